Source: an optimization exercise on an open RTL-to-GDS flow (aim: small area). Production flows keep margins and buffers that such runs may drop.
In this exercise RTL edits were held to simulation tests only and were not proved equivalent to the original.
The runs stand in the order in which they began. Some may have run side by side, so a run need not build on the results above it, and the first need not be the original design.
Not every run is shown, and edits may drop behaviour that the tests do not exercise. The flow treats the clock pin as an ideal source, which a real chip does not have.

===== flow/design.v =====
module baud_tick_gen #(
    parameter int unsigned CLK_FREQ_HZ = 100_000_000
) (
    input  logic        clk,
    input  logic        rst,
    input  logic [31:0] baud_rate,
    output logic        baud_tick
);
    logic [31:0] baud_cycles;
    logic [31:0] counter;
    always_comb begin
        baud_cycles = (baud_rate != 0) ? (CLK_FREQ_HZ / baud_rate) : 1;
    end
    always_ff @(posedge clk or posedge rst) begin
        if (rst)
            counter <= 0;
        else if (counter >= baud_cycles - 1)
            counter <= 0;
        else
            counter <= counter + 1;
    end
    assign baud_tick = (counter == baud_cycles - 1);
endmodule
typedef enum logic [2:0] {
    RX_IDLE,        
    RX_START,       
    RX_DATA,        
    RX_STOP,        
    RX_DONE         
} rx_state_e;
module uart_rx (
    input logic clk,
    input logic rst,
    input logic rx,
    input logic baud_tick,
    input logic baud_half_tick,
    output logic [7:0] data_out,
    output logic data_ready,
    output logic rx_idle,
    output logic rx_start,
    output logic rx_data
);
rx_state_e rx_state;
logic [7:0] sample_data;
logic [3:0] bit_count;
logic data_ready_r;
assign data_ready = data_ready_r;
always_ff @(posedge clk, posedge rst) begin
    if (rst) begin
        rx_state <= RX_IDLE;
        sample_data <= 8'b0;
        bit_count <= 0;
        rx_idle <= 0;
        rx_data <= 0;
        rx_start <= 0;
        data_out <= 8'b0;
        data_ready_r <= 0;
    end else if (baud_tick) begin
        case (rx_state)
            RX_IDLE: begin
                rx_idle <= 1;
                if (rx == 0)
                    rx_state <= RX_START;
            end
            RX_DATA : begin
                rx_data <= 1;
                if (bit_count == 8) begin
                    rx_state <= RX_STOP;
                    bit_count <= 0;
                end else begin
                    sample_data <= {rx, sample_data[7:1]};  
                    bit_count <= bit_count + 1;
                end
            end
            default: rx_state <= RX_IDLE;
        endcase
    end else if (baud_half_tick) begin
        case (rx_state)
            RX_START: begin
                begin
                    rx_state <= RX_DATA;
                    sample_data <= 8'b0;
                    bit_count <= 0;
                    rx_start <= 1;
                end
            end
        endcase
    end else if (rx_state == RX_DONE) begin
        data_ready_r <= 1;
        rx_state <= RX_IDLE;
    end else if (rx_state == RX_STOP) begin
        if (rx == 1) begin
            rx_state <= RX_DONE;
            data_out <= sample_data;
        end else begin
            rx_state <= RX_IDLE;  
        end
    end else begin
        data_ready_r <= 0;
    end
end
endmodule
module byte_fifo #(
    parameter DEPTH = 16,
    parameter ADDR_WIDTH = $clog2(DEPTH)
)(
    input  logic        clk,
    input  logic        rst,
    input  logic        wr_en,
    input  [7:0]  wr_data,
    input  logic        rd_en,
    output [7:0]  rd_data,
    output logic        valid,
    output logic        full,
    output logic        empty
);
logic [7:0] mem [0:DEPTH-1];
logic [ADDR_WIDTH-1:0] wr_ptr, rd_ptr;
logic [ADDR_WIDTH:0] count;
bit valid_write;
bit valid_read;
assign full = (count == DEPTH);
assign empty = (count == 0);
assign valid = !empty;
assign rd_data = mem[rd_ptr];
assign valid_write = (!full && wr_en);
assign valid_read = (!empty && rd_en);
always_ff @(posedge clk, posedge rst) begin
    if (rst) begin
        wr_ptr <= 0;
    end else if (valid_write) begin
        mem[wr_ptr] <= wr_data;
        wr_ptr <= wr_ptr + 1;  
    end 
end
always_ff @(posedge clk, posedge rst) begin
    if (rst) begin
        rd_ptr <= 0;
    end else if (valid_read) begin
        rd_ptr <= rd_ptr + 1;
    end
end
always_ff @ (posedge clk, posedge rst) begin
    if (rst) begin
        count <= 0;
    end else if (valid_write) begin
        count <= count - 1;
    end else if (valid_read) begin
        count <= count + 1;
    end
end
endmodule
module cmd_parser (
    input  logic        clk,
    input  logic        rst,
    input  logic        byte_fifo_valid,
    input  logic [7:0]  byte_fifo_data,
    output logic        byte_fifo_rd_en,
    output logic        cmd_fifo_wr_en,
    output logic [23:0] cmd_fifo_wr_data
);
logic [23:0] cmd_reg;
logic [1:0]  byte_count;
assign byte_fifo_rd_en = byte_fifo_valid;
always_ff @(posedge clk, posedge rst) begin
    if (rst) begin
        cmd_reg <= 0;
        byte_count <= 0;
        cmd_fifo_wr_data <= 0;
        cmd_fifo_wr_en <= 0;
    end else begin
        cmd_fifo_wr_en   <= 0;
        if (byte_fifo_valid) begin
            case (byte_count)
                2'b00: begin
                    cmd_reg[17:16] <= byte_fifo_data[1:0];
                end
                2'b01: begin
                    cmd_reg[15:8] <= byte_fifo_data;
                end
                2'b10: begin
                    cmd_fifo_wr_data <= {
                        cmd_reg[23:16],
                        cmd_reg[15:8],
                        byte_fifo_data
                    };
                    cmd_fifo_wr_en <= 1;
                end
            endcase
            if (byte_count == 2)
                byte_count <= 0;
            else
                byte_count <= byte_count + 1;
        end
    end
end
endmodule
module cmd_fifo #(
    parameter DEPTH = 16,
    parameter ADDR_WIDTH = $clog2(DEPTH)
)(
    input  logic        clk,
    input  logic        rst,
    input  logic        wr_en,
    input  logic [23:0]  wr_data,
    input  logic        rd_en,
    output logic [23:0]  rd_data,
    output logic        valid,
    output logic        full,
    output logic        empty
);
logic [23:0] mem [0:DEPTH-1];
logic [ADDR_WIDTH-1:0] wr_ptr, rd_ptr;
logic [ADDR_WIDTH:0] count;
assign full = (count == DEPTH);
assign empty = (count == 0);
assign valid = !empty;
assign rd_data = mem[rd_ptr];
always_ff @(posedge clk, posedge rst) begin
    if (rst) begin
        wr_ptr <= 0;
    end else if (wr_en && !full) begin
        mem[wr_ptr] <= wr_data;
        wr_ptr <= wr_ptr + 1;  
    end 
end
always_ff @(posedge clk, posedge rst) begin
    if (rst) begin
        rd_ptr <= 0;
    end else if (rd_en && !empty) begin
        rd_ptr <= rd_ptr + 1;
    end
end
always_ff @ (posedge clk, posedge rst) begin
    if (rst) begin
        count <= 0;
    end else if (wr_en && !full) begin
        count <= count + 1;
    end else if (rd_en && !empty) begin
        count <= count - 1;
    end
end
endmodule
typedef enum logic [2:0]{
    IDLE,
    FIFO_COLLECT,
    READ,
    READ_DELAY,
    READ_RX,
    WRITE,
    MODIFY,
    DONE
} cmd_state_t;
module cmd_dispatcher (
    input logic clk,
    input logic rst,
    input logic [23:0] cmd_rd_data,
    input logic cmd_valid,
    output logic cmd_rd_en,
    output logic [7:0] mem_addr,
    output logic mem_write_en,
    output logic [7:0] mem_write_data,
    output logic mem_read_en,
    input logic [7:0] mem_read_data,
    output logic [23:0] data_out_tx,
    output logic out_tx_en
);
cmd_state_t cmd_state;
logic [23:0] active_cmd;
always_ff @(posedge clk, posedge rst) begin
    if (rst) begin
        cmd_rd_en <= '0;
        cmd_state <= IDLE;
        mem_addr <= '0;
        mem_write_en <= '0;
        mem_read_en <= '0;
        data_out_tx <= '0;
        out_tx_en <= '0;
        active_cmd <= 0;
    end else begin
        cmd_rd_en      <= 0;
        mem_write_en   <= 0;
        mem_read_en    <= 0;
        out_tx_en      <= 0;
        case (cmd_state)
            IDLE: begin
                data_out_tx <= '0;
                if (cmd_valid) begin
                    cmd_rd_en <= 1;
                    cmd_state <= FIFO_COLLECT;
                end
            end
            FIFO_COLLECT: begin
                active_cmd <= cmd_rd_data;
                data_out_tx <= cmd_rd_data;
                case (cmd_rd_data[23:16])
                    2'd0: 
                        cmd_state <= READ;
                    2'd1:
                        cmd_state <= WRITE;
                    2'd2:
                        cmd_state <= MODIFY;
                    default:
                        cmd_state <= DONE;
                endcase
            end
            MODIFY: begin
                mem_addr       <= active_cmd[15:8];
                mem_read_en    <= 1;
                cmd_state      <= READ_DELAY;  
            end
            READ: begin
                mem_addr <= active_cmd[15:8];
                mem_read_en <= 1;
                cmd_state <= READ_DELAY;    
            end
            READ_DELAY: begin
                cmd_state <= READ_RX;
            end
            READ_RX: begin
                data_out_tx[7:0] <= mem_read_data;  
                out_tx_en <= 1;
                cmd_state <= DONE;
            end
            WRITE: begin
                mem_addr <= active_cmd[15:8];
                mem_write_en <= 1;
                mem_write_data <= active_cmd[7:0];
                out_tx_en <= 1;
                cmd_state <= DONE;
            end
            DONE: begin
                cmd_state <= IDLE;
            end
        endcase
    end
end
endmodule
module ram (
    input logic clk,
    input logic write_en,
    input logic read_strobe,
    input logic [7:0] addr,
    input logic [7:0] write_data,
    output logic [7:0] read_data 
);
    logic [7:0] ram [0:255];  
    always_ff @(posedge clk) begin
        if (write_en) 
            ram[addr] <= write_data;
    end
    always_ff @(posedge clk) begin
        if (read_strobe)
            read_data <= ram[addr];
    end
endmodule
module resp_fifo #(
    parameter DEPTH = 16,
    parameter ADDR_WIDTH = $clog2(DEPTH)
)(
    input  logic        clk,
    input  logic        rst,
    input  logic        wr_en,
    input  logic [23:0]  wr_data,
    input  logic        rd_en,
    output logic [23:0]  rd_data,
    output logic        valid,
    output logic        full,
    output logic        empty
);
logic [23:0] mem [0:DEPTH-1];
logic [ADDR_WIDTH-1:0] wr_ptr, rd_ptr;
logic [ADDR_WIDTH:0] count;
assign full = (count == DEPTH);
assign empty = (count == 0);
assign valid = !empty;
assign rd_data = mem[rd_ptr];
always_ff @(posedge clk, posedge rst) begin
    if (rst) begin
        wr_ptr <= 0;
    end else if (wr_en && !full) begin
        mem[wr_ptr] <= wr_data;
        wr_ptr <= wr_ptr + 1;  
    end 
end
always_ff @(posedge clk, posedge rst) begin
    if (rst) begin
        rd_ptr <= 0;
    end else if (rd_en && !empty) begin
        rd_ptr <= rd_ptr + 1;
    end
end
always_ff @ (posedge clk, posedge rst) begin
    if (rst) begin
        count <= 0;
    end else if (wr_en && !full) begin
        count <= count + 1;
    end else if (rd_en && !empty) begin
        count <= count - 1;
    end
end
endmodule
typedef enum logic [3:0] {
    TX_IDLE,        
    TX_READ,       
    TX_READ_DELAY,
    TX_READ_FIFO_COLLECT,
    TX_DATA,        
    TX_STOP,        
    TX_DONE         
} tx_state_e;
module uart_tx (
    input logic clk,
    input logic rst,
    input logic baud_tick,
    input logic [23:0] cmd_rsp,
    input logic data_ready,
    output logic data_read_en,
    output logic tx_en,
    output logic tx
);
tx_state_e tx_state;
logic [23:0] current_cmd_rsp;
logic [4:0] bit_count;
logic [29:0] shift_reg;
always_ff @(posedge clk, posedge rst) begin
    if (rst) begin
        tx_state     <= TX_IDLE;
        bit_count    <= 0;
        shift_reg    <= 0;
        tx           <= 1;
        tx_en        <= 0;
        current_cmd_rsp <= '0;
    end else if (baud_tick) begin
        tx           <= 1;
        data_read_en <= 0;
        case (tx_state)            
            TX_DATA : begin
                tx <= shift_reg[0];
                tx_en <= 1;
                shift_reg <= shift_reg >> 1;
                bit_count <= bit_count + 1;
                if (bit_count == 29)
                    tx_state <= TX_STOP;
            end
            TX_STOP : begin
                tx       <= 1;
                tx_en    <= 0;
                tx_state <= TX_DONE;
                shift_reg <= '0;
                bit_count <= '0;
            end
            default: tx_state <= TX_IDLE;
        endcase
    end else begin
        data_read_en <= 0;
        case (tx_state)            
            TX_IDLE: begin
                if (data_ready == 1) begin
                    tx_state     <= TX_READ;
                end
                tx_en <= 0;
            end
            TX_READ: begin
                data_read_en <= 1;
                tx_state     <= TX_READ_FIFO_COLLECT;
                current_cmd_rsp <= cmd_rsp;
            end
            TX_READ_FIFO_COLLECT: begin
                shift_reg <= {
                    1'b1,                                      
                    current_cmd_rsp[7:0],                              
                    1'b0,                                      
                    1'b1,
                    current_cmd_rsp[15:8],
                    1'b0,
                    1'b1,
                    current_cmd_rsp[23:16],
                    1'b0
                };
                tx_state  <= TX_DATA;
            end
            TX_DONE : begin
                tx_state <= TX_IDLE;
            end
        endcase
    end
end
endmodule
module mem_access_tlb(
    input logic clk,
    input logic rst,
    input logic rx,
    output logic tx_en,
    output logic tx,
    output logic rx_idle,
    output logic rx_start,
    output logic rx_data,
    output logic rx_byte_valid,
    input logic baud_half_tick,
    input logic baud_tick
);
    logic [7:0] sampled_byte_data;
    logic       sampled_byte_valid;
    assign rx_byte_valid = sampled_byte_valid;
    logic       byte_fifo_rd_en;
    logic [7:0] byte_fifo_data;
    logic       byte_fifo_valid;
    logic [23:0] cmd_fifo_wr_data;
    logic        cmd_fifo_wr_en;
    logic [23:0] cmd_fifo_rd_data;
    logic        cmd_fifo_rd_en;
    logic        cmd_fifo_valid;
    logic        cmd_fifo_full;
    logic        cmd_fifo_empty;
    logic        reg_read_en;
    logic        reg_write_en;
    logic [7:0]  reg_read_data;
    logic [7:0]  reg_write_data;
    logic [7:0]  reg_addr;
    logic [23:0] resp_fifo_wr_data;
    logic        resp_fifo_wr_en;
    logic [23:0] resp_fifo_rd_data;
    logic        resp_fifo_rd_en;
    logic        resp_fifo_valid;
    uart_rx uart_rx (
        .clk(clk),
        .rst(rst),
        .rx(rx),
        .baud_tick(baud_tick),
        .baud_half_tick(baud_half_tick),
        .data_out(sampled_byte_data),
        .data_ready(sampled_byte_valid),
        .rx_idle(rx_idle),
        .rx_start(rx_start),
        .rx_data(rx_data)
    );
    byte_fifo byte_fifo (
        .clk(clk),
        .rst(rst),
        .wr_en(sampled_byte_valid),
        .wr_data(sampled_byte_data),
        .rd_en(byte_fifo_rd_en),
        .rd_data(byte_fifo_data),
        .valid(byte_fifo_valid),
        .full(),
        .empty()
    );
    cmd_parser cmd_parser (
        .clk(clk),
        .rst(rst),
        .byte_fifo_valid(byte_fifo_valid),
        .byte_fifo_data(byte_fifo_data),
        .byte_fifo_rd_en(byte_fifo_rd_en),
        .cmd_fifo_wr_en(cmd_fifo_wr_en),
        .cmd_fifo_wr_data(cmd_fifo_wr_data)
    );
    cmd_fifo cmd_fifo (
        .clk(clk),
        .rst(rst),
        .wr_en(cmd_fifo_wr_en),
        .wr_data(cmd_fifo_wr_data),
        .rd_en(cmd_fifo_rd_en),
        .rd_data(cmd_fifo_rd_data),
        .valid(cmd_fifo_valid),
        .full(),
        .empty()
    );
    cmd_dispatcher cmd_dispatch (
        .clk(clk),
        .rst(rst),
        .cmd_rd_data(cmd_fifo_rd_data),
        .cmd_valid(cmd_fifo_valid),
        .cmd_rd_en(cmd_fifo_rd_en),
        .mem_addr(reg_addr),
        .mem_write_en(reg_write_en),
        .mem_write_data(reg_write_data),
        .mem_read_en(reg_read_en),
        .mem_read_data(reg_read_data),
        .data_out_tx(resp_fifo_wr_data),
        .out_tx_en(resp_fifo_wr_en)
    );
    ram ram(
        .clk(clk),
        .addr(reg_addr),
        .write_en(reg_write_en),
        .write_data(reg_write_data),
        .read_strobe(reg_read_en),
        .read_data(reg_read_data) 
    );
    resp_fifo resp_fifo (
        .clk(clk),
        .rst(rst),
        .wr_en(resp_fifo_wr_en),
        .wr_data(resp_fifo_wr_data),
        .rd_en(resp_fifo_rd_en),
        .rd_data(resp_fifo_rd_data),
        .valid(resp_fifo_valid),
        .full(),
        .empty()
    );
    uart_tx uart_tx (
        .clk(clk),
        .rst(rst),
        .baud_tick(baud_tick),
        .cmd_rsp(resp_fifo_rd_data),
        .data_ready(resp_fifo_valid),
        .data_read_en(resp_fifo_rd_en),
        .tx(tx),
        .tx_en(tx_en)
    );
endmodule
module mem_access_top(
    input wire clk,
    input wire rst,
    input wire uart_rx,
    output wire uart_tx,
    output reg  led_captured,
    output reg  led_reset,
    output reg uart_idle,
    output reg uart_start,
    output reg uart_data
);  
    logic baud_tick;
    logic baud_half_tick;
    logic rx_idle;
    logic rx_start;
    logic rx_data;
    logic rx_byte_valid;
    mem_access_tlb mem_access (
        .clk(clk),
        .rst(rst),
        .tx(uart_tx),
        .tx_en(),
        .rx(uart_rx),
        .baud_tick(baud_tick),
        .baud_half_tick(baud_half_tick),
        .rx_idle(rx_idle),
        .rx_start(rx_start),
        .rx_data(rx_data),
        .rx_byte_valid(rx_byte_valid)
    );
    baud_tick_gen baud_tick1 (
        .clk(clk),
        .rst(rst),
        .baud_rate(115200),
        .baud_tick(baud_tick)
    );
    baud_tick_gen baud_tick2 (
        .clk(clk),
        .rst(rst),
        .baud_rate(230400),
        .baud_tick(baud_half_tick)
    );
    always_ff @(posedge clk, posedge rst) begin
        if (rst) begin
            led_captured <= 0;
            led_reset    <= 1;
            uart_idle    <= 0;
            uart_start   <= 0;
            uart_data    <= 0;
        end else begin
            led_reset <= 0;
            if (rx_byte_valid == 1) begin
                led_captured <= 1; 
            end
            if (rx_idle == 1) begin
                uart_idle <= 1;
            end 
            if (rx_start == 1) begin
                uart_start <= 1;
            end
            if (rx_data == 1) begin
                uart_data <= 1;
            end
        end
    end
endmodule

===== flow/run.sh =====
#!/bin/bash
# synth_recipe.tcl (not shown) runs the flow's synth.tcl, then flattens the netlist and writes it again
# the make line also repeats each setting of config.mk as NAME=value (left out here)
make -C /OpenROAD-flow-scripts/flow DESIGN_CONFIG=/design/flow/config.mk WORK_HOME=/design/flow/orfs CLKGATE_MAP_FILE= SYNTH_SCRIPT=/design/flow/synth_recipe.tcl finish

===== flow/config.mk =====
export PLATFORM = sky130hd
export DESIGN_NAME = mem_access_top
export DESIGN_NICKNAME = mem_access_top
export VERILOG_FILES = /design/flow/design.v
export SDC_FILE = /design/flow/constraint.sdc
export NUM_CORES = 4
export LEC_CHECK = 0
export CAP_MARGIN = 20
export CORE_MARGIN = 2
export CORE_UTILIZATION = 40
export SLEW_MARGIN = 20

===== flow/constraint.sdc =====
create_clock -name core_clock -period 10.0 [get_ports {clk}]
set_input_delay 2.0000 -clock core_clock [delete_from_list [all_inputs] [get_ports {clk}]]
set_output_delay 2.0000 -clock core_clock [all_outputs]
set_load 0.01 [all_outputs]

==> results of run 1 <==
## routing by layer
metal / vias to the layer above / track usage, % / wire length (µm)
met5: - / 0 / 41
met2: 2281 / 31.6 / 141000
met1: 31930 / 26.6 / 119000
li1: 25405 / - / -
met3: 401 / 3.17 / 19000
met4: 6 / 4.80 / 6920
## worst paths after layout
| kind | slack (ns) | endpoint | from |
|---|---|---|---|
| max | 4.75 | mem_access.ram.read_data[5] | mem_access.cmd_dispatch.mem_addr[0] |
| min | 0.45 | mem_access.cmd_dispatch.mem_write_data[0] | mem_access.cmd_dispatch.active_cmd[0] |
| max reg2reg | 4.75 | mem_access.ram.read_data[5] | mem_access.cmd_dispatch.mem_addr[0] |
| min reg2reg | 0.45 | mem_access.cmd_dispatch.mem_write_data[0] | mem_access.cmd_dispatch.active_cmd[0] |
| max in group asynchronous | 6.86 | mem_access.cmd_dispatch.mem_addr[1] | rst |
| min in group asynchronous | 1.74 | led_captured | rst |
## critical path, cell delays in order, from the launching register on
cell and delay [ns]:
dfrtp_4 0.99, buf_12 0.71, buf_4 0.81, mux4_2 0.59
a22oi_1 0.28, a21oi_1 0.17, o41ai_1 1.09, nand4_1 0.16
## through the flow
stage | std cells | util (%) | cell area [µm²] | setup slack (ns) | hold WS (ns)
CTS | 10450 | 45.4 | 132000 | 4.56 | 0.440
finish | 10457 | 45.5 | 132000 | 4.75 | 0.447
floorplan | 6201 | - | 117000 | 0.481 | 0.420
global placement | 9898 | 42.0 | 122000 | 4.15 | 0.435
global route | 10455 | 45.5 | 132000 | 4.35 | 0.451
detailed placement | 9903 | 42.0 | 122000 | 4.59 | 0.439
## cells by family after synthesis
logic type,share of synthesized area [%]
AND/OR/NAND/NOR,3.90
flip-flops,77.1
multiplexers,10.8
other,0.00321
adder cells (fa/ha/maj),0.491
XOR/XNOR,0.323
buffers and inverters,1.53
AO/OA/AOI/OAI,5.90
## cell usage in the layout, fill, tap and decap left out, drive strengths merged, types with 26 or more instances in the layout
cell type / count
dfrtp: 270
nor3: 73
a222oi: 44
nand4: 32
mux2i: 30
nand2b: 29
inv: 57
mux4: 520
bufinv: 26
edfxtp: 2769
nor2b: 27
clkbuf: 407
conb: 46
buf: 183
a221oi: 51
nand2: 281
nand3: 104
a31oi: 38
mux2: 52
o21ai: 108
xnor2: 32
ha: 41
nor2: 372
o41ai: 33
a22o: 35
a21oi: 205
clkinv: 94
a22oi: 351
## final cells by class
class	count	area (µm²)
Antenna cell	4	10.0
Clock inverter	140	1460
Fill cell	24456	158000
Sequential cell	3041	90000
Timing Repair Buffer	191	1700
Tap cell	3900	4880
Inverter	50	195
Clock buffer	407	8470
Multi-Input combinational cell	2724	25500
==> impl_metrics.tcl, run 1 <==
set metrics [dict create \
    place_congestion 0.801 \
    synth_flop_cell "edfxtp_1" \
    drcViolationCount 0 \
    yosysUniqueCellTypes 80 \
    coreArea_um2 291000 \
    antenna_found_initial 9 \
    die_w_um 544 \
    cts.repair.resized 0 \
    grt_pass1_vias 60428 \
    overflow 0 \
    synthTopCellsByArea "edfxtp_1, mux4_2, dfrtp_1" \
    grt_setup_unrepaired "no" \
    maxSlewViolCount 0 \
    finalHoldViolCount 0 \
    maxCapViolCount 0 \
    cts_buffer_depth 4 \
    reg_top3 "mem_access.ram.ram: 2048 flops, mem_access.cmd_fifo.mem: 288 flops, mem_access.resp_fifo.mem: 288 flops" \
    avgRoutedWirePerCell_um 27.4 \
    worstHoldPathType "reg2reg" \
    synthCells 6156 \
    status "complete, no violations" \
    post_cts_buffers 0 \
    tritoncts "yes" \
    die_area_um2 296000 \
    max_slew_margin_pct 11.8 \
    period_needed_ns 5.25 \
    vias 60023 \
    rows 198 \
    numClockSinks 3041 \
    yosysWarnings 13 \
    yosysSeqAreaShare_pct 77.1 \
    r2r_cells 7 \
    synth-seq-cells 3041 \
    area_delta_synth_final_pct 13.3 \
    critPathMaxFanout 102 \
    largest_register_ffs 2048 \
    initial_core_util_pct 40.2 \
    drt-total-wl_mm 286 \
    final-setup-viol-count 0 \
    drive_above_1_share_pct 19.8 \
    arrival_ns 5.81 \
    dr.pass1.iters 8 \
    layout.nets 6366 \
    clkTransAtPathRegs_ns 0.06 \
    synth_most_common_cell "edfxtp_1" \
    ios 9 \
    regMostFlops "mem_access.ram.ram" \
    worst_pin_slew_ns 1.32 \
    worstPathRequired_ns 10.56 \
    synth_top_area_share_pct 71.2 \
    die_y_um 544 \
    crit_type "reg2reg" \
    dp_hpwl_mm 164 \
    h-tree-depth 5 \
    hold_buffers 0 \
    syn_area_um2 117000 \
    cp-start-kind "flop" \
    via_per_inst 5.74 \
    place.port_buffers 8 \
    fmax_mhz 190 \
    avgSynthCellArea_um2 19.0 \
    crit_path_end_kind "flop" \
    holdPathStages 0 \
    worst_clock_skew_ns 0.0541 \
    synth-edff-count 2769 \
    insertion_delay_ns 0.89 \
    synthTopCellsByCount "edfxtp_1, mux4_2, nor2_1, a22oi_1, nand2_1" \
    cts_buffers 311 \
    yosys.area.top_type "edfxtp_1" \
    setup_tns_ns 0 \
    cts_root_buffer "clkbuf_16" \
    grt_usage_pct 19.2 \
    ant_nets 0 \
    drtIter0Drc 6730 \
    grt_max_degree 257 \
    grt_pass1_wl_mm 421 \
    async_flop_share_pct 8.94 \
    fin_crit_sh_pct 52.5 \
]
Power of run 1 is not shown: the default activity estimate is doubtful for this run.
==> inputs of run 2 (changes only) <==
==> flow/design.v (replaced) <==
module mem_access_top(
    input wire clk,
    input wire rst,
    input wire uart_rx,
    output wire uart_tx,
    output reg  led_captured,
    output reg  led_reset,
    output reg uart_idle,
    output reg uart_start,
    output reg uart_data
);
    localparam int L = 265;
    logic [9:0] cnt;
    wire tick = (cnt == 10'd867);
    wire half = (cnt == 10'd433);
    always_ff @(posedge clk or posedge rst)
        if (rst) cnt <= '0;
        else     cnt <= tick ? 10'd0 : cnt + 10'd1;
    logic [8:0] p;
    logic [8*L-1:0] ring;
    wire  [7:0] tap = ring[8*L-1 -: 8];
    logic [7:0] we, wd;
    wire  [7:0] rin = (we & wd) | (~we & tap);
    always_ff @(posedge clk) begin
        ring <= {ring[8*L-9:0], rin};
        p    <= (p == L-1) ? 9'd0 : p + 9'd1;
    end
    localparam logic [3:0] S_IDLE = 4'd0, S_START = 4'd1, S_STOP = 4'd2,
                           S_DONE = 4'd3, S_RDY = 4'd4, S_D8 = 4'd5;
    logic [3:0] st;
    logic [7:0] sample;
    logic ri, rs, rd;
    always_ff @(posedge clk or posedge rst)
        if (rst) st <= S_IDLE;
        else if (tick) begin
            if (st[3])             st <= (st == 4'd15) ? S_D8 : st + 4'd1;
            else if (st == S_D8)   st <= S_STOP;
            else if (st == S_IDLE) st <= uart_rx ? S_IDLE : S_START;
            else                   st <= S_IDLE;
        end else if (half) begin
            if (st == S_START) st <= 4'd8;
        end else if (st == S_STOP) st <= uart_rx ? S_DONE : S_IDLE;
        else if (st == S_DONE) st <= S_RDY;
        else if (st == S_RDY)  st <= S_IDLE;
    always_ff @(posedge clk or posedge rst)
        if (rst) begin
            ri <= 1'b0; rs <= 1'b0; rd <= 1'b0;
            uart_idle <= 1'b0; uart_start <= 1'b0; uart_data <= 1'b0;
            led_captured <= 1'b0; led_reset <= 1'b1;
        end else begin
            if (tick && st == S_IDLE) ri <= 1'b1;
            if (half && st == S_START) rs <= 1'b1;
            if (tick && (st[3] || st == S_D8)) rd <= 1'b1;
            if (ri) uart_idle <= 1'b1;
            if (rs) uart_start <= 1'b1;
            if (rd) uart_data <= 1'b1;
            if (st == S_RDY) led_captured <= 1'b1;
            led_reset <= 1'b0;
        end
    logic [1:0] bc;           
    logic [1:0] typ;
    logic [7:0] addr;
    logic pend, mpend;        
    logic [2:0] head, tail;   
    wire [8:0] wslot = (bc == 2'd0) ? 9'd264 : {5'b10000, 1'b0, bc == 2'd2, tail[1:0]};
    wire do_mem  = mpend & (p == {1'b0, addr});
    wire do_slot = pend & ~mpend & (p == wslot);
    wire mem_wr  = do_mem & (typ == 2'd1);
    wire mem_rd  = do_mem & (typ != 2'd1);
    wire commit  = (bc == 2'd2) & (typ != 2'd3);
    always_comb
        for (int i = 0; i < 8; i++) begin
            we[i] = mem_wr | (do_slot & ((bc != 2'd0) | (tail[1:0] == i / 2)));
            wd[i] = (bc == 2'd0) ? sample[i % 2] : sample[i];
        end
    always_ff @(posedge clk)
        if (mem_rd) sample <= tap;
        else if (tick && st[3]) sample <= {uart_rx, sample[7:1]};
    always_ff @(posedge clk) begin
        if (do_slot && bc == 2'd0) typ <= sample[1:0];
        if (do_slot && bc == 2'd1) addr <= sample;
    end
    always_ff @(posedge clk or posedge rst)
        if (rst) begin
            bc <= 2'd0; pend <= 1'b0; mpend <= 1'b0; tail <= 3'd0;
        end else begin
            if (st == S_RDY) begin
                pend <= 1'b1;
                if (commit) mpend <= 1'b1;
            end
            if (do_mem) mpend <= 1'b0;
            if (do_slot) begin
                pend <= 1'b0;
                bc <= (bc == 2'd2) ? 2'd0 : bc + 2'd1;
                if (commit) tail <= tail + 3'd1;
            end
        end
    logic active;
    logic [1:0] y;            
    logic [3:0] k;            
    logic fb;                 
    logic txo;
    assign uart_tx = txo;
    wire [8:0] rslot = (y == 2'd0) ? 9'd264 : {5'b10000, 1'b0, y == 2'd2, head[1:0]};
    wire [2:0] bi = k[2:0] - 3'd1;
    wire [2:0] sel = (y == 2'd0) ? {head[1:0], bi[0]} : bi;
    always_ff @(posedge clk)
        if (p == rslot) fb <= (y == 2'd0 && bi[2:1] != 2'd0) ? 1'b0 : tap[sel];
    always_ff @(posedge clk or posedge rst)
        if (rst) begin
            active <= 1'b0; y <= 2'd0; k <= 4'd0; txo <= 1'b1; head <= 3'd0;
        end else if (tick) begin
            if (active) begin
                if (y == 2'd3) begin
                    txo <= 1'b1;
                    active <= 1'b0;
                    head <= head + 3'd1;
                end else begin
                    txo <= (k == 4'd0) ? 1'b0 : (k == 4'd9) ? 1'b1 : fb;
                    if (k == 4'd9) begin
                        k <= 4'd0;
                        y <= y + 2'd1;
                    end else k <= k + 4'd1;
                end
            end else if (head != tail) begin
                txo <= 1'b0;
                active <= 1'b1;
                y <= 2'd0;
                k <= 4'd1;
            end
        end
endmodule
==> impl_metrics.tcl, run 2 <==
set metrics [dict create \
    cts_root_buffer "clkbuf_16" \
    rows 124 \
    multi_input_area_um2 1830 \
    cpPeakStageDelay_ns 0.53 \
    avgSynthCellArea_um2 18.6 \
    fin_crit_sh_pct 38.1 \
    grt_pass1_vias 17517 \
    synthCells 2484 \
    yosysUniqueCellTypes 59 \
    clkTransAtPathRegs_ns 0.06 \
    synthTopCellsByCount "dfxtp_1, dfrtp_1, nor2_1, inv_1, nand2_1" \
    synth_top_area_share_pct 92.3 \
    syn_area_um2 46200 \
    grt_setup_unrepaired "no" \
    antenna_found_initial 0 \
    yosysSeqAreaShare_pct 95.7 \
    synth_flop_cell "dfxtp_1" \
    via_per_inst 3.78 \
    reg_top3 "ring: 2120 flops, cnt: 10 flops, p: 9 flops" \
    cp-start-kind "flop" \
    max_slew_margin_pct 30.3 \
    h-tree-depth 4 \
    diodes 0 \
    cp_top_family "flip-flops" \
    final_common_cell "dfxtp_1" \
    numClockSinks 2188 \
    crit_type "reg2out" \
    insertion_delay_ns 0.74 \
    finalHoldViolCount 0 \
    grt_pass1_wl_mm 87.0 \
    drt-total-wl_mm 50.4 \
    synthTopCellsByArea "dfxtp_1, dfrtp_1, edfxtp_1" \
    drtIter0Drc 886 \
    dr.pass1.iters 6 \
    grt_max_degree 41 \
    drive_above_1_share_pct 11.7 \
    yosys.area.top_type "dfxtp_1" \
    ios 9 \
    cp.buffers_inverters 1 \
    place.port_buffers 8 \
    ant_nets 0 \
    initial_core_util_pct 40.4 \
    vias 16406 \
    yosysWarnings 1 \
    crit_path_top_delay_cell "dfstp_2" \
    place_congestion 0.767 \
    setup_tns_ns 0 \
    die_y_um 344 \
    hold_buffers 0 \
    seqCellArea_um2 44200 \
    overflow 0 \
    avgRoutedWirePerCell_um 11.6 \
    fmax_mhz 263 \
    drcViolationCount 0 \
    die_area_um2 118000 \
    worstPathRequired_ns 8.00 \
    synth_most_common_cell "dfxtp_1" \
    cts.repair.resized 0 \
    status "complete, no violations" \
    cts_buffers 188 \
    arrival_ns 1.81 \
    area_delta_synth_final_pct 17.8 \
    period_needed_ns 3.81 \
    post_cts_buffers 0 \
    regMostFlops "ring" \
    maxCapViolCount 0 \
    dp_hpwl_mm 23.7 \
    coreArea_um2 114000 \
    grt_usage_pct 8.88 \
    maxSlewViolCount 0 \
    final-setup-viol-count 0 \
    cts_buffer_depth 3 \
    synth-seq-cells 2188 \
    worst_clock_skew_ns 0.0250 \
    largest_register_ffs 2120 \
    crit_chain "clkdlybuf4s50_1" \
    worst_pin_slew_ns 1.04 \
    die_w_um 344 \
    synth-edff-count 19 \
    layout.nets 2694 \
    worstHoldPathType "reg2reg" \
    crit_path_end_kind "primary output" \
    nFillCells 9298 \
    layout_common_cells "dfxtp_1, clkbuf_16, clkbuf_1, dfrtp_1, clkbuf_8" \
    tritoncts "yes" \
    critPathMaxFanout 2 \
    async_flop_share_pct 1.83 \
]
## run 2: changes by cell type after synthesis, sizes merged, moves of 94 or more
cell	previous run	this run
buf	136	4
nand3	104	10
a21oi	205	16
clkbuf	250	8
nand2	281	26
dfxtp	0	2129
dfrtp	270	38
mux4	520	2
nor2	372	30
edfxtp	2769	19
a22oi	351	1
## run 2: path summary, 6_finish.rpt
kind                                  from          to  slack (ns)  depth (start not counted)
worst min register to register  ring[1914]  ring[1922]        0.30                          0
max in group asynchronous              rst        k[0]        7.92                          3
worst max register to register        p[2]   sample[5]        7.32                          4
min in group asynchronous              rst       bc[1]        1.70                          3
worst max-delay path                   txo     uart_tx        6.19                          1
worst min-delay path            ring[1914]  ring[1922]        0.30                          0
## run 2: metrics by stage
step / cell area, µm² / instances / setup slack, ns / hold WS, ns / util [%]
4_1_cts: 54400 / 4335 / 6.11 / 0.299 / 47.5
3_5_place_dp: 48100 / 3993 / 6.92 / 0.312 / 42.1
5_1_grt: 54400 / 4336 / 6.09 / 0.304 / 47.6
3_3_place_gp: 48100 / 3993 / 6.89 / 0.312 / 42.1
2_1_floorplan: 46200 / 2484 / 7.09 / 0.310 / -
6_report: 54400 / 4336 / 6.19 / 0.304 / 47.6
## run 2: area by class of cell
| class | count | area share, % |
|---|---|---|
| repair buffers | 10 | 0.182 |
| flip-flops and latches | 2188 | 81.3 |
| inverters | 27 | 0.186 |
| clock buffers | 277 | 10.2 |
| well taps | 1512 | 3.48 |
| clock inverters | 65 | 1.31 |
| multi-input cells | 257 | 3.36 |
## run 2: cell families after synthesis
logic type / count (synthesis) / synth area share [%]
xor gates and xnor gates: 33 / 0.626
AOI/OAI and AO/OA: 67 / 0.951
muxes: 18 / 0.463
adders and majority gates: 19 / 0.515
buffers and inverters: 39 / 0.333
and+or+nand+nor: 119 / 1.38
other: 1 / 0.00812
DFF: 2188 / 95.7
## run 2: metal layers
metal  track usage, %  share of wire [%]  vias to the layer above  routed length [µm]
met5                0                  0                        -                   0
met4             4.97                3.6                        0                1820
met3             2.86                5.6                      175                2820
met2             12.0                 39                      356               19700
met1             12.5                 52                     7679               26000
li1                 -                  -                     8196                   -
Power of run 2 is not shown: the default activity estimate is doubtful for this run.
==> inputs of run 3 (changes only) <==
==> flow/design.v (replaced) <==
module mem_access_top(
    input wire clk,
    input wire rst,
    input wire uart_rx,
    output wire uart_tx,
    output reg  led_captured,
    output reg  led_reset,
    output reg uart_idle,
    output reg uart_start,
    output reg uart_data
);
    localparam int L = 265;
    logic [9:0] cnt;
    wire tick = cnt[0] & cnt[1] & ~cnt[2] & cnt[3] & ~cnt[4] & ~cnt[5] & ~cnt[6]
              & cnt[7] & cnt[8];
    wire half = cnt[0] & cnt[1] & cnt[2] & ~cnt[3] & cnt[4] & ~cnt[6] & cnt[7]
              & ~cnt[8] & ~cnt[9];
    always_ff @(posedge clk or posedge rst)
        if (rst) cnt <= 10'b1100010111;
        else     cnt <= {cnt[8:0], ~(cnt[2] ^ cnt[9]) ^ tick};
    logic [8:0] p;
    logic [8*L-1:0] ring;
    wire  [7:0] tap = ring[8*L-1 -: 8];
    logic [7:0] we, wd;
    wire  [7:0] rin = (we & wd) | (~we & tap);
    always_ff @(posedge clk) begin
        ring <= {ring[8*L-9:0], rin};
        p    <= (p[8] & p[3]) ? 9'd0 : p + 9'd1;    
    end
    localparam logic [3:0] S_IDLE = 4'd0, S_START = 4'd1, S_STOP = 4'd2,
                           S_DONE = 4'd3, S_RDY = 4'd4, S_D8 = 4'd5;
    logic [3:0] st;
    logic [7:0] sample;
    logic ri;
    always_ff @(posedge clk or posedge rst)
        if (rst) st <= S_IDLE;
        else if (tick) begin
            if (st[3])             st <= (st == 4'd15) ? S_D8 : st + 4'd1;
            else if (st == S_D8)   st <= S_STOP;
            else if (st == S_IDLE) st <= uart_rx ? S_IDLE : S_START;
            else                   st <= S_IDLE;
        end else if (half) begin
            if (st == S_START) st <= 4'd8;
        end else if (st == S_STOP) st <= uart_rx ? S_DONE : S_IDLE;
        else if (st == S_DONE) st <= S_RDY;
        else if (st == S_RDY)  st <= S_IDLE;
    always_ff @(posedge clk or posedge rst)
        if (rst) begin
            ri <= 1'b0;
            uart_idle <= 1'b0; uart_start <= 1'b0; uart_data <= 1'b0;
            led_captured <= 1'b0; led_reset <= 1'b1;
        end else begin
            if (tick && st == S_IDLE) ri <= 1'b1;
            uart_idle <= ri;
            if (st == 4'd8) uart_start <= 1'b1;
            if (st == 4'd9) uart_data <= 1'b1;
            if (st == S_RDY) led_captured <= 1'b1;
            led_reset <= 1'b0;
        end
    logic [1:0] bc;           
    logic [1:0] typ;
    logic [7:0] addr;
    logic pend, mpend;        
    logic [1:0] head, tail;   
    wire hit_w   = p[8] & ((bc == 2'd0) ? p[3] : (~p[3] & (p[2] == bc[1]) & (p[1:0] == tail)));
    wire do_mem  = mpend & (p == {1'b0, addr});
    wire do_slot = pend & ~mpend & hit_w;
    wire mem_wr  = do_mem & (typ == 2'd1);
    wire mem_rd  = do_mem & (typ != 2'd1);
    wire commit  = (bc == 2'd2) & (typ != 2'd3);
    always_comb
        for (int i = 0; i < 8; i++) begin
            we[i] = mem_wr | (do_slot & ((bc != 2'd0) | (tail == i / 2)));
            wd[i] = (bc == 2'd0) ? sample[i % 2] : sample[i];
        end
    always_ff @(posedge clk)
        if (mem_rd) sample <= tap;
        else if (tick && st[3]) sample <= {uart_rx, sample[7:1]};
    always_ff @(posedge clk) begin
        if (do_slot && bc == 2'd0) typ <= sample[1:0];
        if (do_slot && bc == 2'd1) addr <= sample;
    end
    always_ff @(posedge clk or posedge rst)
        if (rst) begin
            bc <= 2'd0; pend <= 1'b0; mpend <= 1'b0; tail <= 2'd0;
        end else begin
            if (st == S_RDY) begin
                pend <= 1'b1;
                if (commit) mpend <= 1'b1;
            end
            if (do_mem) mpend <= 1'b0;
            if (do_slot) begin
                pend <= 1'b0;
                bc <= (bc == 2'd2) ? 2'd0 : bc + 2'd1;
                if (commit) tail <= tail + 2'd1;
            end
        end
    logic active;
    logic [1:0] y;            
    logic [3:0] k;            
    logic fb;                 
    logic txo;
    assign uart_tx = txo;
    wire hit_r = p[8] & ((y == 2'd0) ? p[3] : (~p[3] & (p[2] == y[1]) & (p[1:0] == head)));
    wire [2:0] bi = k[2:0] - 3'd1;
    wire [2:0] sel = (y == 2'd0) ? {head, bi[0]} : bi;
    always_ff @(posedge clk)
        if (hit_r) fb <= (y == 2'd0 && bi[2:1] != 2'd0) ? 1'b0 : tap[sel];
    always_ff @(posedge clk or posedge rst)
        if (rst) begin
            active <= 1'b0; y <= 2'd0; k <= 4'd0; txo <= 1'b1; head <= 2'd0;
        end else if (tick) begin
            if (active) begin
                if (y == 2'd3) begin
                    txo <= 1'b1;
                    active <= 1'b0;
                    head <= head + 2'd1;
                end else begin
                    txo <= (k == 4'd0) ? 1'b0 : (k == 4'd9) ? 1'b1 : fb;
                    if (k == 4'd9) begin
                        k <= 4'd0;
                        y <= y + 2'd1;
                    end else k <= k + 4'd1;
                end
            end else if (head != tail) begin
                txo <= 1'b0;
                active <= 1'b1;
                y <= 2'd0;
                k <= 4'd1;
            end
        end
endmodule
--- a/flow/config.mk
+++ b/flow/config.mk
@@ -8,4 +8,6 @@
 export CAP_MARGIN = 20
 export CORE_MARGIN = 2
 export CORE_UTILIZATION = 40
+export CTS_CLUSTER_DIAMETER = 100
+export CTS_CLUSTER_SIZE = 35
 export SLEW_MARGIN = 20
==> impl_metrics.tcl, run 3 <==
set metrics [dict create \
    yosysUniqueCellTypes 62 \
    numClockSinks 2184 \
    maxSlewViolCount 0 \
    grt_setup_unrepaired "no" \
    layout_common_cells "dfxtp_1, clkbuf_16, dfrtp_1, inv_1" \
    finalHoldViolCount 0 \
    initial_core_util_pct 40.2 \
    yosys.area.top_type "dfxtp_1" \
    synth_compound_area_share_pct 1.15 \
    rows 124 \
    synthCells 2438 \
    insertion_delay_ns 0.66 \
    synth_top_area_share_pct 93.0 \
    hold_buffers 0 \
    place_congestion 0.722 \
    cp-start-kind "flop" \
    post_cts_buffers 0 \
    max_slew_margin_pct 27.7 \
    cts_buffers 72 \
    cts.repair.resized 0 \
    grt_pass1_wl_mm 79.9 \
    final_common_cell "dfxtp_1" \
    nFillCells 9708 \
    grt_usage_pct 8.09 \
    h-tree-depth 3 \
    synthXorXnorAreaFrac_pct 0.459 \
    tritoncts "yes" \
    ant_nets 0 \
    setup_tns_ns 0 \
    dr.pass1.iters 5 \
    synth_top_family_by_area "compound AO/OA/AOI/OAI gates" \
    via_per_inst 3.76 \
    antenna_found_initial 0 \
    die_w_um 343 \
    synth-simple-area-share_pct 0.977 \
    worst_clock_skew_ns 0.0234 \
    worstHoldPathType "reg2reg" \
    synth-seq-cells 2184 \
    crit_path_end_kind "primary output" \
    coreArea_um2 114000 \
    reg_top3 "ring: 2120 flops, cnt: 10 flops, p: 9 flops" \
    cp_top_family "flip-flops" \
    avgRoutedWirePerCell_um 11.4 \
    yosysWarnings 1 \
    synth-edff-count 19 \
    overflow 0 \
    synth_flop_cell "dfxtp_1" \
    die_area_um2 117000 \
    area_delta_synth_final_pct 8.41 \
    synth_fa_ha_area_share_pct 0.382 \
    fmax_mhz 268 \
    status "complete, no violations" \
    worstPathRequired_ns 8.00 \
    async_flop_share_pct 1.65 \
    yosysSeqAreaShare_pct 96.2 \
    final-setup-viol-count 0 \
    fin_crit_sh_pct 37.4 \
    arrival_ns 1.74 \
    synthMuxAreaShare_pct 0.431 \
    ios 9 \
    drtIter0Drc 815 \
    synthTopCellsByCount "dfxtp_1, dfrtp_1, inv_1, a21oi_1, o21ai_0" \
    drive_above_1_share_pct 4.29 \
    syn_area_um2 45800 \
    drcViolationCount 0 \
    clkTransAtPathRegs_ns 0.12 \
    worst_pin_slew_ns 1.08 \
    largest_register_ffs 2120 \
    synth_most_common_cell "dfxtp_1" \
    crit_chain "clkdlybuf4s50_1" \
    diodes 0 \
    cts_buffer_depth 3 \
    critPathMaxFanout 2 \
    avgSynthCellArea_um2 18.8 \
    synthTopCellsByArea "dfxtp_1, dfrtp_1, edfxtp_1" \
    cpPeakStageDelay_ns 0.56 \
    crit_type "reg2out" \
    period_needed_ns 3.74 \
    vias 15171 \
    place.port_buffers 8 \
    dp_hpwl_mm 22.7 \
    cts_root_buffer "clkbuf_16" \
    cp.buffers_inverters 1 \
    grt_max_degree 37 \
    grt_pass1_vias 15843 \
    regMostFlops "ring" \
    layout.nets 2522 \
    crit_path_top_delay_cell "dfstp_2" \
    maxCapViolCount 0 \
    drt-total-wl_mm 45.9 \
    die_y_um 343 \
]
-- run 3: final cells by class --
type | instances | area, µm² | area share, %
Clock buffer | 79 | 1850 | 3.72
Clock inverter | 8 | 101 | 0.204
Inverter | 27 | 101 | 0.204
Multi-Input combinational cell | 212 | 1560 | 3.14
Sequential cell | 2184 | 44100 | 88.8
Tap cell | 1512 | 1890 | 3.81
Timing Repair Buffer | 8 | 80.1 | 0.161
-- run 3: kinds of logic after synthesis --
group / Yosys count
compound gates: 77
mux: 16
flops: 2184
simple gates: 80
xor+xnor: 24
fa+ha+maj: 14
buf+inv: 42
other cells: 1
-- run 3: path summary, 6_finish.rpt --
kind | slack, ns | endpoint | depth (start not counted) | startpoint
hold / removal | 0.32 | ring[1892] | 0 | ring[1884]
min in group asynchronous | 1.79 | cnt[3] | 2 | rst
setup reg to reg | 7.38 | addr[4] | 4 | bc[1]
max in group asynchronous | 7.75 | k[0] | 2 | rst
setup / recovery | 6.26 | uart_tx | 1 | txo
hold reg to reg | 0.32 | ring[1892] | 0 | ring[1884]
-- run 3: routing by layer --
| layer | track usage (%) | routed length (µm) |
|---|---|---|
| met3 | 1.80 | 1980 |
| met2 | 11.2 | 17900 |
| met5 | 0 | 0 |
| met4 | 3.32 | 1190 |
| met1 | 12.1 | 24900 |
-- run 3: metrics by stage --
stage / setup slack (ns) / cell area [µm²] / util, % / cells / hold slack (ns)
floorplan: 7.21 / 45800 / - / 2438 / 0.310
CTS: 6.20 / 49700 / 43.6 / 4030 / 0.322
finish: 6.26 / 49700 / 43.6 / 4030 / 0.322
global route: 6.19 / 49700 / 43.6 / 4030 / 0.324
global placement: 6.53 / 47700 / 41.9 / 3943 / 0.313
detailed placement: 6.80 / 47700 / 41.9 / 3943 / 0.312
Power of run 3 is not shown: the default activity estimate is doubtful for this run.
==> inputs of run 4 (changes only) <==
--- a/flow/config.mk
+++ b/flow/config.mk
@@ -9,5 +9,5 @@
 export CORE_MARGIN = 2
 export CORE_UTILIZATION = 40
 export CTS_CLUSTER_DIAMETER = 100
-export CTS_CLUSTER_SIZE = 35
+export CTS_CLUSTER_SIZE = 30
 export SLEW_MARGIN = 20
==> impl_metrics.tcl, run 4 <==
set metrics [dict create \
    status "complete, no violations" \
    grt_pass1_vias 16019 \
    dr.pass1.iters 5 \
    syn_area_um2 45800 \
    yosys.area.top_type "dfxtp_1" \
    grt_usage_pct 8.15 \
    crit_path_top_delay_cell "dfstp_2" \
    place_area_um2 47700 \
    synth-edff-count 19 \
    place_congestion 0.722 \
    rows 124 \
    synthCells 2438 \
    synth-seq-cells 2184 \
    fin_crit_sh_pct 37.2 \
    drive_above_1_share_pct 4.71 \
    critPathMaxFanout 2 \
    layout.nets 2532 \
    max_slew_margin_pct 48.8 \
    largest_register_ffs 2120 \
    area_delta_synth_final_pct 9.07 \
    finish.instance_area_um2 50000 \
    cp.buffers_inverters 1 \
    cp_top_family "flip-flops" \
    clkTransAtPathRegs_ns 0.11 \
    diodes 0 \
    cts_buffers 82 \
    synth_most_common_cell "dfxtp_1" \
    ios 9 \
    synth_top_area_share_pct 93.0 \
    layout_common_cells "dfxtp_1, clkbuf_16, dfrtp_1, inv_1" \
    worstHoldPathType "reg2reg" \
    dp_hpwl_mm 22.7 \
    drtIter0Drc 884 \
    multi_input_area_um2 1570 \
    final_common_cell "dfxtp_1" \
    grt_setup_unrepaired "no" \
    insertion_delay_ns 0.66 \
    period_needed_ns 3.72 \
    numClockSinks 2184 \
    cts.repair.resized 0 \
    maxSlewViolCount 0 \
    avgSynthCellArea_um2 18.8 \
    cts_root_buffer "clkbuf_16" \
    antenna_found_initial 0 \
    synth_flop_cell "dfxtp_1" \
    cts_buffer_depth 3 \
    synthTopCellsByCount "dfxtp_1, dfrtp_1, inv_1, a21oi_1, o21ai_0" \
    hold_buffers 0 \
    regMostFlops "ring" \
    avgRoutedWirePerCell_um 11.4 \
    crit_type "reg2out" \
    cpPeakStageDelay_ns 0.55 \
    seqCellArea_um2 44100 \
    initial_core_util_pct 40.2 \
    finalHoldViolCount 0 \
    yosysSeqAreaShare_pct 96.2 \
    tritoncts "yes" \
    drcViolationCount 0 \
    nFillCells 9674 \
    setup_tns_ns 0 \
    place.port_buffers 8 \
    h-tree-depth 3 \
    yosysWarnings 1 \
    crit_path_end_kind "primary output" \
    worstPathRequired_ns 8.00 \
    vias 15233 \
    worst_pin_slew_ns 0.748 \
    maxCapViolCount 0 \
    worst_clock_skew_ns 0.0215 \
    coreArea_um2 114000 \
    synthTopCellsByArea "dfxtp_1, dfrtp_1, edfxtp_1" \
    cp-start-kind "flop" \
    die_y_um 343 \
    die_w_um 343 \
    via_per_inst 3.77 \
    grt_pass1_wl_mm 80.5 \
    ant_nets 0 \
    fmax_mhz 269 \
    overflow 0 \
    yosysUniqueCellTypes 62 \
    die_area_um2 117000 \
    drt-total-wl_mm 46.1 \
    arrival_ns 1.72 \
    grt_max_degree 37 \
    reg_top3 "ring: 2120 flops, cnt: 10 flops, p: 9 flops" \
    post_cts_buffers 0 \
    final-setup-viol-count 0 \
    async_flop_share_pct 1.65 \
    crit_chain "clkdlybuf4s50_1" \
]
run 4: cell counts after synthesis:
No cell type changed its count.
run 4: logic make-up after synthesis:
logic type               Yosys count  share of synthesized area (%)
XOR/XNOR                          24                          0.459
other                              1                        0.00818
adder cells (fa/ha/maj)           14                          0.382
multiplexers                      16                          0.431
AND/OR/NAND/NOR                   80                          0.977
flip-flops                      2184                           96.2
buffers and inverters             42                          0.374
AO/OA/AOI/OAI                     77                           1.15
run 4: cell type report:
class                   instances  area share [%]
clock buffers                  92            4.33
clock inverters                 5           0.175
inverters                      27           0.203
multi-input cells             212            3.13
flip-flops and latches       2184            88.2
well taps                    1512            3.78
repair buffers                  8           0.160
run 4: layer usage:
metal  vias to the layer above  global-route usage (%)  wire (µm)  part of all wire [%]
li1                       7698                       -          -                     -
met2                       225                    11.3      17900                    39
met1                      7216                    12.1      25000                    54
met3                        94                    1.82       2000                   4.3
met4                         0                    3.52       1270                   2.8
met5                         -                       0          0                     0
run 4: worst paths after layout:
check	slack (ns)	start	depth (start not counted)	endpoint
max reg2reg	7.37	p[3]	4	sample[7]
min in group asynchronous	1.80	rst	2	cnt[6]
min	0.32	ring[716]	0	ring[724]
min reg2reg	0.32	ring[716]	0	ring[724]
max in group asynchronous	7.73	rst	2	k[0]
max	6.28	txo	1	uart_tx
run 4: per-stage QoR:
stage | setup WS [ns] | std cells | hold slack, ns | utilization (%)
floorplan | 7.21 | 2438 | 0.310 | -
global placement | 6.53 | 3943 | 0.313 | 41.9
detailed placement | 6.80 | 3943 | 0.312 | 41.9
CTS | 6.20 | 4040 | 0.321 | 43.8
global route | 6.20 | 4040 | 0.321 | 43.8
finish | 6.28 | 4040 | 0.318 | 43.8
Power of run 4 is not shown: the default activity estimate is doubtful for this run.
==> inputs of run 5 (changes only) <==
==> flow/design.v (replaced) <==
module mem_access_top(
    input wire clk,
    input wire rst,
    input wire uart_rx,
    output wire uart_tx,
    output reg  led_captured,
    output reg  led_reset,
    output reg uart_idle,
    output reg uart_start,
    output reg uart_data
);
    localparam int L = 265;
    logic [9:0] cnt;
    wire tick = cnt[0] & cnt[1] & ~cnt[2] & cnt[3] & ~cnt[4] & ~cnt[5] & ~cnt[6]
              & cnt[7] & cnt[8];
    wire half = cnt[0] & cnt[1] & cnt[2] & ~cnt[3] & cnt[4] & ~cnt[6] & cnt[7]
              & ~cnt[8] & ~cnt[9];
    always_ff @(posedge clk or posedge rst)
        if (rst) cnt <= 10'b1100010111;
        else     cnt <= {cnt[8:0], ~(cnt[2] ^ cnt[9]) ^ tick};
    logic [8:0] p;
    logic [8*L-1:0] ring;
    wire  [7:0] tap = ring[8*L-1 -: 8];
    logic [7:0] we;
    logic wbit;
    wire  [7:0] rin = (we & {8{wbit}}) | (~we & tap);
    always_ff @(posedge clk) begin
        ring <= {ring[8*L-9:0], rin};
        p    <= (p[8] & p[3]) ? 9'd0 : p + 9'd1;    
    end
    localparam logic [3:0] S_D8 = 4'd0, S_IDLE = 4'd1, S_START = 4'd2,
                           S_STOP = 4'd3, S_DONE = 4'd4, S_RDY = 4'd5;
    logic [3:0] st;
    logic ri;
    always_ff @(posedge clk or posedge rst)
        if (rst) st <= S_IDLE;
        else if (tick) begin
            if (st[3])             st <= st + 4'd1;
            else if (st == S_D8)   st <= S_STOP;
            else if (st == S_IDLE) st <= uart_rx ? S_IDLE : S_START;
            else                   st <= S_IDLE;
        end else if (half) begin
            if (st == S_START) st <= 4'b1000;
        end else if (st == S_STOP) st <= uart_rx ? S_DONE : S_IDLE;
        else if (st == S_DONE) st <= S_RDY;
        else if (st == S_RDY)  st <= S_IDLE;
    always_ff @(posedge clk or posedge rst)
        if (rst) begin
            ri <= 1'b0;
            uart_idle <= 1'b0; uart_start <= 1'b0; uart_data <= 1'b0;
            led_captured <= 1'b0; led_reset <= 1'b1;
        end else begin
            if (tick && st == S_IDLE) ri <= 1'b1;
            uart_idle <= ri;
            if (st == 4'b1000) uart_start <= 1'b1;
            if (st == 4'b1001) uart_data <= 1'b1;
            if (st == S_RDY) led_captured <= 1'b1;
            led_reset <= 1'b0;
        end
    wire samp = tick & st[3];             
    wire [2:0] k = st[2:0] - 3'd1;        
    logic rbit;                           
    logic [1:0] bc;                       
    logic [1:0] typ;
    logic [7:0] addr;
    logic bpend, mpend;                   
    logic [1:0] head, tail;               
    wire hit_w   = p[8] & ((bc == 2'd0) ? p[3] : (~p[3] & (p[2] == bc[1]) & (p[1:0] == tail)));
    wire do_mem  = mpend & (p == {1'b0, addr});
    wire do_slot = bpend & ~mpend & hit_w;
    wire mem_wr  = do_mem & (typ == 2'd1);
    wire mem_rd  = do_mem & (typ != 2'd1);
    wire wen     = mem_wr | (do_slot & ((bc != 2'd0) | (k[2:1] == 2'd0)));
    wire [2:0] wlane = (bc == 2'd0) ? {tail, k[0]} : k;
    assign wbit = rbit;
    always_comb
        for (int i = 0; i < 8; i++) we[i] = wen & (wlane == i);
    logic [2:0] fsel;
    wire  [2:0] tsel = p[8] ? fsel : k;
    wire  tbit = tap[tsel];
    always_ff @(posedge clk) begin
        if (samp) rbit <= uart_rx;
        else if (mem_rd) rbit <= tbit;
        if (samp && bc == 2'd0 && st[2:0] == 3'd0) typ[0] <= uart_rx;
        if (samp && bc == 2'd0 && st[2:0] == 3'd1) typ[1] <= uart_rx;
        if (samp && bc == 2'd1) addr <= {uart_rx, addr[7:1]};
    end
    always_ff @(posedge clk or posedge rst)
        if (rst) begin
            bc <= 2'd0; bpend <= 1'b0; mpend <= 1'b0; tail <= 2'd0;
        end else begin
            if (samp) begin
                bpend <= 1'b1;
                if (bc == 2'd2 && typ != 2'd3) mpend <= 1'b1;
            end
            if (do_mem) mpend <= 1'b0;
            if (do_slot) bpend <= 1'b0;
            if (st == S_RDY) begin
                bc <= (bc == 2'd2) ? 2'd0 : bc + 2'd1;
                if (bc == 2'd2 && typ != 2'd3) tail <= tail + 2'd1;
            end
        end
    logic active;
    logic [1:0] y;            
    logic [3:0] kt;           
    logic fb;                 
    logic txo;
    assign uart_tx = txo;
    wire hit_r = p[8] & ((y == 2'd0) ? p[3] : (~p[3] & (p[2] == y[1]) & (p[1:0] == head)));
    wire [2:0] bi = kt[2:0] - 3'd1;
    assign fsel = (y == 2'd0) ? {head, bi[0]} : bi;
    always_ff @(posedge clk)
        if (hit_r) fb <= (y == 2'd0 && bi[2:1] != 2'd0) ? 1'b0 : tbit;
    always_ff @(posedge clk or posedge rst)
        if (rst) begin
            active <= 1'b0; y <= 2'd0; kt <= 4'd0; txo <= 1'b1; head <= 2'd0;
        end else if (tick) begin
            if (active) begin
                if (y == 2'd3) begin
                    txo <= 1'b1;
                    active <= 1'b0;
                    head <= head + 2'd1;
                end else begin
                    txo <= (kt == 4'd0) ? 1'b0 : (kt == 4'd9) ? 1'b1 : fb;
                    if (kt == 4'd9) begin
                        kt <= 4'd0;
                        y <= y + 2'd1;
                    end else kt <= kt + 4'd1;
                end
            end else if (head != tail) begin
                txo <= 1'b0;
                active <= 1'b1;
                y <= 2'd0;
                kt <= 4'd1;
            end
        end
endmodule
--- a/flow/config.mk
+++ b/flow/config.mk
@@ -9,5 +9,5 @@
 export CORE_MARGIN = 2
 export CORE_UTILIZATION = 40
 export CTS_CLUSTER_DIAMETER = 100
-export CTS_CLUSTER_SIZE = 30
+export CTS_CLUSTER_SIZE = 35
 export SLEW_MARGIN = 20
==> impl_metrics.tcl, run 5 <==
set metrics [dict create \
    cts.repair.resized 0 \
    cp.buffers_inverters 1 \
    place.port_buffers 8 \
    fmax_mhz 266 \
    drt-total-wl_mm 46.0 \
    reg2reg_from "st[0]" \
    synthTopCellsByCount "dfxtp_1, dfrtp_1, o21ai_0, inv_1" \
    dr.pass1.iters 6 \
    synth-edff-count 12 \
    drcViolationCount 0 \
    drive_above_1_share_pct 4.40 \
    synthMuxAreaShare_pct 0.525 \
    worstHoldPathType "reg2reg" \
    status "complete, no violations" \
    reg_top3 "ring: 2120 flops, cnt: 10 flops, p: 9 flops" \
    cts_root_buffer "clkbuf_16" \
    numClockSinks 2177 \
    setup_tns_ns 0 \
    synth_flop_cell "dfxtp_1" \
    synthXorXnorAreaFrac_pct 0.441 \
    vias 15112 \
    period_needed_ns 3.76 \
    yosysSeqAreaShare_pct 96.0 \
    antenna_found_initial 0 \
    synth_most_common_cell "dfxtp_1" \
    worstPathRequired_ns 8.00 \
    avgRoutedWirePerCell_um 11.4 \
    syn_area_um2 45700 \
    maxSlewViolCount 0 \
    use_met3_pct 2.29 \
    endpoint "led_captured" \
    synthCells 2444 \
    synth_top_family_by_area "simple AND/OR/NAND/NOR gates" \
    grt_most_used_layer "met1" \
    die_w_um 342 \
    max_slew_margin_pct 51.0 \
    yosysUniqueCellTypes 60 \
    rrSetupSlack_ns 7.22 \
    yosysWarnings 1 \
    maxCapViolCount 0 \
    synthTopCellsByArea "dfxtp_1, dfrtp_1, edfxtp_1" \
    finalHoldViolCount 0 \
    layoutNonFillerInstCount 4032 \
    post_cts_buffers 0 \
    worst_pin_slew_ns 0.730 \
    cpPeakStageDelay_ns 0.73 \
    grt_usage_pct 8.03 \
    worst_clock_skew_ns 0.0173 \
    synth-simple-area-share_pct 1.29 \
    regMostFlops "ring" \
    grt_pass1_vias 15540 \
    cp.depth 1 \
    holdWs_ns 0.322 \
    insertion_delay_ns 0.66 \
    yosys.area.top_type "dfxtp_1" \
    place_congestion 0.783 \
    cp_top_family "buffers and inverters" \
    grt_pass1_wl_mm 79.1 \
    rows 124 \
    area_delta_synth_final_pct 8.46 \
    async_flop_share_pct 1.65 \
    synth_compound_area_share_pct 1.05 \
    final_common_cell "dfxtp_1" \
    crit_path_top_delay_cell "clkdlybuf4s50_1" \
    hold_start "ring[749]" \
    layout_common_cells "dfxtp_1, clkbuf_16, dfrtp_1, o21ai_0, inv_1" \
    h-tree-depth 3 \
    critPathMaxFanout 2 \
    cp-start-kind "flop" \
    diodes 0 \
    initial_core_util_pct 40.2 \
    grtUsageMet2_pct 10.6 \
    largest_register_ffs 2120 \
    grt_max_degree 37 \
    crit_type "reg2out" \
    cts_buffer_depth 3 \
    fin_crit_sh_pct 37.6 \
    via_per_inst 3.75 \
    clkTransAtPathRegs_ns 0.12 \
    synth_top_area_share_pct 93.2 \
    ios 9 \
    tritoncts "yes" \
    startpoint "led_captured" \
    drtIter0Drc 1017 \
    die_area_um2 117000 \
    arrival_ns 1.76 \
    grt_setup_unrepaired "no" \
    hold_buffers 0 \
    avgSynthCellArea_um2 18.7 \
    r2r_cells 7 \
    crit_path_end_kind "primary output" \
    finish.utilization_pct 43.6 \
    ant_nets 0 \
    dp.cells 3944 \
    synth-seq-cells 2177 \
    coreArea_um2 114000 \
    layout.nets 2520 \
    overflow 0 \
    cts_buffers 72 \
    grt_use_met1_pct 12.2 \
    crit_chain "clkdlybuf4s50_1" \
    synth_fa_ha_area_share_pct 0.301 \
    dp_hpwl_mm 22.4 \
    reg2reg_to "ring[6]" \
    final-setup-viol-count 0 \
    die_y_um 342 \
]
[run 5: cell count changes after synthesis, sizes merged, moves of 7 or more]
| cell | delta |
|---|---|
| o211ai | +7 |
| edfxtp | -7 |
| a21o | -8 |
| nor2b | +7 |
| a21oi | -8 |
| nand3 | +10 |
| inv | -8 |
[run 5: worst min-delay path by stage]
stage                      end  slack [ns]  cells past startpoint
floorplan           ring[1000]        0.31                      0
global placement    ring[2104]        0.31                      0
detailed placement  ring[1046]        0.31                      0
CTS                  ring[757]        0.33                      0
global route        ring[1297]        0.33                      0
finish               ring[757]        0.32                      0
[run 5: cells by family (layout without fill, tap and decap cells)]
kind of cell,Yosys count,in the layout
buffers and inverters,40,116
muxes,20,20
and+or+nand+nor,99,99
AOI/OAI and AO/OA,73,73
xor gates and xnor gates,23,23
adders and majority gates,11,11
DFF,2177,2177
other,1,1
[run 5: metal layers]
layer  part of all wire, %  vias to the layer above  routed length (µm)
met3                   4.6                      122                2120
met5                     0                        -                   0
met2                    37                      220               17100
met4                   3.3                        0                1540
li1                      -                     7688                   -
met1                    55                     7082               25300
[run 5: cell type report]
| cell class | count | area (µm²) |
|---|---|---|
| flip-flops and latches | 2177 | 43900 |
| clock buffers | 78 | 1860 |
| multi-input cells | 227 | 1660 |
| fillers | 9772 | 64300 |
| well taps | 1512 | 1890 |
| inverters | 19 | 71.3 |
| clock inverters | 10 | 135 |
| repair buffers | 9 | 87.6 |
[run 5: metrics by stage]
step / instance area [µm²] / setup slack, ns
floorplan: 45700 / 7.21
global placement: 47600 / 6.43
detailed placement: 47600 / 6.51
CTS: 49600 / 6.08
global route: 49600 / 5.98
finish: 49600 / 6.24
[run 5: worst register-to-register path, delay by kind of cell, from the launching register on]
family / cells / cell delay [ns]
simple gates: 1 / 0.19
mux: 1 / 0.35
fa+ha+maj: 2 / 0.76
compound gates: 2 / 0.50
flops: 1 / 0.70
buf+inv: 1 / 0.18
Power of run 5 is not shown: the default activity estimate is doubtful for this run.
==> inputs of run 6 (changes only) <==
--- a/flow/config.mk
+++ b/flow/config.mk
@@ -5,6 +5,7 @@
 export SDC_FILE = /design/flow/constraint.sdc
 export NUM_CORES = 4
 export LEC_CHECK = 0
+export ABC_AREA = 1
 export CAP_MARGIN = 20
 export CORE_MARGIN = 2
 export CORE_UTILIZATION = 40
==> impl_metrics.tcl, run 6 <==
set metrics [dict create \
    crit_type "reg2out" \
    finalHoldViolCount 0 \
    grt_usage_pct 8.12 \
    yosysUniqueCellTypes 40 \
    die_area_um2 117000 \
    synth-edff-count 12 \
    area_delta_synth_final_pct 8.67 \
    worst_pin_slew_ns 0.638 \
    initial_core_util_pct 40.5 \
    coreArea_um2 113000 \
    synth-seq-cells 2177 \
    clkTransAtPathRegs_ns 0.12 \
    synthCells 2536 \
    dr.pass1.iters 5 \
    yosys.area.top_type "dfxtp_1" \
    h-tree-depth 3 \
    ios 9 \
    ant_nets 0 \
    grt_pass1_vias 15727 \
    async_flop_share_pct 1.65 \
    post_cts_buffers 0 \
    pre_cts_ws_ns 6.71 \
    dp.cells 4040 \
    synthTopCellsByArea "dfxtp_1, dfrtp_1, nand2_1" \
    dp_hpwl_mm 23.3 \
    drt-total-wl_mm 46.5 \
    status "complete, no violations" \
    grt_max_degree 37 \
    hold_buffers 0 \
    cp-start-kind "flop" \
    finish.instance_area_um2 49600 \
    setup_tns_ns 0 \
    insertion_delay_ns 0.64 \
    cpPeakStageDelay_ns 0.55 \
    synthTopCellsByCount "dfxtp_1, nand2_1, inv_1, nor2_1, o21ai_0" \
    layoutNonFillerInstCount 4126 \
    nFillCells 9552 \
    overflow 0 \
    fin_ws_ns 6.26 \
    synth_top_area_share_pct 93.3 \
    maxCapViolCount 0 \
    cts_root_buffer "clkbuf_16" \
    worst_clock_skew_ns 0.0272 \
    hold_start "ring[1027]" \
    max_slew_margin_pct 57.2 \
    fin_crit_sh_pct 37.4 \
    period_needed_ns 3.74 \
    die_w_um 342 \
    cts.repair.resized 0 \
    yosysWarnings 1 \
    critPathMaxFanout 2 \
    regMostFlops "ring" \
    crit_path_end_kind "primary output" \
    maxSlewViolCount 0 \
    grt_pass1_wl_mm 79.7 \
    reg_top3 "ring: 2120 flops, cnt: 10 flops, p: 9 flops" \
    cts_buffer_depth 3 \
    worstHoldPathType "reg2reg" \
    cp_top_family "flip-flops" \
    numClockSinks 2177 \
    fmax_mhz 267 \
    place_congestion 0.740 \
    final_common_cell "dfxtp_1" \
    vias 15440 \
    grt_setup_unrepaired "no" \
    yosysSeqAreaShare_pct 96.1 \
    crit_chain "clkdlybuf4s50_1" \
    drive_above_1_share_pct 4.57 \
    tritoncts "yes" \
    avgRoutedWirePerCell_um 11.3 \
    layout.nets 2629 \
    synth_flop_cell "dfxtp_1" \
    final-setup-viol-count 0 \
    place_area_um2 47600 \
    multi_input_area_um2 1500 \
    die_y_um 342 \
    startpoint "txo" \
    layout_common_cells "dfxtp_1, nand2_1, clkbuf_16, inv_1, nor2_1" \
    cp.buffers_inverters 1 \
    antenna_found_initial 0 \
    diodes 0 \
    arrival_ns 1.74 \
    largest_register_ffs 2120 \
    crit_path_top_delay_cell "dfstp_2" \
    syn_area_um2 45700 \
    rows 123 \
    avgSynthCellArea_um2 18.0 \
    synth_most_common_cell "dfxtp_1" \
    reg2reg_from "st[0]" \
    drtIter0Drc 801 \
    place.port_buffers 8 \
    via_per_inst 3.74 \
    drcViolationCount 0 \
    worstPathRequired_ns 8.00 \
    cts_buffers 73 \
    seqCellArea_um2 43900 \
]
==> run 6: cell count changes in the layout (fill, tap and decap cells not counted), sizes merged, moves of 9 or more <==
cell | previous run | this run
inv | 24 | 64
o21ai | 21 | 37
mux2 | 12 | 0
xnor2 | 16 | 4
nand2 | 15 | 121
nor2b | 9 | 0
nand3 | 16 | 31
nor2 | 12 | 41
==> run 6: cells by family after synthesis <==
logic type / synth area share, %
AND/OR/NAND/NOR: 2.05
XOR/XNOR: 0.173
adder cells (fa/ha/maj): 0.301
buffers and inverters: 0.603
AO/OA/AOI/OAI: 0.748
other: 0.00821
flip-flops: 96.1
==> run 6: layout make-up <==
type	count	share of cell area, %
inverters	62	0.469
well taps	1500	3.78
multi-input cells	292	3.03
flip-flops and latches	2177	88.4
repair buffers	9	0.176
clock buffers	81	3.89
clock inverters	5	0.204
==> run 6: final timing paths <==
check	endpoint	slack (ns)	cells past startpoint
max	uart_tx	6.26	1
min	ring[1035]	0.31	0
max reg2reg	ring[3]	7.62	10
min reg2reg	ring[1035]	0.31	0
max in group asynchronous	cnt[1]	7.84	3
min in group asynchronous	led_reset	1.64	2
==> run 6: per-stage QoR <==
step / utilization [%] / hold WS (ns)
6_report: 44.0 / 0.310
5_1_grt: 44.0 / 0.306
3_3_place_gp: 42.2 / 0.311
4_1_cts: 44.0 / 0.314
2_1_floorplan: - / 0.310
3_5_place_dp: 42.2 / 0.312
==> run 6: per-layer routing <==
| layer | GRT usage [%] | vias to the layer above | part of all wire (%) |
|---|---|---|---|
| met5 | 0 | - | 0 |
| met4 | 2.96 | 0 | 3.0 |
| met3 | 2.17 | 100 | 4.0 |
| met2 | 10.9 | 170 | 38 |
| met1 | 12.4 | 7284 | 55 |
| li1 | - | 7886 | - |
Power of run 6 is not shown: the default activity estimate is doubtful for this run.
==> inputs of run 7 (changes only) <==
--- a/flow/design.v
+++ b/flow/design.v
@@ -113,25 +113,28 @@
         if (hit_r) fb <= (y == 2'd0 && bi[2:1] != 2'd0) ? 1'b0 : tbit;
     always_ff @(posedge clk or posedge rst)
         if (rst) begin
-            active <= 1'b0; y <= 2'd0; kt <= 4'd0; txo <= 1'b1; head <= 2'd0;
+            active <= 1'b0; txo <= 1'b1; head <= 2'd0;
         end else if (tick) begin
             if (active) begin
                 if (y == 2'd3) begin
                     txo <= 1'b1;
                     active <= 1'b0;
                     head <= head + 2'd1;
-                end else begin
+                end else
                     txo <= (kt == 4'd0) ? 1'b0 : (kt == 4'd9) ? 1'b1 : fb;
-                    if (kt == 4'd9) begin
-                        kt <= 4'd0;
-                        y <= y + 2'd1;
-                    end else kt <= kt + 4'd1;
-                end
             end else if (head != tail) begin
                 txo <= 1'b0;
                 active <= 1'b1;
+            end
+        end
+    always_ff @(posedge clk)
+        if (tick) begin
+            if (!active) begin
                 y <= 2'd0;
                 kt <= 4'd1;
-            end
+            end else if (kt == 4'd9) begin
+                kt <= 4'd0;
+                y <= y + 2'd1;
+            end else kt <= kt + 4'd1;
         end
 endmodule
==> flow/flow/run.sh (new file) <==
#!/bin/bash
# The standard layout (standard.sh, unchanged synthesis, floorplan,
# placement, routing), with the clock tree built by TritonCTS options that the
# flow settings do not reach: no dummy loads, sink clusters of up to 38
# flip-flops within 100 um, and leaf buffers sized by a derated max cap
# (0.06) instead of always the strongest buffer.
set -euo pipefail
export CTS_ARGS="-sink_clustering_enable -repair_clock_nets -dont_use_dummy_load -sink_clustering_size 38 -sink_clustering_max_diameter 100 -sink_buffer_max_cap_derate 0.06"
bash standard.sh > standard_flow.log 2>&1
==> flow/standard.sh (new file) <==
#!/bin/bash
# synth_recipe.tcl (not shown) runs the flow's synth.tcl, then flattens the netlist and writes it again
# the make line also repeats each setting of config.mk as NAME=value (left out here)
make -C /OpenROAD-flow-scripts/flow DESIGN_CONFIG=/design/flow/config.mk WORK_HOME=/design/flow/orfs CLKGATE_MAP_FILE= SYNTH_SCRIPT=/design/flow/synth_recipe.tcl "${@:-finish}"
--- a/flow/config.mk
+++ b/flow/config.mk
@@ -9,6 +9,4 @@
 export CAP_MARGIN = 20
 export CORE_MARGIN = 2
 export CORE_UTILIZATION = 40
-export CTS_CLUSTER_DIAMETER = 100
-export CTS_CLUSTER_SIZE = 35
 export SLEW_MARGIN = 20
removed: flow/run.sh
==> impl_metrics.tcl, run 7 <==
set metrics [dict create \
    status "complete, no violations" \
    cts_root_buffer "clkbuf_4" \
    drt-total-wl_mm 46.1 \
    dr.pass1.iters 7 \
    cpPeakStageDelay_ns 0.59 \
    yosys.area.top_type "dfxtp_1" \
    area_delta_synth_final_pct 7.75 \
    r2r_cells 5 \
    die_area_um2 117000 \
    syn_area_um2 45600 \
    layout.nets 2613 \
    holdPathStages 0 \
    arrival_ns 2.01 \
    drtIter0Drc 909 \
    finalHoldViolCount 0 \
    cp.buffers_inverters 1 \
    avgRoutedWirePerCell_um 11.2 \
    die_y_um 342 \
    min_to "ring[683]" \
    grt_max_degree 39 \
    synthTopCellsByCount "dfxtp_1, nand2_1, inv_1, nor2_1, nand3_1" \
    numClockSinks 2177 \
    tritoncts "yes" \
    overflow 0 \
    worst_pin_slew_ns 0.763 \
    clkTransAtPathRegs_ns 0.12 \
    max_slew_margin_pct 49.0 \
    grt_pass1_vias 15346 \
    worstHoldPathType "reg2reg" \
    ant_nets 0 \
    synthCells 2523 \
    synth_most_common_cell "dfxtp_1" \
    cp-start-kind "flop" \
    place_congestion 0.754 \
    maxSlewViolCount 0 \
    largest_register_ffs 2120 \
    crit_path_top_delay_cell "clkdlybuf4s50_1" \
    reg2reg_to "addr[4]" \
    grt_usage_pct 8.04 \
    reg2reg_from "cnt[8]" \
    drcViolationCount 0 \
    grt_pass1_wl_mm 78.5 \
    worstPathRequired_ns 8.00 \
    grt_setup_unrepaired "no" \
    async_flop_share_pct 1.38 \
    place.port_buffers 8 \
    fin_ws_ns 5.99 \
    worst_clock_skew_ns 0.0891 \
    yosysUniqueCellTypes 38 \
    nFillCells 9575 \
    fin_crit_sh_pct 40.1 \
    synth-edff-count 18 \
    synthTopCellsByArea "dfxtp_1, edfxtp_1, dfrtp_1" \
    pre_cts_ws_ns 6.62 \
    final_common_cell "dfxtp_1" \
    reg_top3 "ring: 2120 flops, cnt: 10 flops, p: 9 flops" \
    vias 15084 \
    synth_flop_cell "dfxtp_1" \
    period_needed_ns 4.01 \
    ios 9 \
    final-setup-viol-count 0 \
    dp_hpwl_mm 23.0 \
    regMostFlops "ring" \
    drive_above_1_share_pct 3.66 \
    crit_chain "clkdlybuf4s50_1" \
    critPathMaxFanout 2 \
    coreArea_um2 113000 \
    synth-seq-cells 2177 \
    maxCapViolCount 0 \
    yosysWarnings 1 \
    cts.repair.resized 0 \
    cp_top_family "buffers and inverters" \
    insertion_delay_ns 0.98 \
    hold_start "ring[675]" \
    cp.depth 1 \
    initial_core_util_pct 40.4 \
    via_per_inst 3.68 \
    cts_buffers 69 \
    crit_path_end_kind "primary output" \
    antenna_found_initial 3 \
    fmax_mhz 250 \
    h-tree-depth 3 \
    hold_buffers 0 \
    crit_type "reg2out" \
    holdWs_ns 0.263 \
    yosysSeqAreaShare_pct 96.3 \
    rrSetupSlack_ns 7.34 \
    setup_tns_ns 0 \
    avgSynthCellArea_um2 18.1 \
    post_cts_buffers 0 \
    die_w_um 342 \
    synth_top_area_share_pct 93.5 \
    rows 123 \
    layout_common_cells "dfxtp_1, nand2_1, inv_1, clkbuf_16, nor2_1" \
    cts_buffer_depth 3 \
]
==> run 7: kinds of logic after synthesis <==
| family | share of synthesized area, % |
|---|---|
| compound gates | 0.576 |
| xor+xnor | 0.231 |
| fa+ha+maj | 0.302 |
| buf+inv | 0.615 |
| flops | 96.3 |
| other cells | 0.00822 |
| simple gates | 1.94 |
==> run 7: worst max path at each step <==
stage / startpoint / endpoint / slack (ns)
floorplan: rst / active / 7.38
global placement: uart_rx / st[0] / 6.62
detailed placement: uart_rx / st[0] / 6.62
CTS: txo / uart_tx / 5.83
global route: txo / uart_tx / 5.83
finish: txo / uart_tx / 5.99
==> run 7: stage by stage <==
| stage | cell area (µm²) | instances | utilization, % |
|---|---|---|---|
| 6_report | 49100 | 4103 | 43.6 |
| 5_1_grt | 49100 | 4103 | 43.6 |
| 4_1_cts | 49100 | 4097 | 43.5 |
| 3_5_place_dp | 47500 | 4028 | 42.1 |
| 3_3_place_gp | 47500 | 4028 | 42.1 |
| 2_1_floorplan | 45600 | 2523 | - |
==> run 7: cell type report <==
| type | count | area, µm² | share of cell area [%] |
|---|---|---|---|
| Inverter | 69 | 259 | 0.527 |
| Timing Repair Buffer | 9 | 87.6 | 0.178 |
| Antenna cell | 6 | 15.0 | 0.0306 |
| Multi-Input combinational cell | 273 | 1400 | 2.84 |
| Sequential cell | 2177 | 43900 | 89.4 |
| Tap cell | 1500 | 1880 | 3.82 |
| Clock buffer | 69 | 1570 | 3.19 |
==> run 7: per-layer routing <==
metal  track usage, %  vias to the layer above  wire length, µm
met5                0                        -                0
met4             3.09                        0             1470
met3             1.98                       97             1670
met2             10.8                      148            17000
met1             12.4                     7024            26000
li1                 -                     7815                -
Power of run 7 is not shown: the default activity estimate is doubtful for this run.
==> inputs of run 8 (changes only) <==
==> flow/flow/run.sh (replaced) <==
#!/bin/bash
# The standard layout (standard.sh, unchanged synthesis, floorplan,
# placement, routing), with the clock tree built by TritonCTS options that the
# flow settings do not reach: no dummy loads, sink clusters of up to 36
# flip-flops within 100 um, and leaf buffers sized by a derated max cap
# (0.06) instead of always the strongest buffer.
set -euo pipefail
export CTS_ARGS="-sink_clustering_enable -repair_clock_nets -dont_use_dummy_load -sink_clustering_size 36 -sink_clustering_max_diameter 100 -sink_buffer_max_cap_derate 0.06"
bash standard.sh > standard_flow.log 2>&1
==> impl_metrics.tcl, run 8 <==
set metrics [dict create \
    layout.nets 2617 \
    cp_top_family "buffers and inverters" \
    finalHoldViolCount 0 \
    fin_crit_sh_pct 40.3 \
    ant_nets 0 \
    fmax_mhz 248 \
    maxSlewViolCount 0 \
    ios 9 \
    synthTopCellsByArea "dfxtp_1, edfxtp_1, dfrtp_1" \
    antenna_found_initial 3 \
    dr.pass1.iters 4 \
    synth-edff-count 18 \
    final_common_cell "dfxtp_1" \
    grt_pass1_wl_mm 78.9 \
    wl_met2_mm 17.1 \
    cts_root_buffer "clkbuf_4" \
    drcViolationCount 0 \
    status "complete, no violations" \
    finish.utilization_pct 43.6 \
    grt_max_degree 37 \
    top_layer "met4" \
    post_cts_buffers 0 \
    avgRoutedWirePerCell_um 11.2 \
    crit_type "reg2out" \
    drive_above_1_share_pct 3.81 \
    grt_usage_pct 8.07 \
    multi_input_area_um2 1400 \
    synth_flop_cell "dfxtp_1" \
    synth-seq-cells 2177 \
    yosys.area.top_type "dfxtp_1" \
    maxCapViolCount 0 \
    crit_path_top_delay_cell "clkdlybuf4s50_1" \
    critPathMaxFanout 2 \
    setup_tns_ns 0 \
    synthTopCellsByCount "dfxtp_1, nand2_1, inv_1, nor2_1, nand3_1" \
    vias 15090 \
    die_y_um 342 \
    finish.instance_area_um2 49200 \
    cp-start-kind "flop" \
    syn_area_um2 45600 \
    grt_setup_unrepaired "no" \
    synth_top_area_share_pct 93.5 \
    drt-total-wl_mm 46.0 \
    seqCellArea_um2 43900 \
    initial_core_util_pct 40.4 \
    worstPathRequired_ns 8.00 \
    cts.repair.resized 0 \
    worst_pin_slew_ns 0.751 \
    via_per_inst 3.68 \
    tritoncts "yes" \
    place.port_buffers 8 \
    cpPeakStageDelay_ns 0.59 \
    coreArea_um2 113000 \
    layout_common_cells "dfxtp_1, nand2_1, inv_1, clkbuf_16, nor2_1" \
    yosysWarnings 1 \
    hold_buffers 0 \
    area_delta_synth_final_pct 7.95 \
    dp_hpwl_mm 23.0 \
    numClockSinks 2177 \
    worstHoldPathType "reg2reg" \
    crit_path_end_kind "primary output" \
    avgSynthCellArea_um2 18.1 \
    die_w_um 342 \
    nFillCells 9565 \
    regMostFlops "ring" \
    largest_register_ffs 2120 \
    period_needed_ns 4.03 \
    worst_clock_skew_ns 0.0650 \
    die_area_um2 117000 \
    grt_pass1_vias 15350 \
    rows 123 \
    cts_buffers 73 \
    met1_length_mm 25.7 \
    insertion_delay_ns 1.00 \
    cp.buffers_inverters 1 \
    h-tree-depth 3 \
    arrival_ns 2.03 \
    max_slew_margin_pct 49.8 \
    cts_buffer_depth 3 \
    synthCells 2523 \
    place_congestion 0.754 \
    final-setup-viol-count 0 \
    drtIter0Drc 943 \
    synth_most_common_cell "dfxtp_1" \
    async_flop_share_pct 1.38 \
    overflow 0 \
    yosysUniqueCellTypes 38 \
    clkTransAtPathRegs_ns 0.12 \
    met3_length_mm 1.78 \
    place_area_um2 47500 \
    reg_top3 "ring: 2120 flops, cnt: 10 flops, p: 9 flops" \
    crit_chain "clkdlybuf4s50_1" \
    yosysSeqAreaShare_pct 96.3 \
]
## run 8: cell types whose count changed in the layout (fill, tap and decap cells not counted)
cell,change
diode_2,-3
clkbuf_16,+4
## run 8: cell type report
cell class	count	share of cell area [%]
Antenna cell	3	0.0153
Clock buffer	73	3.39
Multi-Input combinational cell	273	2.84
Timing Repair Buffer	9	0.178
Sequential cell	2177	89.2
Tap cell	1500	3.81
Inverter	69	0.526
## run 8: path summary, 6_finish.rpt
check | slack [ns] | endpoint | start | cells past startpoint
setup / recovery | 5.97 | uart_tx | txo | 1
hold / removal | 0.27 | ring[1023] | ring[1015] | 0
setup reg to reg | 7.40 | addr[3] | cnt[8] | 5
hold reg to reg | 0.27 | ring[1023] | ring[1015] | 0
max in group asynchronous | 8.19 | bc[1] | rst | 3
min in group asynchronous | 1.45 | cnt[6] | rst | 3
## run 8: kinds of logic after synthesis
group,count (synthesis),share of synthesized area (%)
AO/OA/AOI/OAI,48,0.576
XOR/XNOR,12,0.231
adder cells (fa/ha/maj),11,0.302
buffers and inverters,73,0.615
flip-flops,2177,96.3
other,1,0.00822
AND/OR/NAND/NOR,201,1.94
## run 8: metal layers
metal | vias to the layer above | GRT usage (%)
met3 | 103 | 2.03
met2 | 150 | 10.8
met1 | 7012 | 12.4
li1 | 7825 | -
met4 | 0 | 3.00
met5 | - | 0
## run 8: stage by stage
step / hold slack, ns / worst slack [ns] / cells
detailed placement: 0.312 / 6.62 / 4028
global route: 0.268 / 5.80 / 4104
finish: 0.271 / 5.97 / 4104
CTS: 0.270 / 5.78 / 4101
global placement: 0.312 / 6.62 / 4028
floorplan: 0.310 / 7.38 / 2523
Power of run 8 is not shown: the default activity estimate is doubtful for this run.

afterwards: timing with drivers on the ports:
No port has a modelled driver above. Below, the same layouts with a new extraction and two added sets of constraints. Step 1 sets driving cells, clkbuf_16 on the clock port and buf_2 on the other inputs (assumed; they add their load-dependent delay and slew). Step 2 adds t to the input delays and takes it off the output delays; t is the mean of the earliest and latest rising clock arrival at the registers after step 1. Input paths then give back, and output paths get back, about the clock's delay inside the block. Slacks: ideal / step 1 / step 2; pairs: ideal / step 1.
| run | shift t [ns] | setup slack, ns | hold WS [ns] | worst slew at a driven data input, ns |
|---|---|---|---|---|
| run 1 | 0.951 | 4.749 / 4.749 / 4.749 | 0.447 / 0.447 / 0.447 | 0.04 |
| run 2 | 0.793 | 6.195 / 6.132 / 6.886 | 0.304 / 0.304 / 0.304 | 0.04 |
| run 3 | 0.706 | 6.264 / 6.201 / 6.763 | 0.322 / 0.322 / 0.322 | 0.03 |
| run 4 | 0.708 | 6.276 / 6.216 / 6.806 | 0.318 / 0.318 / 0.318 | 0.03 |
| run 5 | 0.713 | 6.238 / 6.176 / 6.473 | 0.322 / 0.322 / 0.322 | 0.05 |
| run 6 | 0.694 | 6.256 / 6.196 / 6.677 | 0.310 / 0.310 / 0.310 | 0.03 |
| run 7 | 0.988 | 5.993 / 5.935 / 6.511 | 0.263 / 0.263 / 0.263 | 0.03 |
| run 8 | 0.996 | 5.970 / 5.913 / 6.586 | 0.271 / 0.271 / 0.271 | 0.03 |
After both steps every run listed still meets setup and hold.
